Context: an optimization exercise on an open-source flow, tuned for a short achievable clock period and few clock cycles. The choices shown serve that exercise and are no tape-out recipe. Where RTL was checked, it was by simulation tests only, not by an equivalence proof against the original. Runs are listed by start time; runs that overlapped did not see each other's results, and the first one shown may already differ from the original design. Not every run is shown, and edits may drop behaviour that the tests do not exercise. No functional check of the RTL was part of run 2. Power and IR drop assume default switching activity.

==> flow/design.v <==
`timescale 1 ns / 100 ps
module sign_ext_16_32(d, q);
	input [15:0] d;
	output [31:0] q;
	assign q = { {16{d[15]}}, d};
endmodule
`timescale 1ns/1ps
module alu(alucont, rd1, rd2, res, zero);
	input [3:0] alucont;
	input [31:0] rd1;
	input [31:0] rd2;
	output reg [31:0] res;
	output wire zero;
	localparam AND 	= 4'b0000;
	localparam OR 	= 4'b0001;
	localparam ADD 	= 4'b0010;
	localparam SUB 	= 4'b0110;
	localparam SLT 	= 4'b0111;
	localparam NOR 	= 4'b1100;
	always @(*) begin
		case(alucont)
			AND		: begin
				res = rd1 & rd2;
			end
			OR 		: begin
				res = rd1 | rd2;
			end
			ADD 	: begin
				res = rd1 + rd2;
			end
			SUB 	: begin
				res = rd1 - rd2;
			end
			SLT 	: begin
				res = (rd1 < rd2) ? 1 : 0;
			end
			NOR 	: begin
				res = ~(rd1 | rd2);
			end
			default	: begin
				res = 32'b0;
			end
		endcase
	end
	assign zero = ~(|res);
endmodule
`timescale 1ns/1ns
module register_file(clk, ra1, ra2, wa, wd, rd1, rd2, regwrite);
	input clk;
	input [4:0] ra1;
	input [4:0] ra2;
	input [4:0] wa;
	input [31:0] wd;
	output reg [31:0] rd1;
	output reg [31:0] rd2;
	input regwrite;
	reg [31:0] memory [1:31];
	always @(*) begin
		rd1 = (ra1 == 5'd0) ? 32'b0 : memory[ra1];
		rd2 = (ra2 == 5'd0) ? 32'b0 : memory[ra2];
	end
	always @(posedge clk) begin
		if(regwrite && (wa != 5'd0))
			memory[wa] <= wd;	
	end
endmodule
`timescale 1ns/1ns
module single_cycle_mips_32(clk, rst, imem_addr, imem_rdata, dmem_addr,
	dmem_wdata, dmem_we, dmem_rdata);
	input clk;
	input rst;
	output [31:0] imem_addr;
	input [31:0] imem_rdata;
	output [31:0] dmem_addr;
	output [31:0] dmem_wdata;
	output dmem_we;
	input [31:0] dmem_rdata;
	localparam R_TYPE 		= 6'b000000;
	localparam LOAD_WORD 	= 6'b100011;
	localparam STORE_WORD 	= 6'b101011;
	localparam BRANCH_EQ	= 6'b000100;
	localparam JUMP 		= 6'b000010;
	reg RegDst;
	reg Branch;
	reg MemRead;
	reg MemToReg;
	reg [1:0] AluOP;
	reg MemWrite;
	reg ALUSrc;
	reg RegWrite;
	reg Jump;
	wire [31:0] instruction;
	always @(*) begin
		case(instruction[31:26])
			R_TYPE 	: begin
				RegDst <= 1'b1;
				ALUSrc <= 1'b0;
				MemToReg <= 1'b0;
				RegWrite <= 1'b1;
				MemRead <= 1'b0;
				MemWrite <= 1'b0;
				Branch <= 1'b0;
				AluOP <= 2'b10;
				Jump <= 1'b0;
			end
			LOAD_WORD 	: begin
				RegDst <= 1'b0;
				ALUSrc <= 1'b1;
				MemToReg <= 1'b1;
				RegWrite <= 1'b1;
				MemRead <= 1'b1;
				MemWrite <= 1'b0;
				Branch <= 1'b0;
				AluOP <= 2'b00;
				Jump <= 1'b0;
			end
			STORE_WORD 	: begin
				RegDst <= 1'b0;
				ALUSrc <= 1'b1;
				MemToReg <= 1'b0;
				RegWrite <= 1'b0;
				MemRead <= 1'b0;
				MemWrite <= 1'b1; 
				Branch <= 1'b0;
				AluOP <= 2'b00;
				Jump <= 1'b0;
			end
			BRANCH_EQ 	: begin
				RegDst <= 1'b0;
				ALUSrc <= 1'b0;
				MemToReg <= 1'b0;
				RegWrite <= 1'b0;
				MemRead <= 1'b0;
				MemWrite <= 1'b0;
				Branch = 1'b1;
				AluOP <= 2'b01;
				Jump <= 1'b0;
			end
			JUMP 	: begin
				RegDst <= 1'b0;
				ALUSrc <= 1'b0;
				MemToReg <= 1'b0;
				RegWrite <= 1'b0;
				MemRead <= 1'b0;
				MemWrite <= 1'b0;
				Branch = 1'b0;
				AluOP <= 2'b00;
				Jump <= 1'b1;
			end
			default begin
				RegDst <= 1'b0;
				ALUSrc <= 1'b0;
				MemToReg <= 1'b0;
				RegWrite <= 1'b0;
				MemRead <= 1'b0;
				MemWrite <= 1'b0;
				Branch = 1'b0;
				AluOP <= 2'b00;
				Jump <= 1'b0;
			end
		endcase
	end
	wire [31:0] next_instruction;
	reg [31:0] program_counter;
	always @(posedge clk or posedge rst) begin
		if (rst) begin
			program_counter <= 32'b0;
		end
		else begin
			program_counter <= next_instruction;	
		end
	end
	wire [31:0] program_counter_plus_4;
	assign program_counter_plus_4 = program_counter + 4;
	assign imem_addr = program_counter;
	assign instruction = imem_rdata;
	wire [4:0] write_address;
	assign write_address = RegDst ? instruction[15:11] : instruction[20:16];
	wire [31:0] write_data;
	wire [31:0] read_data_1;
	wire [31:0] read_data_2;
	register_file reg_file(
		.clk(clk),
		.ra1(instruction[25:21]),
		.ra2(instruction[20:16]),
		.wa(write_address),
		.wd(write_data),
		.rd1(read_data_1),
		.rd2(read_data_2),
		.regwrite(RegWrite)
		);
	wire [31:0] sign_extended_immediate_16;
	sign_ext_16_32 sign_ext(
		.d(instruction[15:0]),
		.q(sign_extended_immediate_16)
		);
	reg [3:0] alu_control;
	localparam AND 	= 4'b0000;
	localparam OR 	= 4'b0001;
	localparam ADD 	= 4'b0010;
	localparam SUB 	= 4'b0110;
	localparam SLT 	= 4'b0111;
	localparam NOR 	= 4'b1100;
	wire [5:0] funct_control;
	assign funct_control = instruction[5:0];
	always @(*) begin
		if (~AluOP[1] && ~AluOP[0]) begin
			alu_control <= ADD;
		end
		else if (AluOP[0]) begin
			alu_control <= SUB;
		end
		else if(AluOP[1]) begin
			if(funct_control[3:0] == 4'b0000)
				alu_control <= ADD;
			else if(funct_control[3:0] == 4'b0010)
				alu_control <= SUB;
			else if(funct_control[3:0] == 4'b0100)
				alu_control <= AND;
			else if(funct_control[3:0] == 4'b0101)
				alu_control <= OR;
			else if(funct_control[3:0] == 4'b1010)
				alu_control <= SLT;
			else if(funct_control[3:0] == 4'b0111)
				alu_control <= NOR;
			else
				alu_control <= 4'b0000;
		end
		else
			alu_control <= 4'b0000;
	end
	wire [31:0] alu_input_1;
	wire [31:0] alu_input_2;
	wire [31:0] alu_result;
	wire alu_zero;
	assign alu_input_1 = read_data_1;
	assign alu_input_2 = ALUSrc ? sign_extended_immediate_16 : read_data_2;
	alu alu(
		.alucont(alu_control),
		.rd1(alu_input_1),
		.rd2(alu_input_2),
		.res(alu_result),
		.zero(alu_zero)
		);
	wire [31:0] address_calc;
	wire [31:0] immediate_shift_left_2;
	wire PCSrc;
	wire [31:0] pre_jump_inst;
	wire [31:0] jump_address;
	assign jump_address = {program_counter_plus_4[31:28], instruction[25:0], 2'b0};
	assign PCSrc = Branch & alu_zero;
	assign immediate_shift_left_2 = {sign_extended_immediate_16[29:0], 2'b0};
	assign address_calc = program_counter_plus_4 + immediate_shift_left_2;
	assign pre_jump_inst = PCSrc ? address_calc : program_counter_plus_4;
	assign next_instruction = Jump ? jump_address : pre_jump_inst;
	wire [31:0] data_mem_data;
	assign dmem_addr = alu_result;
	assign dmem_wdata = read_data_2;
	assign dmem_we = MemWrite;
	assign data_mem_data = dmem_rdata;
	assign write_data = MemToReg ? data_mem_data : alu_result;
endmodule
==> flow/run.sh <==
#!/bin/bash
# synth_recipe.tcl (not shown) runs the flow's synth.tcl, then flattens the netlist and writes it again
# the make line also repeats each setting of config.mk as NAME=value (left out here)
make -C /OpenROAD-flow-scripts/flow DESIGN_CONFIG=/design/flow/config.mk WORK_HOME=/design/flow/orfs CLKGATE_MAP_FILE= SYNTH_SCRIPT=/design/flow/synth_recipe.tcl finish
==> flow/config.mk <==
export PLATFORM = sky130hd
export DESIGN_NAME = single_cycle_mips_32
export DESIGN_NICKNAME = single_cycle_mips_32
export VERILOG_FILES = /design/flow/design.v
export SDC_FILE = /design/flow/constraint.sdc
export NUM_CORES = 4
export LEC_CHECK = 0
export CAP_MARGIN = 20
export CORE_MARGIN = 2
export CORE_UTILIZATION = 40
export SLEW_MARGIN = 20
==> flow/constraint.sdc <==
create_clock -name core_clock -period 12.0 [get_ports {clk}]
set_input_delay 2.4000 -clock core_clock [delete_from_list [all_inputs] [get_ports {clk}]]
set_output_delay 2.4000 -clock core_clock [all_outputs]
set_load 0.01 [all_outputs]
==> results of run 1 <==
## power by group
group	switching (uW)	internal (uW)
clock network	1400	1930
logic	1610	890
registers	48.1	4390
total	3060	7220
## worst min path at each step
stage                                    from                   to  cells past startpoint  slack, ns
after floorplan           program_counter[31]  program_counter[31]                      2       0.63
after global routing      program_counter[31]  program_counter[31]                      2       0.66
final                     program_counter[31]  program_counter[31]                      2       0.61
after global placement    program_counter[31]  program_counter[31]                      2       0.59
after CTS                 program_counter[31]  program_counter[31]                      2       0.63
after detailed placement  program_counter[31]  program_counter[31]                      2       0.62
## state kept, by name (all words and copies together) (netlist names)
name             cells
reg_file.memory    992
program_counter     30
## per-layer routing
metal	share of wire	vias to the layer above	global-route usage
li1	-	15253	-
met1	0.40	19330	0.3579
met2	0.47	1959	0.4187
met3	0.088	326	0.04332
met4	0.036	8	0.09154
met5	0.00032	-	0
## critical path: cells and delay by family
| kind | cells | cell delay, ns |
|---|---|---|
| AO/OA/AOI/OAI | 12 | 3.11 |
| buffers and inverters | 6 | 2.10 |
| multiplexers | 2 | 0.52 |
| adder cells (fa/ha/maj) | 1 | 0.42 |
| AND/OR/NAND/NOR | 1 | 0.09 |
## cell type report
| class | count | area, um^2 | area share |
|---|---|---|---|
| sequential | 1022 | 30540 | 0.4829 |
| timing repair buffer | 314 | 2912 | 0.04604 |
| antenna | 2 | 5.005 | 0.00007914 |
| inverter | 123 | 461.7 | 0.007301 |
| tap | 1794 | 2245 | 0.03550 |
| clock inverter | 64 | 735.7 | 0.01163 |
| multi-input combinational | 2270 | 23600 | 0.3731 |
| clock buffer | 128 | 2745 | 0.04341 |
## through the flow
stage               setup WS, ns  utilization  area, um^2  cells
floorplan                  1.409            -       55300   3678
global placement          0.9111       0.4351       59740   5523
detailed placement        0.9372       0.4351       59750   5523
CTS                       0.9064       0.4605       63230   5715
global route              0.3245       0.4605       63230   5715
finish                    0.8295       0.4605       63240   5717
## placed cells by master, fill, tap and decap left out, types with 24 or more instances in the layout
master / n
ha_1: 126
nand2_1: 145
nor2_4: 31
nor3_1: 41
xor2_1: 24
nor2_1: 209
o21ai_0: 113
mux2i_1: 197
a221o_1: 25
xnor2_1: 69
clkbuf_16: 106
dfrtp_1: 30
a21o_1: 28
a221oi_1: 33
edfxtp_1: 992
a211oi_1: 32
mux2_2: 85
buf_4: 147
inv_1: 122
clkdlybuf4s50_1: 149
mux4_2: 468
o221ai_1: 34
a21oi_1: 238
nand3_1: 25
## cells by family after synthesis
group / synth area share
DFF: 0.5523
AOI/OAI and AO/OA: 0.08314
adders and majority gates: 0.02960
other: 0.00006782
xor gates and xnor gates: 0.01473
and+or+nand+nor: 0.05001
buffers and inverters: 0.02657
muxes: 0.2436
==> qor.yml, run 1 <==
cells_and_area:
  nets: 4031
  drive_gt1_frac: 0.2410
  areaGrowthSynthToFinish_pct: 14.37
  fillCellCount: 11862
synthesis:
  async_flop_share: 0.02935
  ys_seq_elements: 1022
  synthTopCellsByCount: "edfxtp_1 (992), mux4_2 (468), a21oi_1 (242), nor2_1 (241), mux2i_1 (197)"
  synth_flop_cell: "edfxtp_1"
  synth_seq_area_share: 0.5523
  synth_most_common_cell: "edfxtp_1"
  netlist-cell-type-count: 86
  synth_area_per_cell_um2: 15.04
  synth-edff-count: 992
  synth_area_leader_cell: "edfxtp_1"
  mappedNetlistArea_um2: 55290
  synthTopCellsByArea: "edfxtp_1 (54%), mux4_2 (19%), mux2i_1 (3.6%), ha_1 (2.9%), a21oi_1 (2.2%)"
  postSynthCellCount: 3677
  synth_top_area_share: 0.5387
  ys.warnings.count: 3
timing:
  fmax_ghz: 0.08952
  setup_viol: 0
  tns_ns: 0
  slew_headroom: 0.2712
  finalHoldViolCount: 0
  drv_slew: 0
  timing.final.crit_share: 0.9309
  finalClockSkew_ns: 0.04074
  hold_ws_ns: 0.6119
  worst_pin_slew_ns: 1.091
  rsz0062_at_grt: "false"
  min_period_ns: 11.17
clock_tree:
  cts_sinks: 1022
  cts_hold_buf: 0
  worstSkewPairLatency_ns: 0.73
  postCtsSetupBuffers: 0
  numCtsBuffers: 105
  clockBufferDepth: 3
  cts_tree: "done"
  post_cts_resized: 0
  cts_max_level: 3
  cts_root_buffer: "clkbuf_16"
  cts.clk_slew.worst_paths_ns: 0.05
route:
  postRouteAntennaNets: 0
  drtIter0Drc: 4952
  vias_per_cell: 6.450
  wl_per_cell_um: 32.53
  post-route-drc-count: 0
  firstDrtPassIters: 6
  vias: 36876
  wl_mm: 186.0
worst_setup_path:
  start_kind: "input port"
  critPathMostFrequentCell: "a21oi_1"
  r2r_start: "reg_file.memory[15][6]"
  critPathSlowestCell: "clkdlybuf4s50_1"
  worstReg2RegEnd: "program_counter[30]"
  ff2ff_setup_slack_ns: 4.19
  critPathCapture: "dmem_addr[31]"
  crit_chain: "buf_8 > buf_12 > buf_4 > mux2_2 > a21oi_1 > o21ai_0 > a21oi_1 > nor3b_1 > o21ai_0 > inv_1 > a21oi_1 > ha_1 > inv_1 > a21oi_1 > o31ai_1 > a211oi_1 > o31ai_1 > a311oi_1 > o21bai_1 > mux2i_1 > a211o_1 > clkdlybuf4s50_1"
  critPathMaxFanout: 50
  cpPeakStageDelay_ns: 0.52
  worst-r2r-cell-count: 20
  endpoint_kind: "output port"
  crit_type: "in -> out"
  cp_data_required_time_ns: 9.60
  critPathLaunch: "imem_rdata[16]"
  crit_arrival_ns: 8.77
placed_design:
  gp_congestion: 0.9307
  hpwl_mm: 119.0
  port_buffers: 160
power:
  p_leak_uw: 0.02132
  p_per_area_nw_per_um2: 162.6
  p_total_uw: 10280
  peakVddDrop_v: 0.0001157
die:
  ios: 163
  die_x_um: 375.8
  die_y_um: 375.8
  dieArea_um2: 141200
  start_util: 0.4027
  row_count: 136
  core-area_um2: 137300
global_routing:
  grt_max_degree: 90
  grt_pass1_wl_mm: 263.6
  grt-ovfl-total: 0
  antenna_found_initial: 4
  grt_usage: 0.2602
  first_global_vias: 35944
run_status:
  status: "complete, no violations"
flow_run:
  maxCapViolations: 0
hold_path:
  min_path_type: "reg -> reg"
Testbench counts, summed over its fixed seeds: cycles 44,232.
==> run 2, diff against run 1 <==
==> flow/design.v (replaced) <==
`timescale 1 ns / 100 ps
module sign_ext_16_32(d, q);
	input [15:0] d;
	output [31:0] q;
	assign q = { {16{d[15]}}, d};
endmodule
`timescale 1ns/1ps
module alu(op_sub, sel_sum, sel_slt, sel_and, sel_or, sel_nor, rd1, rd2, res);
	input op_sub;
	input sel_sum;
	input sel_slt;
	input sel_and;
	input sel_or;
	input sel_nor;
	input [31:0] rd1;
	input [31:0] rd2;
	output [31:0] res;
	wire [32:0] sum;
	assign sum = {1'b0, rd1} + {1'b0, rd2 ^ {32{op_sub}}} + {32'b0, op_sub};
	wire [31:0] orv = rd1 | rd2;
	assign res = ({32{sel_sum}} & sum[31:0])
		| {31'b0, sel_slt & ~sum[32]}
		| ({32{sel_and}} & (rd1 & rd2))
		| ({32{sel_or}} & orv)
		| ({32{sel_nor}} & ~orv);
endmodule
`timescale 1ns/1ns
module register_file(clk, rsel1, rsel2, we, wd, rd1, rd2);
	input clk;
	input [31:1] rsel1;
	input [31:1] rsel2;
	input [31:1] we;
	input [31:0] wd;
	output reg [31:0] rd1;
	output reg [31:0] rd2;
	reg [31:0] memory [1:31];
	integer i;
	always @(*) begin
		rd1 = 32'b0;
		rd2 = 32'b0;
		for (i = 1; i < 32; i = i + 1) begin
			rd1 = rd1 | ({32{rsel1[i]}} & memory[i]);
			rd2 = rd2 | ({32{rsel2[i]}} & memory[i]);
		end
	end
	genvar g;
	generate
		for (g = 1; g < 32; g = g + 1) begin : regs
			always @(posedge clk) begin
				if (we[g])
					memory[g] <= wd;
			end
		end
	endgenerate
endmodule
`timescale 1ns/1ns
module single_cycle_mips_32(clk, rst, imem_addr, imem_rdata, dmem_addr,
	dmem_wdata, dmem_we, dmem_rdata);
	input clk;
	input rst;
	output [31:0] imem_addr;
	input [31:0] imem_rdata;
	output [31:0] dmem_addr;
	output [31:0] dmem_wdata;
	output dmem_we;
	input [31:0] dmem_rdata;
	localparam R_TYPE 		= 6'b000000;
	localparam LOAD_WORD 	= 6'b100011;
	localparam STORE_WORD 	= 6'b101011;
	localparam BRANCH_EQ	= 6'b000100;
	localparam JUMP 		= 6'b000010;
	reg [31:0] pc;
	reg x_valid;
	reg [31:0] x_pc4;
	reg [15:0] x_imm;
	reg [31:1] x_rs_oh;
	reg [31:1] x_rt_oh;
	reg [31:1] x_wd_oh;		 
	reg x_lw;
	reg x_sw;
	reg x_beq;
	reg x_imm_b;			 
	reg x_sub;
	reg x_sel_sum, x_sel_slt, x_sel_and, x_sel_or, x_sel_nor;
	reg x_fwd_rs;			 
	reg x_fwd_rt;
	reg x_luse;				 
	reg [31:0] m_res;
	reg [31:0] m_wdata;
	reg m_we;
	reg m_lw;
	reg [31:1] m_wd_oh;
	assign imem_addr = pc;
	wire [31:0] fi = imem_rdata;
	wire [31:0] pc4 = pc + 32'd4;
	wire [5:0] f_op = fi[31:26];
	wire [4:0] f_rs = fi[25:21];
	wire [4:0] f_rt = fi[20:16];
	wire [4:0] f_rd = fi[15:11];
	wire [3:0] f_fn = fi[3:0];
	wire f_rtype = f_op == R_TYPE;
	wire f_lw = f_op == LOAD_WORD;
	wire f_sw = f_op == STORE_WORD;
	wire f_beq = f_op == BRANCH_EQ;
	wire f_j = f_op == JUMP;
	wire [4:0] f_dst = f_rtype ? f_rd : f_rt;
	wire f_wen = (f_rtype | f_lw) & (f_dst != 5'd0);
	wire f_add = f_lw | f_sw | (f_rtype & (f_fn == 4'b0000));
	wire f_subf = f_rtype & (f_fn == 4'b0010);
	wire f_and = f_rtype & (f_fn == 4'b0100);
	wire f_or = f_rtype & (f_fn == 4'b0101);
	wire f_slt = f_rtype & (f_fn == 4'b1010);
	wire f_nor = f_rtype & (f_fn == 4'b0111);
	wire f_and_other = f_rtype & ~((f_fn == 4'b0000) | (f_fn == 4'b0010) |
		(f_fn == 4'b0101) | (f_fn == 4'b1010) | (f_fn == 4'b0111));
	wire f_use_rt = f_rtype | f_sw | f_beq;
	wire f_use_rs = f_rtype | f_sw | f_beq | f_lw;
	wire [4:0] x_dst;
	wire x_wen;
	wire f_hit_rs = x_valid & x_wen & (x_dst == f_rs);
	wire f_hit_rt = x_valid & x_wen & (x_dst == f_rt);
	integer k;
	reg [31:1] f_rs_oh, f_rt_oh, f_wd_oh;
	always @(*) begin
		for (k = 1; k < 32; k = k + 1) begin
			f_rs_oh[k] = f_rs == k;
			f_rt_oh[k] = f_rt == k;
			f_wd_oh[k] = f_wen & (f_dst == k);
		end
	end
	reg [4:0] x_dst_r;
	reg x_wen_r;
	assign x_dst = x_dst_r;
	assign x_wen = x_wen_r;
	wire [31:0] rf_rd1, rf_rd2;
	wire [31:0] wd;
	register_file reg_file(
		.clk(clk),
		.rsel1(x_rs_oh),
		.rsel2(x_rt_oh),
		.we(m_wd_oh),
		.wd(wd),
		.rd1(rf_rd1),
		.rd2(rf_rd2)
		);
	wire [31:0] rs_val = x_fwd_rs ? m_res : rf_rd1;
	wire [31:0] rt_val = x_fwd_rt ? m_res : rf_rd2;
	wire [31:0] x_sext;
	sign_ext_16_32 sign_ext(
		.d(x_imm),
		.q(x_sext)
		);
	wire [31:0] alu_b = x_imm_b ? x_sext : rt_val;
	wire [31:0] alu_res;
	alu alu(
		.op_sub(x_sub),
		.sel_sum(x_sel_sum),
		.sel_slt(x_sel_slt),
		.sel_and(x_sel_and),
		.sel_or(x_sel_or),
		.sel_nor(x_sel_nor),
		.rd1(rs_val),
		.rd2(alu_b),
		.res(alu_res)
		);
	wire stall = x_valid & x_luse;
	wire x_go = x_valid & ~x_luse;
	wire x_taken = x_go & x_beq & (rs_val == rt_val);
	wire [31:0] x_target = x_pc4 + {x_sext[29:0], 2'b00};
	always @(posedge clk or posedge rst) begin
		if (rst)
			pc <= 32'b0;
		else if (x_taken)
			pc <= x_target;
		else if (stall)
			pc <= pc;
		else if (f_j)
			pc <= {pc4[31:28], fi[25:0], 2'b00};
		else
			pc <= pc4;
	end
	always @(posedge clk or posedge rst) begin
		if (rst) begin
			x_valid <= 1'b0;
			x_luse <= 1'b0;
			x_fwd_rs <= 1'b0;
			x_fwd_rt <= 1'b0;
		end
		else if (stall) begin
			x_luse <= 1'b0;
			x_fwd_rs <= 1'b0;
			x_fwd_rt <= 1'b0;
		end
		else begin
			x_valid <= ~x_taken & ~f_j;
			x_luse <= x_lw & ((f_use_rs & f_hit_rs) | (f_use_rt & f_hit_rt));
			x_fwd_rs <= ~x_lw & f_hit_rs;
			x_fwd_rt <= ~x_lw & f_hit_rt;
		end
	end
	always @(posedge clk) begin
		if (~stall) begin
			x_pc4 <= pc4;
			x_imm <= fi[15:0];
			x_rs_oh <= f_rs_oh;
			x_rt_oh <= f_rt_oh;
			x_wd_oh <= f_wd_oh;
			x_dst_r <= f_dst;
			x_wen_r <= f_wen;
			x_lw <= f_lw;
			x_sw <= f_sw;
			x_beq <= f_beq;
			x_imm_b <= f_lw | f_sw;
			x_sub <= f_subf | f_slt;
			x_sel_sum <= f_add | f_subf;
			x_sel_slt <= f_slt;
			x_sel_and <= f_and | f_and_other;
			x_sel_or <= f_or;
			x_sel_nor <= f_nor;
		end
	end
	always @(posedge clk or posedge rst) begin
		if (rst) begin
			m_we <= 1'b0;
			m_wd_oh <= 31'b0;
		end
		else begin
			m_we <= x_go & x_sw;
			m_wd_oh <= x_go ? x_wd_oh : 31'b0;
		end
	end
	always @(posedge clk) begin
		m_res <= alu_res;
		m_wdata <= rt_val;
		m_lw <= x_lw;
	end
	assign dmem_addr = m_res;
	assign dmem_wdata = m_wdata;
	assign dmem_we = m_we;
	assign wd = m_lw ? dmem_rdata : m_res;
endmodule
==> flow/flow/run.sh (new file) <==
#!/bin/bash
# Standard synthesis and layout; the timing repair steps aim for a larger
# setup margin than the 12 ns clock needs, so that the achieved period shrinks.
set -euo pipefail
bash standard.sh synth > synth.log 2>&1
bash standard.sh SETUP_SLACK_MARGIN=${MARGIN:-8.2} finish > layout.log 2>&1
==> flow/standard.sh (new file) <==
#!/bin/bash
# synth_recipe.tcl (not shown) runs the flow's synth.tcl, then flattens the netlist and writes it again
# the make line also repeats each setting of config.mk as NAME=value (left out here)
make -C /OpenROAD-flow-scripts/flow DESIGN_CONFIG=/design/flow/config.mk WORK_HOME=/design/flow/orfs CLKGATE_MAP_FILE= SYNTH_SCRIPT=/design/flow/synth_recipe.tcl "${@:-finish}"
--- a/flow/config.mk
+++ b/flow/config.mk
@@ -6,4 +6,5 @@
 export NUM_CORES = 4
 export LEC_CHECK = 0
+export ABC_CLOCK_PERIOD_IN_PS = 3000
 export CAP_MARGIN = 20
 export CORE_MARGIN = 2
removed: flow/run.sh
==> run 2 against run 1 <==
Final area rose by 7.5%. Worst setup slack improved by 6.2 ns. Combinational power fell by 36%. Synthesized area rose by 2.1%.
==> qor.yml, run 2 <==
placed_design:
  preCtsSetupSlack_ns: 6.115
  post_dp_cell_area_um2: 60930
  gp_congestion: 0.9827
  port_buffers: 162
  dp.cells: 5948
  hpwl_mm: 151.3
cells_and_area:
  areaGrowthSynthToFinish_pct: 20.37
  nets: 4479
  regArea_um2: 37670
  stdcell_count: 6343
  final_common_cell: "edfxtp_1"
  fillCellCount: 12034
  final_area_um2: 67980
  final_cell_mix: "edfxtp_1 (1,149), a22oi_1 (331), a22o_1 (317)"
  largest_reg_flops: 992
  drive_gt1_frac: 0.1978
  regMostFlops: "reg_file.memory"
  multi_input_area_um2: 18780
synthesis:
  synthTopCellsByArea: "edfxtp_1 (61%), a22o_1 (4.9%), a221oi_1 (4.9%), a22oi_1 (4.4%), dfrtp_1 (3.0%)"
  synth_most_common_cell: "edfxtp_1"
  netlist-cell-type-count: 75
  postSynthCellCount: 4008
  synth_xor_area_frac: 0.02202
  synth-edff-count: 1149
  muxShareOfSynthArea: 0.01759
  synth_flop_cell: "edfxtp_1"
  synth_top_area_share: 0.6109
  ys.warnings.count: 3
  synth_area_leader_cell: "edfxtp_1"
  synth_fa_ha_area_frac: 0.01422
  async_flop_share: 0.05304
  yosys.area_share.simple: 0.06655
  mappedNetlistArea_um2: 56480
  synth_area_per_cell_um2: 14.09
  synth_compound_area_frac: 0.1938
  synth_top_family_by_area: "compound AO/OA/AOI/OAI gates"
  synthTopCellsByCount: "edfxtp_1 (1,149), a22oi_1 (331), a22o_1 (317), a221oi_1 (313), clkbuf_1 (174)"
  synth_seq_area_share: 0.6641
  ys_seq_elements: 1282
global_routing:
  antenna_found_initial: 5
  grt-ovfl-total: 0
  grt_pass1_wl_mm: 367.1
  grt_max_degree: 106
  grt_usage: 0.3681
  first_global_vias: 44225
timing:
  fmax_ghz: 0.2016
  finalClockSkew_ns: 0.03973
  setup_viol: 0
  setup_ws_ns: 7.040
  tns_ns: 0
  worst_pin_slew_ns: 1.155
  drv_slew: 0
  timing.final.crit_share: 0.4133
  min_period_ns: 4.960
  slew_headroom: 0.2298
  finalHoldViolCount: 0
  rsz0062_at_grt: "true"
die:
  row_count: 137
  start_util: 0.4038
  die_x_um: 379.8
  core-area_um2: 139900
  ios: 163
  dieArea_um2: 144200
  die_y_um: 379.8
power:
  p_total_uw: 10920
  p_sw_frac: 0.2630
  p_per_area_nw_per_um2: 160.6
  switchingPower_uw: 2872
  p_comb_frac: 0.147
  pwr-share-seq: 0.461
  p_int_uw: 8046
  clockPowerShare: 0.393
  p_leak_uw: 0.02360
  peakVddDrop_v: 0.0001509
route:
  firstDrtPassIters: 14
  vias: 47587
  wl_per_cell_um: 43.42
  vias_per_cell: 7.502
  wl_mm: 275.4
  drtIter0Drc: 11116
  post-route-drc-count: 0
  postRouteAntennaNets: 0
worst_setup_path:
  critPathSlowestCell: "o32a_1"
  cp_data_required_time_ns: 12.66
  endpoint_kind: "flip-flop"
  crit_chain: "buf_4 > inv_2 > buf_4 > o32a_1 > a21oi_4 > xnor2_1 > ha_1 > and3_2 > nand2_1 > o21ai_1 > a41oi_4 > o21ai_2 > a31o_2 > a41o_1 > nor2_2 > a211oi_1 > o22ai_1"
  cp_top_family: "compound AO/OA/AOI/OAI gates"
  crit_type: "reg -> reg"
  cpPeakStageDelay_ns: 0.57
  crit_arrival_ns: 5.62
  critPathMaxFanout: 19
  cp.buffers_inverters: 3
  start_kind: "flip-flop"
  critPathMostFrequentCell: "buf_4"
clock_tree:
  worstSkewPairLatency_ns: 0.81
  cts_tree: "done"
  numCtsBuffers: 137
  clockBufferDepth: 3
  cts_root_buffer: "clkbuf_16"
  cts_max_level: 4
  cts_sinks: 1282
  cts.clk_slew.worst_paths_ns: 0.06
run_status:
  status: "complete, no violations"
flow_run:
  maxCapViolations: 0
hold_path:
  min_path_type: "reg -> reg"
[run 2: changes by cell type in the layout (fill, tap and decap cells not counted), moves of 74 or more]
cell	before	now
a21oi_1	238	146
a221oi_1	33	303
a22o_1	2	317
a22oi_1	23	331
clkdlybuf4s50_1	149	55
edfxtp_1	992	1149
ha_1	126	51
inv_1	122	33
mux2i_1	197	35
mux4_2	468	0
nand4_1	13	147
o21ai_0	113	39
[run 2: metrics by stage]
| stage | hold slack (ns) | util |
|---|---|---|
| 6_report | 0.4355 | 0.4860 |
| 4_1_cts | 0.4288 | 0.4817 |
| 3_3_place_gp | 0.4129 | 0.4356 |
| 5_1_grt | 0.4322 | 0.4858 |
| 3_5_place_dp | 0.4317 | 0.4356 |
| 2_1_floorplan | 0.3946 | - |
[run 2: worst reg2reg max path: stages (launching register included)]
cell and delay [ns]:
dfrtp_2 0.39, buf_4 0.28, inv_2 0.50, buf_4 0.57
o32a_1 0.58, a21oi_4 0.21, xnor2_1 0.18, ha_1 0.41
and3_2 0.29, nand2_1 0.10, o21ai_1 0.24, a41oi_4 0.07
o21ai_2 0.19, a31o_2 0.19, a41o_1 0.21, nor2_2 0.06
a211oi_1 0.26, o22ai_1 0.11
[run 2: final cells by class]
class | count | share of cell area
Multi-Input combinational cell | 2421 | 0.2762
Sequential cell | 1282 | 0.5541
Timing Repair Buffer | 466 | 0.06648
Clock buffer | 173 | 0.05547
Tap cell | 1876 | 0.03453
Inverter | 42 | 0.002632
Antenna cell | 14 | 0.0005153
Clock inverter | 69 | 0.01005
[run 2: kinds of logic after synthesis]
family                     count (synthesis)
xor gates and xnor gates                 142
AOI/OAI and AO/OA                       1397
DFF                                     1282
adders and majority gates                 63
buffers and inverters                    305
muxes                                     94
and+or+nand+nor                          725
[run 2: power groups by stage]
| stage | Combinational [uW] | Sequential [uW] | Clock, uW |
|---|---|---|---|
| after floorplan | 815 | 5130 | 0 |
| after global placement | 1350 | 5150 | 0 |
| after detailed placement | 1350 | 5150 | 0 |
| after CTS | 1480 | 5030 | 4260 |
| after global routing | 1670 | 5030 | 4440 |
| final | 1600 | 5030 | 4290 |
[run 2: worst paths after layout]
check                      startpoint     endpoint  slack [ns]  cells after the start
hold reg to reg                  x_lw         m_lw        0.44                      0
setup reg to reg             x_fwd_rt     m_res[0]        7.04                     17
hold / removal                   x_lw         m_lw        0.44                      0
min in group asynchronous         rst        pc[9]        2.29                      3
max in group asynchronous         rst  m_wd_oh[25]        9.02                      3
setup / recovery             x_fwd_rt     m_res[0]        7.04                     17
[run 2: what timing repair did]
item	CTS	global route
gates resized for setup	591	119
pin swaps	37	35
setup buffers	110	21
hold buffers	0	0
setup endpoints to repair	194	115
gates cloned	6	2
[run 2: layer usage]
| layer | vias to the layer above | global-route usage | wire, um |
|---|---|---|---|
| met5 | - | 0 | 48 |
| met4 | 6 | 0.2568 | 25450 |
| met3 | 1470 | 0.1680 | 47760 |
| met2 | 5402 | 0.5002 | 108100 |
| met1 | 23267 | 0.4629 | 94080 |
| li1 | 17442 | - | - |
==> run 3, diff against run 2 <==
==> flow/design.v (replaced) <==
`timescale 1 ns / 100 ps
module sign_ext_16_32(d, q);
	input [15:0] d;
	output [31:0] q;
	assign q = { {16{d[15]}}, d};
endmodule
`timescale 1ns/1ps
module alu(op_sub, sel_sum, sel_slt, sel_and, sel_or, sel_nor, rd1, rd2, res);
	input op_sub;
	input sel_sum;
	input sel_slt;
	input sel_and;
	input sel_or;
	input sel_nor;
	input [31:0] rd1;
	input [31:0] rd2;
	output [31:0] res;
	wire [31:0] bx = rd2 ^ {32{op_sub}};
	wire [31:0] sum;
	wire cout;
	ks_add #(.W(32)) adder(.a(rd1), .b(bx), .cin(op_sub), .sum(sum), .cout(cout));
	wire [31:0] orv = rd1 | rd2;
	assign res = ({32{sel_sum}} & sum)
		| {31'b0, sel_slt & ~cout}
		| ({32{sel_and}} & (rd1 & rd2))
		| ({32{sel_or}} & orv)
		| ({32{sel_nor}} & ~orv);
endmodule
module ks_add(a, b, cin, sum, cout);
	parameter W = 32;
	localparam L = (W > 16) ? 5 : (W > 8) ? 4 : (W > 4) ? 3 : (W > 2) ? 2 : 1;
	input [W-1:0] a;
	input [W-1:0] b;
	input cin;
	output [W-1:0] sum;
	output cout;
	wire [W-1:0] p0 = a ^ b;
	wire [W-1:0] g0 = a & b;
	wire [W-1:0] g [0:L];
	wire [W-1:0] p [0:L];
	assign g[0] = {g0[W-1:1], g0[0] | (p0[0] & cin)};
	assign p[0] = p0;
	genvar l, i;
	generate
		for (l = 0; l < L; l = l + 1) begin : lvl
			for (i = 0; i < W; i = i + 1) begin : bt
				if (i >= (1 << l)) begin : comb
					if (l % 2 == 0) begin : t
						pg_aoi c(.g1(g[l][i]), .p1(p[l][i]),
							.g0(g[l][i - (1 << l)]), .p0(p[l][i - (1 << l)]),
							.gn(g[l+1][i]), .pn(p[l+1][i]));
					end
					else begin : n
						pg_oai c(.gn1(g[l][i]), .pn1(p[l][i]),
							.gn0(g[l][i - (1 << l)]), .pn0(p[l][i - (1 << l)]),
							.g(g[l+1][i]), .p(p[l+1][i]));
					end
				end
				else begin : pass
					pg_inv c(.g(g[l][i]), .p(p[l][i]),
						.gn(g[l+1][i]), .pn(p[l+1][i]));
				end
			end
		end
	endgenerate
	wire [W-1:0] gl = (L % 2 == 1) ? ~g[L] : g[L];
	assign sum = p0 ^ {gl[W-2:0], cin};
	assign cout = gl[W-1];
endmodule
module pg_aoi(g1, p1, g0, p0, gn, pn);
	input g1;
	input p1;
	input g0;
	input p0;
	output gn;
	output pn;
	assign gn = ~(g1 | (p1 & g0));
	assign pn = ~(p1 & p0);
endmodule
module pg_oai(gn1, pn1, gn0, pn0, g, p);
	input gn1;
	input pn1;
	input gn0;
	input pn0;
	output g;
	output p;
	assign g = ~(gn1 & (pn1 | gn0));
	assign p = ~(pn1 | pn0);
endmodule
module pg_inv(g, p, gn, pn);
	input g;
	input p;
	output gn;
	output pn;
	assign gn = ~g;
	assign pn = ~p;
endmodule
`timescale 1ns/1ns
module register_file(clk, ra1, ra2, we, wd, rd1, rd2);
	input clk;
	input [4:0] ra1;
	input [4:0] ra2;
	input [31:1] we;
	input [31:0] wd;
	output [31:0] rd1;
	output [31:0] rd2;
	reg [31:0] memory [1:31];
	reg [31:1] s1, s2;
	integer i;
	always @(*) begin
		for (i = 1; i < 32; i = i + 1) begin
			s1[i] = ra1 == i;
			s2[i] = ra2 == i;
		end
	end
	genvar g, b;
	generate
		for (g = 1; g < 32; g = g + 1) begin : regs
			always @(posedge clk) begin
				if (we[g])
					memory[g] <= wd;
			end
		end
		for (b = 0; b < 32; b = b + 1) begin : rd
			wire [31:1] col;
			for (g = 1; g < 32; g = g + 1) begin : c
				assign col[g] = memory[g][b];
			end
			rf_read_bit r1(.s(s1), .d(col), .q(rd1[b]));
			rf_read_bit r2(.s(s2), .d(col), .q(rd2[b]));
		end
	endgenerate
endmodule
module rf_read_bit(s, d, q);
	input [31:1] s;
	input [31:1] d;
	output q;
	wire [15:0] pn;
	rf_nand2 p0(.a(s[1]), .b(d[1]), .y(pn[0]));
	genvar k;
	generate
		for (k = 1; k < 16; k = k + 1) begin : pr
			rf_aoi22 p(.a0(s[2*k]), .b0(d[2*k]), .a1(s[2*k+1]), .b1(d[2*k+1]),
				.y(pn[k]));
		end
	endgenerate
	wire [3:0] o;
	rf_nand4 n0(.a(pn[0]), .b(pn[1]), .c(pn[2]), .d(pn[3]), .y(o[0]));
	rf_nand4 n1(.a(pn[4]), .b(pn[5]), .c(pn[6]), .d(pn[7]), .y(o[1]));
	rf_nand4 n2(.a(pn[8]), .b(pn[9]), .c(pn[10]), .d(pn[11]), .y(o[2]));
	rf_nand4 n3(.a(pn[12]), .b(pn[13]), .c(pn[14]), .d(pn[15]), .y(o[3]));
	wire [1:0] on;
	rf_nor2 r0(.a(o[0]), .b(o[1]), .y(on[0]));
	rf_nor2 r1(.a(o[2]), .b(o[3]), .y(on[1]));
	rf_nand2 f(.a(on[0]), .b(on[1]), .y(q));
endmodule
module rf_aoi22(a0, b0, a1, b1, y);
	input a0;
	input b0;
	input a1;
	input b1;
	output y;
	assign y = ~((a0 & b0) | (a1 & b1));
endmodule
module rf_nand2(a, b, y);
	input a;
	input b;
	output y;
	assign y = ~(a & b);
endmodule
module rf_nand4(a, b, c, d, y);
	input a;
	input b;
	input c;
	input d;
	output y;
	assign y = ~(a & b & c & d);
endmodule
module rf_nor2(a, b, y);
	input a;
	input b;
	output y;
	assign y = ~(a | b);
endmodule
`timescale 1ns/1ns
module single_cycle_mips_32(clk, rst, imem_addr, imem_rdata, dmem_addr,
	dmem_wdata, dmem_we, dmem_rdata);
	input clk;
	input rst;
	output [31:0] imem_addr;
	input [31:0] imem_rdata;
	output [31:0] dmem_addr;
	output [31:0] dmem_wdata;
	output dmem_we;
	input [31:0] dmem_rdata;
	localparam R_TYPE 		= 6'b000000;
	localparam LOAD_WORD 	= 6'b100011;
	localparam STORE_WORD 	= 6'b101011;
	localparam BRANCH_EQ	= 6'b000100;
	localparam JUMP 		= 6'b000010;
	reg [31:0] pc_o;		 
	reg [31:0] pc_n;		 
	wire [31:0] pc = ~pc_n;
	reg x_valid;
	reg [31:0] x_target;		 
	reg [15:0] x_imm;
	reg [31:0] x_a;			 
	reg [31:0] x_b;			 
	reg x_fm_a, x_fm_b;		 
	reg x_lu_a, x_lu_b;		 
	reg [4:0] x_dst;
	reg x_wen;
	reg x_lw;
	reg x_sw;
	reg x_beq;				 
	reg x_sub;
	reg x_sel_sum, x_sel_slt, x_sel_and, x_sel_or, x_sel_nor;
	reg [31:0] m_res;
	reg [31:0] m_addr;
	reg [31:0] m_wdata;
	reg m_we;
	reg m_lw;
	reg [31:1] m_wd_oh;
	reg [4:0] m_dst;
	reg m_wen;
	assign imem_addr = pc_o;
	wire [31:0] fi = imem_rdata;
	wire [31:0] pc4 = pc + 32'd4;
	wire [5:0] f_op = fi[31:26];
	wire [4:0] f_rs = fi[25:21];
	wire [4:0] f_rt = fi[20:16];
	wire [4:0] f_rd = fi[15:11];
	wire [3:0] f_fn = fi[3:0];
	wire f_rtype = f_op == R_TYPE;
	wire f_lw = f_op == LOAD_WORD;
	wire f_sw = f_op == STORE_WORD;
	wire f_beq = f_op == BRANCH_EQ;
	wire f_j = f_op == JUMP;
	wire f_same = f_rs == f_rt;
	wire f_bsame = f_beq & f_same;
	wire [4:0] f_dst = f_rtype ? f_rd : f_rt;
	wire f_wen = (f_rtype | f_lw) & (f_dst != 5'd0);
	wire fn_add = f_fn == 4'b0000;
	wire fn_sub = f_fn == 4'b0010;
	wire fn_or = f_fn == 4'b0101;
	wire fn_slt = f_fn == 4'b1010;
	wire fn_nor = f_fn == 4'b0111;
	wire fn_and = ~(fn_add | fn_sub | fn_or | fn_slt | fn_nor);
	wire f_use_rs = f_rtype | f_sw | f_beq | f_lw;
	wire f_use_rt = f_rtype | f_sw | f_beq;
	wire hx_a = x_valid & x_wen & (x_dst == f_rs);
	wire hx_b = x_valid & x_wen & (x_dst == f_rt);
	wire hm_a = m_wen & (m_dst == f_rs);
	wire hm_b = m_wen & (m_dst == f_rt);
	wire [31:0] rf_rd1, rf_rd2;
	wire [31:0] wd;
	register_file reg_file(
		.clk(clk),
		.ra1(f_rs),
		.ra2(f_rt),
		.we(m_wd_oh),
		.wd(wd),
		.rd1(rf_rd1),
		.rd2(rf_rd2)
		);
	wire f_tnear = (fi[15:7] == 9'h000) | (fi[15:7] == 9'h1ff);
	wire [8:0] f_tlo;
	ks_add #(.W(8)) f_tadd(.a(pc4[9:2]), .b(fi[7:0]), .cin(1'b0),
		.sum(f_tlo[7:0]), .cout(f_tlo[8]));
	wire [21:0] pc4_hi = pc4[31:10];
	wire [21:0] pc4_hi_p1 = pc4_hi + 22'd1;
	wire [21:0] pc4_hi_m1 = pc4_hi - 22'd1;
	wire [21:0] f_thi;
	near_hi f_tsel(.c(f_tlo[8]), .s(fi[15]), .hi(pc4_hi), .hi_p1(pc4_hi_p1),
		.hi_m1(pc4_hi_m1), .q(f_thi));
	wire [31:0] f_target = {f_thi, f_tlo[7:0], pc4[1:0]};
	wire f_bnear = f_bsame & f_tnear;
	wire [16:0] f_blo;
	ks_add #(.W(16)) f_badd(.a(pc4[17:2]), .b(fi[15:0]), .cin(1'b0),
		.sum(f_blo[15:0]), .cout(f_blo[16]));
	wire [13:0] f_bhi;
	wire [13:0] pc4_bhi_p1 = pc4[31:18] + 14'd1;
	wire [13:0] pc4_bhi_m1 = pc4[31:18] - 14'd1;
	near_hi #(.W(14)) f_bsel(.c(f_blo[16]), .s(fi[15]), .hi(pc4[31:18]),
		.hi_p1(pc4_bhi_p1), .hi_m1(pc4_bhi_m1), .q(f_bhi));
	wire [31:0] f_btarget = {f_bhi, f_blo[15:0], pc4[1:0]};
	wire [31:0] rs_val = x_fm_a ? m_res : x_a;
	wire [31:0] rt_val = x_fm_b ? m_res : x_b;
	wire [31:0] x_sext;
	sign_ext_16_32 x_sign_ext(
		.d(x_imm),
		.q(x_sext)
		);
	wire [31:0] alu_res;
	alu alu(
		.op_sub(x_sub),
		.sel_sum(x_sel_sum),
		.sel_slt(x_sel_slt),
		.sel_and(x_sel_and),
		.sel_or(x_sel_or),
		.sel_nor(x_sel_nor),
		.rd1(rs_val),
		.rd2(rt_val),
		.res(alu_res)
		);
	wire [31:0] agu;
	wire agu_c;
	ks_add #(.W(32)) agu_add(.a(rs_val), .b(x_sext), .cin(1'b0),
		.sum(agu), .cout(agu_c));
	integer k;
	reg [31:1] x_wd_oh;
	always @(*) begin
		for (k = 1; k < 32; k = k + 1)
			x_wd_oh[k] = x_wen & (x_dst == k);
	end
	wire stall = x_valid & (x_lu_a | x_lu_b);
	wire x_go = x_valid & ~(x_lu_a | x_lu_b);
	wire x_taken = x_go & x_beq & (rs_val == rt_val);
	wire [31:0] pc_base = x_taken ? x_target : stall ? pc : pc4;
	wire pc_use_ft = f_bnear & ~x_taken & ~stall;
	wire pc_use_j = f_j & ~x_taken & ~stall;
	wire [31:0] pc_next;
	pc_pick pick(.sel_ft(pc_use_ft), .ft(f_target), .sel_j(pc_use_j),
		.jt({pc4[31:28], fi[25:0], 2'b00}), .base(pc_base), .q(pc_next));
	always @(posedge clk or posedge rst) begin
		if (rst) begin
			pc_o <= 32'b0;
			pc_n <= 32'hffffffff;
		end
		else begin
			pc_o <= pc_next;
			pc_n <= ~pc_next;
		end
	end
	always @(posedge clk or posedge rst) begin
		if (rst)
			x_valid <= 1'b0;
		else if (~stall)
			x_valid <= ~x_taken & ~f_j & ~f_bnear;
	end
	always @(posedge clk) begin
		if (stall) begin
			x_a <= x_lu_a ? wd : rs_val;
			x_b <= x_lu_b ? wd : rt_val;
			x_fm_a <= 1'b0;
			x_fm_b <= 1'b0;
			x_lu_a <= 1'b0;
			x_lu_b <= 1'b0;
		end
		else begin
			x_a <= hm_a ? wd : rf_rd1;
			x_b <= hm_b ? wd : rf_rd2;
			x_fm_a <= hx_a & ~x_lw;
			x_fm_b <= hx_b & ~x_lw;
			x_lu_a <= hx_a & x_lw & f_use_rs;
			x_lu_b <= hx_b & x_lw & f_use_rt;
			x_target <= f_btarget;
			x_imm <= fi[15:0];
			x_dst <= f_dst;
			x_wen <= f_wen;
			x_lw <= f_lw;
			x_sw <= f_sw;
			x_beq <= f_beq & ~f_bnear;
			x_sub <= f_rtype & (fn_sub | fn_slt);
			x_sel_sum <= f_rtype & (fn_add | fn_sub);
			x_sel_slt <= f_rtype & fn_slt;
			x_sel_and <= f_rtype & fn_and;
			x_sel_or <= f_rtype & fn_or;
			x_sel_nor <= f_rtype & fn_nor;
		end
	end
	always @(posedge clk or posedge rst) begin
		if (rst) begin
			m_we <= 1'b0;
			m_wen <= 1'b0;
			m_wd_oh <= 31'b0;
		end
		else begin
			m_we <= x_go & x_sw;
			m_wen <= x_go & x_wen;
			m_wd_oh <= x_go ? x_wd_oh : 31'b0;
		end
	end
	always @(posedge clk) begin
		m_res <= alu_res;
		m_addr <= agu;
		m_wdata <= rt_val;
		m_lw <= x_lw;
		m_dst <= x_dst;
	end
	assign dmem_addr = m_addr;
	assign dmem_wdata = m_wdata;
	assign dmem_we = m_we;
	assign wd = m_lw ? dmem_rdata : m_res;
endmodule
module near_hi(c, s, hi, hi_p1, hi_m1, q);
	parameter W = 22;
	input c;
	input s;
	input [W-1:0] hi;
	input [W-1:0] hi_p1;
	input [W-1:0] hi_m1;
	output [W-1:0] q;
	assign q = (c == s) ? hi : (c ? hi_p1 : hi_m1);
endmodule
module pc_pick(sel_ft, ft, sel_j, jt, base, q);
	input sel_ft;
	input [31:0] ft;
	input sel_j;
	input [31:0] jt;
	input [31:0] base;
	output [31:0] q;
	assign q = sel_ft ? ft : (sel_j ? jt : base);
endmodule
==> flow/flow/run.sh (replaced) <==
#!/bin/bash
# Standard synthesis, except that full/half adders are not extracted (ABC maps
# the adders' gates for speed); then the standard layout, with strong port
# buffers and timing repair aiming for a larger setup margin than the 12 ns
# clock needs, so that the achieved period shrinks.
set -euo pipefail
bash standard.sh ADDER_MAP_FILE= synth > synth.log 2>&1
bash standard.sh SETUP_SLACK_MARGIN=${MARGIN:-8.8} \
  "BUFFER_PORTS_ARGS=-buffer_cell sky130_fd_sc_hd__buf_4" finish > layout.log 2>&1
--- a/flow/config.mk
+++ b/flow/config.mk
@@ -6,7 +6,9 @@
 export NUM_CORES = 4
 export LEC_CHECK = 0
-export ABC_CLOCK_PERIOD_IN_PS = 3000
 export CAP_MARGIN = 20
+export CELL_PAD_IN_SITES_DETAIL_PLACEMENT = 1
+export CELL_PAD_IN_SITES_GLOBAL_PLACEMENT = 2
 export CORE_MARGIN = 2
 export CORE_UTILIZATION = 40
 export SLEW_MARGIN = 20
+export SYNTH_HIERARCHICAL = 1
==> run 3 against run 2 <==
Clock skew is 0.0080 ns higher. Die area is 24% higher. Clock power is 14% higher. Critical endpoint is now x_b[20]. Largest power group unchanged.
==> qor.yml, run 3 <==
global_routing:
  grt_usage: 0.3619
  grt_max_degree: 145
  first_global_vias: 55717
  antenna_found_initial: 8
  grt-ovfl-total: 0
  grt_pass1_wl_mm: 455.3
placed_design:
  hpwl_mm: 180.1
  post_dp_cell_area_um2: 75590
  gp_congestion: 0.8445
  port_buffers: 162
worst_setup_path:
  worst-r2r-cell-count: 17
  cp_top_family: "simple AND/OR/NAND/NOR gates"
  critPathMaxFanout: 8
  critPathSlowestCell: "or3b_4"
  cp.buffers_inverters: 6
  endpoint_kind: "flip-flop"
  crit_arrival_ns: 4.56
  ff2ff_setup_slack_ns: 8.27
  critPathLaunch: "imem_rdata[18]"
  critPathMostFrequentCell: "buf_6"
  crit_chain: "buf_16 > buf_6 > or3b_4 > buf_6 > buf_6 > nor2_4 > buf_6 > buf_12 > nand2_4 > nand4_1 > nor2_2 > nand2_2 > o21ai_4 > o21ai_2"
  worstReg2RegEnd: "pc_o[2]"
  cp_num_cells: 14
  critPathCapture: "x_b[20]"
  start_kind: "input port"
  cp_data_required_time_ns: 12.73
  cpPeakStageDelay_ns: 0.45
  r2r_start: "x_fm_b"
  crit_type: "in -> reg"
synthesis:
  postSynthCellCount: 5379
  mappedNetlistArea_um2: 70400
  ys.warnings.count: 12
  synth_area_per_cell_um2: 13.09
cells_and_area:
  final_common_cell: "edfxtp_1"
  final_area_um2: 94080
  nets: 6327
  drive_gt1_frac: 0.5123
  areaGrowthSynthToFinish_pct: 33.63
  regMostFlops: "reg_file.memory"
  largest_reg_flops: 992
  final_cell_mix: "edfxtp_1 (1,055), a22oi_2 (961), buf_4 (392)"
timing:
  finalClockSkew_ns: 0.04772
  timing.final.crit_share: 0.3190
  tns_ns: 0
  min_period_ns: 3.828
  finalHoldViolCount: 0
  drv_slew: 0
  worst_pin_slew_ns: 1.003
  rsz0062_at_grt: "true"
  fmax_ghz: 0.2612
  slew_headroom: 0.3315
  setup_viol: 0
run_status:
  status: "complete, no violations"
route:
  wl_per_cell_um: 38.28
  wl_mm: 333.9
  firstDrtPassIters: 5
  vias: 55581
  vias_per_cell: 6.373
  post-route-drc-count: 0
  drtIter0Drc: 6532
  postRouteAntennaNets: 0
die:
  die_x_um: 423.5
  core-area_um2: 174400
  die_y_um: 423.5
  row_count: 153
  start_util: 0.4037
  ios: 163
  dieArea_um2: 179400
clock_tree:
  cts_root_buffer: "clkbuf_16"
  numCtsBuffers: 156
  cts_tree: "done"
  clockBufferDepth: 3
  cts_max_level: 4
  cts.clk_slew.worst_paths_ns: 0.06
  cts_sinks: 1323
  worstSkewPairLatency_ns: 0.83
flow_run:
  maxCapViolations: 0
power:
  p_per_area_nw_per_um2: 151.2
  peakVddDrop_v: 0.0001172
  p_leak_uw: 0.03189
hold_path:
  min_path_type: "reg -> reg"
run 3: routing by layer:
layer | global-route usage | vias to the layer above | wire length [um]
li1 | - | 22800 | -
met3 | 0.06961 | 605 | 28860
met1 | 0.5157 | 29327 | 143400
met2 | 0.5518 | 2845 | 148600
met5 | 0 | - | 34
met4 | 0.1218 | 4 | 12970
run 3: area by class of cell:
cell class / count / area, um^2
sequential: 1323 / 37720
inverter: 169 / 666.9
tap: 2325 / 2909
timing repair buffer: 883 / 11790
clock buffer: 213 / 4269
multi-input combinational: 3728 / 35810
antenna: 2 / 5.005
fill: 16806 / 80320
clock inverter: 79 / 913.4
run 3: worst min-delay path by stage:
stage / startpoint / endpoint / slack [ns] / cells after the start
2_1_floorplan: x_dst[2] / m_dst[2] / 0.37 / 0
3_3_place_gp: x_lw / m_lw / 0.43 / 0
3_5_place_dp: x_lw / m_lw / 0.43 / 0
4_1_cts: x_lw / m_lw / 0.44 / 0
5_1_grt: x_lw / m_lw / 0.46 / 0
6_report: x_lw / m_lw / 0.44 / 0
run 3: report_power, final:
group	switching, uW	total, uW	internal, uW
clock	2100	4890	2800
combinational	2170	3940	1770
sequential	207	5390	5190
run 3: timing repair:
item | 4_1_cts | 5_1_grt
buffers inserted | 375 | 107
setup endpoints to repair | 321 | 337
pin swaps | 463 | 280
cloned | 85 | 7
hold buffers | 0 | 0
resized for setup | 1206 | 341
run 3: through the flow:
step / setup slack (ns) / total power, uW / utilization / hold WS [ns] / cells
2_1_floorplan: 7.846 / 7423 / - / 0.3691 / 5386
3_3_place_gp: 6.314 / 8315 / 0.4334 / 0.4336 / 7854
3_5_place_dp: 6.236 / 8325 / 0.4334 / 0.4253 / 7854
4_1_cts: 8.138 / 13970 / 0.5248 / 0.4385 / 8606
5_1_grt: 8.165 / 14640 / 0.5394 / 0.4628 / 8721
6_report: 8.172 / 14220 / 0.5394 / 0.4395 / 8722
run 3: worst register-to-register path, delay by kind of cell, from the launching register on:
| kind | cells | cell delay, ns |
|---|---|---|
| AO/OA/AOI/OAI | 2 | 0.27 |
| XOR/XNOR | 1 | 0.18 |
| buffers and inverters | 8 | 1.04 |
| flip-flops | 1 | 0.36 |
| multiplexers | 3 | 0.83 |
| AND/OR/NAND/NOR | 3 | 0.93 |
Testbench counts for the RTL of run 3, summed over its fixed seeds: cycles 45,670.
==> run 4, diff against run 3 <==
--- a/flow/design.v
+++ b/flow/design.v
@@ -106,14 +106,16 @@
 	output [31:0] rd2;
 	reg [31:0] memory [1:31];
-	reg [31:1] s1, s2;
-	integer i;
-	always @(*) begin
-		for (i = 1; i < 32; i = i + 1) begin
-			s1[i] = ra1 == i;
-			s2[i] = ra2 == i;
-		end
-	end
+	wire [7:0] lo1 [0:3];
+	wire [3:0] hi1 [0:3];
+	wire [7:0] lo2 [0:3];
+	wire [3:0] hi2 [0:3];
 	genvar g, b;
 	generate
+		for (b = 0; b < 4; b = b + 1) begin : dec
+			rf_dec3 l1(.a(ra1[2:0]), .s(lo1[b]));
+			rf_dec2 h1(.a(ra1[4:3]), .s(hi1[b]));
+			rf_dec3 l2(.a(ra2[2:0]), .s(lo2[b]));
+			rf_dec2 h2(.a(ra2[4:3]), .s(hi2[b]));
+		end
 		for (g = 1; g < 32; g = g + 1) begin : regs
 			always @(posedge clk) begin
@@ -127,31 +129,50 @@
 				assign col[g] = memory[g][b];
 			end
-			rf_read_bit r1(.s(s1), .d(col), .q(rd1[b]));
-			rf_read_bit r2(.s(s2), .d(col), .q(rd2[b]));
+			rf_read_bit r1(.lo(lo1[b / 8]), .hi(hi1[b / 8]), .d(col), .q(rd1[b]));
+			rf_read_bit r2(.lo(lo2[b / 8]), .hi(hi2[b / 8]), .d(col), .q(rd2[b]));
 		end
 	endgenerate
 endmodule
-module rf_read_bit(s, d, q);
-	input [31:1] s;
+module rf_dec3(a, s);
+	input [2:0] a;
+	output reg [7:0] s;
+	integer i;
+	always @(*) begin
+		for (i = 0; i < 8; i = i + 1)
+			s[i] = a == i;
+	end
+endmodule
+module rf_dec2(a, s);
+	input [1:0] a;
+	output reg [3:0] s;
+	integer i;
+	always @(*) begin
+		for (i = 0; i < 4; i = i + 1)
+			s[i] = a == i;
+	end
+endmodule
+module rf_read_bit(lo, hi, d, q);
+	input [7:0] lo;
+	input [3:0] hi;
 	input [31:1] d;
 	output q;
 	wire [15:0] pn;
-	rf_nand2 p0(.a(s[1]), .b(d[1]), .y(pn[0]));
+	rf_nand2 p0(.a(lo[1]), .b(d[1]), .y(pn[0]));
 	genvar k;
 	generate
 		for (k = 1; k < 16; k = k + 1) begin : pr
-			rf_aoi22 p(.a0(s[2*k]), .b0(d[2*k]), .a1(s[2*k+1]), .b1(d[2*k+1]),
-				.y(pn[k]));
+			rf_aoi22 p(.a0(lo[(2*k) % 8]), .b0(d[2*k]), .a1(lo[(2*k+1) % 8]),
+				.b1(d[2*k+1]), .y(pn[k]));
 		end
 	endgenerate
-	wire [3:0] o;
-	rf_nand4 n0(.a(pn[0]), .b(pn[1]), .c(pn[2]), .d(pn[3]), .y(o[0]));
-	rf_nand4 n1(.a(pn[4]), .b(pn[5]), .c(pn[6]), .d(pn[7]), .y(o[1]));
-	rf_nand4 n2(.a(pn[8]), .b(pn[9]), .c(pn[10]), .d(pn[11]), .y(o[2]));
-	rf_nand4 n3(.a(pn[12]), .b(pn[13]), .c(pn[14]), .d(pn[15]), .y(o[3]));
-	wire [1:0] on;
-	rf_nor2 r0(.a(o[0]), .b(o[1]), .y(on[0]));
-	rf_nor2 r1(.a(o[2]), .b(o[3]), .y(on[1]));
-	rf_nand2 f(.a(on[0]), .b(on[1]), .y(q));
+	wire [3:0] grp;
+	rf_nand4 n0(.a(pn[0]), .b(pn[1]), .c(pn[2]), .d(pn[3]), .y(grp[0]));
+	rf_nand4 n1(.a(pn[4]), .b(pn[5]), .c(pn[6]), .d(pn[7]), .y(grp[1]));
+	rf_nand4 n2(.a(pn[8]), .b(pn[9]), .c(pn[10]), .d(pn[11]), .y(grp[2]));
+	rf_nand4 n3(.a(pn[12]), .b(pn[13]), .c(pn[14]), .d(pn[15]), .y(grp[3]));
+	wire [1:0] hn;
+	rf_aoi22 h0(.a0(hi[0]), .b0(grp[0]), .a1(hi[1]), .b1(grp[1]), .y(hn[0]));
+	rf_aoi22 h1(.a0(hi[2]), .b0(grp[2]), .a1(hi[3]), .b1(grp[3]), .y(hn[1]));
+	rf_nand2 f(.a(hn[0]), .b(hn[1]), .y(q));
 endmodule
 module rf_aoi22(a0, b0, a1, b1, y);
@@ -177,10 +198,4 @@
 	assign y = ~(a & b & c & d);
 endmodule
-module rf_nor2(a, b, y);
-	input a;
-	input b;
-	output y;
-	assign y = ~(a | b);
-endmodule
 `timescale 1ns/1ns
 module single_cycle_mips_32(clk, rst, imem_addr, imem_rdata, dmem_addr,
@@ -276,4 +291,5 @@
 	wire [31:0] f_target = {f_thi, f_tlo[7:0], pc4[1:0]};
 	wire f_bnear = f_bsame & f_tnear;
+	wire f_take = f_bnear;
 	wire [16:0] f_blo;
 	ks_add #(.W(16)) f_badd(.a(pc4[17:2]), .b(fi[15:0]), .cin(1'b0),
@@ -316,11 +332,24 @@
 	wire stall = x_valid & (x_lu_a | x_lu_b);
 	wire x_go = x_valid & ~(x_lu_a | x_lu_b);
-	wire x_taken = x_go & x_beq & (rs_val == rt_val);
-	wire [31:0] pc_base = x_taken ? x_target : stall ? pc : pc4;
-	wire pc_use_ft = f_bnear & ~x_taken & ~stall;
-	wire pc_use_j = f_j & ~x_taken & ~stall;
-	wire [31:0] pc_next;
-	pc_pick pick(.sel_ft(pc_use_ft), .ft(f_target), .sel_j(pc_use_j),
-		.jt({pc4[31:28], fi[25:0], 2'b00}), .base(pc_base), .q(pc_next));
+	wire x_eq = rs_val == rt_val;
+	wire x_taken = x_go & x_beq & x_eq;
+	wire x_bgo = x_go & x_beq;
+	wire [31:0] pc_jt = {pc4[31:28], fi[25:0], 2'b00};
+	wire [31:0] pc_next, pc_next_n;
+	genvar h;
+	generate
+		for (h = 0; h < 2; h = h + 1) begin : pk
+			pc_pick po(.bgo(x_bgo), .a(rs_val), .b(rt_val),
+				.xtarget(x_target[16*h+15:16*h]), .st(stall), .pc(pc[16*h+15:16*h]),
+				.bnear(f_take), .ft(f_target[16*h+15:16*h]), .j(f_j),
+				.jt(pc_jt[16*h+15:16*h]), .pc4(pc4[16*h+15:16*h]),
+				.q(pc_next[16*h+15:16*h]));
+			pc_pick pn(.bgo(x_bgo), .a(rs_val), .b(rt_val),
+				.xtarget(x_target[16*h+15:16*h]), .st(stall), .pc(pc[16*h+15:16*h]),
+				.bnear(f_take), .ft(f_target[16*h+15:16*h]), .j(f_j),
+				.jt(pc_jt[16*h+15:16*h]), .pc4(pc4[16*h+15:16*h]),
+				.q(pc_next_n[16*h+15:16*h]));
+		end
+	endgenerate
 	always @(posedge clk or posedge rst) begin
 		if (rst) begin
@@ -330,5 +359,5 @@
 		else begin
 			pc_o <= pc_next;
-			pc_n <= ~pc_next;
+			pc_n <= ~pc_next_n;
 		end
 	end
@@ -337,5 +366,5 @@
 			x_valid <= 1'b0;
 		else if (~stall)
-			x_valid <= ~x_taken & ~f_j & ~f_bnear;
+			x_valid <= ~x_taken & ~f_j & ~f_take;
 	end
 	always @(posedge clk) begin
@@ -361,5 +390,5 @@
 			x_lw <= f_lw;
 			x_sw <= f_sw;
-			x_beq <= f_beq & ~f_bnear;
+			x_beq <= f_beq & ~f_take;
 			x_sub <= f_rtype & (fn_sub | fn_slt);
 			x_sel_sum <= f_rtype & (fn_add | fn_sub);
@@ -404,11 +433,19 @@
 	assign q = (c == s) ? hi : (c ? hi_p1 : hi_m1);
 endmodule
-module pc_pick(sel_ft, ft, sel_j, jt, base, q);
-	input sel_ft;
-	input [31:0] ft;
-	input sel_j;
-	input [31:0] jt;
-	input [31:0] base;
-	output [31:0] q;
-	assign q = sel_ft ? ft : (sel_j ? jt : base);
+module pc_pick(bgo, a, b, xtarget, st, pc, bnear, ft, j, jt, pc4, q);
+	input bgo;
+	input [31:0] a;
+	input [31:0] b;
+	input [15:0] xtarget;
+	input st;
+	input [15:0] pc;
+	input bnear;
+	input [15:0] ft;
+	input j;
+	input [15:0] jt;
+	input [15:0] pc4;
+	output [15:0] q;
+	wire xt = bgo & (a == b);
+	wire [15:0] f = bnear ? ft : (j ? jt : pc4);
+	assign q = xt ? xtarget : (st ? pc : f);
 endmodule
==> run 4 against run 3 <==
Sequential power barely moved. Die area rose by 6.3%. Worst hold slack improved by 0.036 ns. Final cell count rose by 5.9%. Synthesized cell count rose by 8.5%. Total power rose by 2.9%. Non-clock buffer count fell by 95. Synthesized area rose by 6.3%. Still clean on timing, DRC and antenna.
==> qor.yml, run 4 <==
run_status:
  status: "complete, no violations"
synthesis:
  synth_area_per_cell_um2: 12.83
  mappedNetlistArea_um2: 74870
  postSynthCellCount: 5837
  ys.warnings.count: 15
die:
  start_util: 0.4033
  die_y_um: 436.6
  ios: 163
  dieArea_um2: 190600
  die_x_um: 436.6
  row_count: 158
  core-area_um2: 185600
worst_setup_path:
  endpoint_kind: "flip-flop"
  crit_type: "in -> reg"
  critPathMaxFanout: 8
  start_kind: "input port"
  cp_data_required_time_ns: 12.78
  crit_arrival_ns: 4.76
cells_and_area:
  areaGrowthSynthToFinish_pct: 29.28
  largest_reg_flops: 992
  final_cell_mix: "a22oi_2 (1,089), edfxtp_1 (1,055), nand2_1 (450)"
  final_area_um2: 96790
  final_common_cell: "a22oi_2"
  regMostFlops: "reg_file.memory"
  drive_gt1_frac: 0.4824
  nets: 6695
  fillCellCount: 18185
placed_design:
  gp_congestion: 0.8642
  preCtsSetupSlack_ns: 5.525
  post_dp_cell_area_um2: 80300
  port_buffers: 162
  hpwl_mm: 187.9
flow_run:
  maxCapViolations: 0
timing:
  min_period_ns: 3.978
  tns_ns: 0
  finalClockSkew_ns: 0.03415
  setup_ws_ns: 8.022
  setup_viol: 0
  timing.final.crit_share: 0.3315
  worst_pin_slew_ns: 1.252
  finalHoldViolCount: 0
  rsz0062_at_grt: "true"
  fmax_ghz: 0.2514
  slew_headroom: 0.1617
  drv_slew: 0
route:
  post-route-drc-count: 0
  vias_per_cell: 6.344
  vias: 58613
  wl_per_cell_um: 37.60
  wl_mm: 347.4
  postRouteAntennaNets: 0
  drtIter0Drc: 5913
  firstDrtPassIters: 6
global_routing:
  grt_pass1_wl_mm: 473.9
  grt-ovfl-total: 0
  first_global_vias: 59123
  grt_usage: 0.3518
  grt_max_degree: 126
  antenna_found_initial: 14
clock_tree:
  cts.clk_slew.worst_paths_ns: 0.06
  cts_sinks: 1323
  clockBufferDepth: 3
  numCtsBuffers: 159
  cts_root_buffer: "clkbuf_16"
  worstSkewPairLatency_ns: 0.84
  cts_max_level: 4
  cts_tree: "done"
power:
  clockPowerShare: 0.328
  p_leak_uw: 0.03278
  switchingPower_uw: 4769
  p_int_uw: 9869
  p_sw_frac: 0.3258
  p_total_uw: 14640
  peakVddDrop_v: 0.0001339
  p_per_area_nw_per_um2: 151.2
  pwr-share-seq: 0.367
  p_comb_frac: 0.305
hold_path:
  min_path_type: "reg -> reg"
[run 4: area by class of cell]
type,count,area (um^2),share of cell area
clock buffer,230,4499,0.04649
sequential,1323,37760,0.3901
multi-input combinational,4142,39240,0.4055
timing repair buffer,788,10780,0.1114
antenna,3,7.507,0.00007757
tap,2480,3103,0.03206
clock inverter,58,560.5,0.005792
inverter,215,832.0,0.008597
[run 4: worst max-delay path, cell delays in order]
cell	delay, ns
buf_12	0.10
maj3_2	0.33
a21oi_4	0.14
o21ai_2	0.10
a21oi_4	0.28
inv_8	0.14
buf_12	0.16
buf_16	0.14
mux2i_1	0.11
mux2i_1	0.32
a21oi_1	0.14
o21ai_1	0.16
mux2_4	0.17
inv_2	0.03
[run 4: layer usage]
| layer | routed length, um | part of all wire | vias up | track usage |
|---|---|---|---|---|
| met4 | 16900 | 0.049 | 2 | 0.1576 |
| met5 | 12 | 0.000035 | - | 0 |
| met1 | 147300 | 0.42 | 30715 | 0.4871 |
| met3 | 27480 | 0.079 | 695 | 0.06044 |
| met2 | 155700 | 0.45 | 2706 | 0.5394 |
| li1 | - | - | 24495 | - |
[run 4: power by group through the flow]
stage | combinational (uW) | clock [uW] | sequential, uW
after global routing | 4690 | 5030 | 5380
after global placement | 3380 | 0 | 5420
after detailed placement | 3400 | 0 | 5410
after CTS | 4230 | 4850 | 5350
after floorplan | 2370 | 0 | 5370
final | 4470 | 4800 | 5370
[run 4: repair_timing]
item	CTS	global route
hold buffers	0	0
pin swaps	490	344
gates resized for setup	1084	258
setup endpoints to repair	348	335
setup buffers	264	100
cloned	97	12
[run 4: final timing paths]
path                          startpoint     endpoint  slack [ns]  cells after the start
max reg2reg                      pc_n[2]     pc_n[31]        8.15                     17
min                                 x_lw         m_lw        0.48                      0
max                        imem_rdata[0]     pc_n[31]        8.02                     14
min reg2reg                         x_lw         m_lw        0.48                      0
max in group asynchronous            rst  m_wd_oh[17]        9.09                      4
min in group asynchronous            rst     pc_o[24]        1.77                      3
[run 4: per-stage QoR]
stage	hold slack [ns]	std cells	util
after floorplan	0.3691	5846	-
after global placement	0.4571	8475	0.4326
after detailed placement	0.4551	8475	0.4326
final	0.4759	9239	0.5214
after global routing	0.4835	9239	0.5214
after CTS	0.4727	9124	0.5092
Testbench counts for the RTL of run 4, summed over its fixed seeds: cycles 45,670.
==> run 5, diff against run 4 <==
--- a/flow/design.v
+++ b/flow/design.v
@@ -291,5 +291,7 @@
 	wire [31:0] f_target = {f_thi, f_tlo[7:0], pc4[1:0]};
 	wire f_bnear = f_bsame & f_tnear;
-	wire f_take = f_bnear;
+	wire f_bzc;
+	wire x_zero;
+	wire f_take = f_bnear | (f_bzc & x_zero);
 	wire [16:0] f_blo;
 	ks_add #(.W(16)) f_badd(.a(pc4[17:2]), .b(fi[15:0]), .cin(1'b0),
@@ -332,5 +334,8 @@
 	wire stall = x_valid & (x_lu_a | x_lu_b);
 	wire x_go = x_valid & ~(x_lu_a | x_lu_b);
-	wire x_eq = rs_val == rt_val;
+	wire x_eq;
+	zero32 x_eqz(.t(rs_val ^ rt_val), .z(x_eq));
+	assign f_bzc = f_beq & f_tnear & (f_rt == 5'd0) & hx_a & ~x_lw & x_sel_sum;
+	zero_res x_zr(.a(rs_val), .b(rt_val), .sub(x_sub), .z(x_zero));
 	wire x_taken = x_go & x_beq & x_eq;
 	wire x_bgo = x_go & x_beq;
@@ -340,12 +345,12 @@
 	generate
 		for (h = 0; h < 2; h = h + 1) begin : pk
-			pc_pick po(.bgo(x_bgo), .a(rs_val), .b(rt_val),
+			pc_pick po(.bgo(x_bgo), .a(rs_val), .b(rt_val), .bzc(f_bzc), .sub(x_sub),
 				.xtarget(x_target[16*h+15:16*h]), .st(stall), .pc(pc[16*h+15:16*h]),
-				.bnear(f_take), .ft(f_target[16*h+15:16*h]), .j(f_j),
+				.bnear(f_bnear), .ft(f_target[16*h+15:16*h]), .j(f_j),
 				.jt(pc_jt[16*h+15:16*h]), .pc4(pc4[16*h+15:16*h]),
 				.q(pc_next[16*h+15:16*h]));
-			pc_pick pn(.bgo(x_bgo), .a(rs_val), .b(rt_val),
+			pc_pick pn(.bgo(x_bgo), .a(rs_val), .b(rt_val), .bzc(f_bzc), .sub(x_sub),
 				.xtarget(x_target[16*h+15:16*h]), .st(stall), .pc(pc[16*h+15:16*h]),
-				.bnear(f_take), .ft(f_target[16*h+15:16*h]), .j(f_j),
+				.bnear(f_bnear), .ft(f_target[16*h+15:16*h]), .j(f_j),
 				.jt(pc_jt[16*h+15:16*h]), .pc4(pc4[16*h+15:16*h]),
 				.q(pc_next_n[16*h+15:16*h]));
@@ -433,8 +438,10 @@
 	assign q = (c == s) ? hi : (c ? hi_p1 : hi_m1);
 endmodule
-module pc_pick(bgo, a, b, xtarget, st, pc, bnear, ft, j, jt, pc4, q);
+module pc_pick(bgo, a, b, bzc, sub, xtarget, st, pc, bnear, ft, j, jt, pc4, q);
 	input bgo;
 	input [31:0] a;
 	input [31:0] b;
+	input bzc;
+	input sub;
 	input [15:0] xtarget;
 	input st;
@@ -446,6 +453,56 @@
 	input [15:0] pc4;
 	output [15:0] q;
-	wire xt = bgo & (a == b);
-	wire [15:0] f = bnear ? ft : (j ? jt : pc4);
+	wire eq;
+	zero32 eqz(.t(a ^ b), .z(eq));
+	wire xt = bgo & eq;
+	wire z;
+	zero_res zr(.a(a), .b(b), .sub(sub), .z(z));
+	wire take = bnear | (bzc & z);
+	wire [15:0] f = take ? ft : (j ? jt : pc4);
 	assign q = xt ? xtarget : (st ? pc : f);
 endmodule
+module zero_res(a, b, sub, z);
+	input [31:0] a;
+	input [31:0] b;
+	input sub;
+	output z;
+	wire [31:0] t_add = (a ^ b) ^ {a[30:0] | b[30:0], 1'b0};
+	wire [31:0] t = sub ? (a ^ b) : t_add;
+	zero32 tz(.t(t), .z(z));
+endmodule
+module zero32(t, z);
+	input [31:0] t;
+	output z;
+	wire [15:0] l1;
+	wire [7:0] l2;
+	wire [3:0] l3;
+	wire [1:0] l4;
+	genvar i;
+	generate
+		for (i = 0; i < 16; i = i + 1) begin : a1
+			z_nor2 g(.a(t[2*i]), .b(t[2*i+1]), .y(l1[i]));
+		end
+		for (i = 0; i < 8; i = i + 1) begin : a2
+			z_nand2 g(.a(l1[2*i]), .b(l1[2*i+1]), .y(l2[i]));
+		end
+		for (i = 0; i < 4; i = i + 1) begin : a3
+			z_nor2 g(.a(l2[2*i]), .b(l2[2*i+1]), .y(l3[i]));
+		end
+		for (i = 0; i < 2; i = i + 1) begin : a4
+			z_nand2 g(.a(l3[2*i]), .b(l3[2*i+1]), .y(l4[i]));
+		end
+	endgenerate
+	z_nor2 g5(.a(l4[0]), .b(l4[1]), .y(z));
+endmodule
+module z_nor2(a, b, y);
+	input a;
+	input b;
+	output y;
+	assign y = ~(a | b);
+endmodule
+module z_nand2(a, b, y);
+	input a;
+	input b;
+	output y;
+	assign y = ~(a & b);
+endmodule
==> run 5 against run 4 <==
Still clean on timing, DRC and antenna. Register-to-register slack gained 0.17 ns. Core utilization is 1.0 points lower. Final cell count is 8.1% higher. Die area rose by 6.4%. Combinational power is 11% higher. Synthesized area increased by 6.5%. Critical path type is now reg -> out. Highest routed layer is now met4.
==> qor.yml, run 5 <==
cells_and_area:
  nets: 7280
  areaGrowthSynthToFinish_pct: 26.77
  finalCoreUtilization: 0.5113
  largest_reg_flops: 992
  drive_gt1_frac: 0.4318
  final_cell_mix: "a22oi_2 (1,089), edfxtp_1 (1,055), nand2_1 (481)"
  final_common_cell: "a22oi_2"
  regMostFlops: "reg_file.memory"
global_routing:
  grt_max_degree: 117
  grt_usage: 0.3369
  grt-ovfl-total: 0
  antenna_found_initial: 6
  grt_pass1_wl_mm: 491.7
  first_global_vias: 63626
route:
  post-route-drc-count: 0
  drtIter0Drc: 6122
  firstDrtPassIters: 5
  vias: 62703
  vias_per_cell: 6.280
  wl_mm: 360.8
  wl_per_cell_um: 36.14
  postRouteAntennaNets: 0
synthesis:
  synth_area_per_cell_um2: 12.32
  postSynthCellCount: 6469
  mappedNetlistArea_um2: 79710
  ys.warnings.count: 15
worst_setup_path:
  cp.buffers_inverters: 1
  crit_chain: "buf_6"
  critPathSlowestCell: "dfrtp_2"
  critPathMaxFanout: 1
  crit_type: "reg -> out"
  cp_data_required_time_ns: 9.60
  cp_top_family: "flip-flops"
  endpoint_kind: "output port"
  cpPeakStageDelay_ns: 0.47
  crit_arrival_ns: 1.44
  start_kind: "flip-flop"
run_status:
  status: "complete, no violations"
clock_tree:
  cts.clk_slew.worst_paths_ns: 0.06
  cts_hold_buf: 0
  cts_tree: "done"
  worstSkewPairLatency_ns: 0.84
  cts_max_level: 4
  cts_root_buffer: "clkbuf_16"
  cts_sinks: 1323
  clockBufferDepth: 3
  numCtsBuffers: 156
placed_design:
  port_buffers: 162
  hpwl_mm: 186.5
  gp_congestion: 0.8237
die:
  row_count: 163
  ios: 163
  start_util: 0.4033
  die_x_um: 450.4
  dieArea_um2: 202900
  die_y_um: 450.4
  core-area_um2: 197600
timing:
  hold_ws_ns: 0.4915
  finalHoldViolCount: 0
  slew_headroom: 0.2883
  tns_ns: 0
  worst_pin_slew_ns: 1.068
  drv_slew: 0
  min_period_ns: 3.843
  finalClockSkew_ns: 0.04879
  setup_viol: 0
  timing.final.crit_share: 0.3202
  fmax_ghz: 0.2602
  rsz0062_at_grt: "true"
hold_path:
  min_path_type: "reg -> reg"
flow_run:
  maxCapViolations: 0
power:
  p_per_area_nw_per_um2: 148.0
  p_leak_uw: 0.03482
  peakVddDrop_v: 0.0001398
## run 5: routing by layer
| metal | wire length, um | up-vias | global-route usage |
|---|---|---|---|
| li1 | - | 26445 | - |
| met1 | 157200 | 33056 | 0.4677 |
| met2 | 163600 | 2569 | 0.5274 |
| met3 | 23870 | 633 | 0.04899 |
| met4 | 16090 | 0 | 0.1363 |
| met5 | 0 | - | 0 |
## run 5: worst paths after layout
check | from | to | slack, ns | cells past startpoint
setup / recovery | pc_o[19] | imem_addr[19] | 8.16 | 1
hold reg to reg | x_sw | m_we | 0.49 | 1
setup reg to reg | x_fm_a | pc_n[1] | 8.32 | 15
max in group asynchronous | rst | pc_n[17] | 9.47 | 4
hold / removal | x_sw | m_we | 0.49 | 1
min in group asynchronous | rst | pc_o[28] | 1.67 | 3
## run 5: area by class of cell
| class | count | area (um^2) |
|---|---|---|
| antenna | 1 | 2.502 |
| timing repair buffer | 723 | 9945 |
| sequential | 1323 | 37720 |
| tap | 2640 | 3303 |
| clock buffer | 202 | 4149 |
| fill | 19748 | 96580 |
| inverter | 258 | 997.2 |
| clock inverter | 85 | 735.7 |
| multi-input combinational | 4752 | 44190 |
## run 5: timing repair
item                                    4_1_cts  5_1_grt
gates cloned                                108       34
pin swaps                                   308      396
gates resized for setup                     902      308
endpoints found under the hold margin         0        0
endpoints found under the setup margin      507      319
setup buffers                               174      116
## run 5: where the power goes
| part | switching [uW] | internal (uW) |
|---|---|---|
| combinational | 2810 | 2130 |
| clock | 2070 | 2590 |
| sequential | 189 | 5170 |
## run 5: per-stage QoR
step                      setup slack [ns]  area, um^2  cells  total power [uW]
after detailed placement             6.290       85160   9262              9350
after CTS                            8.119       97850   9831             14700
after floorplan                      7.564       80480   6478              8203
final                                8.157      101000   9984             14950
after global placement               6.317       85160   9262              9298
after global routing                 8.102      101000   9983             15510
Testbench counts for the RTL of run 5, summed over its fixed seeds: cycles 45,000.
==> run 6, diff against run 5 <==
--- a/flow/design.v
+++ b/flow/design.v
@@ -458,7 +458,8 @@
 	wire z;
 	zero_res zr(.a(a), .b(b), .sub(sub), .z(z));
-	wire take = bnear | (bzc & z);
-	wire [15:0] f = take ? ft : (j ? jt : pc4);
-	assign q = xt ? xtarget : (st ? pc : f);
+	wire take = (bnear | (bzc & z)) & ~st;
+	wire [15:0] other = st ? pc : (j ? jt : pc4);
+	wire [15:0] f = take ? ft : other;
+	assign q = xt ? xtarget : f;
 endmodule
 module zero_res(a, b, sub, z);
==> run 6 against run 5 <==
Register-to-register slack barely moved. Clock skew rose by 0.016 ns. Final cell count fell by 0.15%. Combinational power fell by 4%. Via count rose by 0.26%. Core utilization fell by 0.37 points.
==> qor.yml, run 6 <==
route:
  wl_met3_mm: 25.79
  drtIter0Drc: 6321
  wl_per_cell_um: 36.01
  post-route-drc-count: 0
  vias: 62869
  route.met2.wl_mm: 163.4
  firstDrtPassIters: 6
  vias_per_cell: 6.306
  highest_layer: "met4"
  wl_mm: 359.0
  wl_met1_mm: 153.6
  postRouteAntennaNets: 0
power:
  p_sw_frac: 0.3362
  switchingPower_uw: 5019
  pwr-share-seq: 0.358
  peakVddDrop_v: 0.0001282
  clockPowerShare: 0.324
  p_per_area_nw_per_um2: 149.1
  p_leak_uw: 0.03408
  p_comb_frac: 0.318
  p_int_uw: 9909
die:
  start_util: 0.4024
  ios: 163
  dieArea_um2: 202000
  row_count: 163
  core-area_um2: 197200
  die_x_um: 449.4
  die_y_um: 449.4
timing:
  rsz0062_at_grt: "true"
  setup_viol: 0
  fmax_ghz: 0.2578
  timing.final.crit_share: 0.3233
  drv_slew: 0
  worst_pin_slew_ns: 1.197
  tns_ns: 0
  min_period_ns: 3.879
  finalClockSkew_ns: 0.06431
  finalHoldViolCount: 0
  slew_headroom: 0.2021
  hold_ws_ns: 0.4685
synthesis:
  mappedNetlistArea_um2: 79370
  postSynthCellCount: 6493
  synth_area_per_cell_um2: 12.22
  ys.warnings.count: 15
clock_tree:
  cts_sinks: 1323
  numCtsBuffers: 157
  clockBufferDepth: 3
  worstSkewPairLatency_ns: 0.86
  cts_tree: "done"
  cts.clk_slew.worst_paths_ns: 0.07
  cts_hold_buf: 0
  cts_max_level: 4
  cts_root_buffer: "clkbuf_16"
worst_setup_path:
  cp_num_cells: 1
  worst-r2r-cell-count: 13
  cp.buffers_inverters: 1
  r2r_start: "pc_n[8]"
  critPathSlowestCell: "dfrtp_2"
  crit_type: "reg -> out"
  start_kind: "flip-flop"
  cp_data_required_time_ns: 9.60
  worstReg2RegEnd: "pc_o[30]"
  crit_arrival_ns: 1.48
  cp_top_family: "flip-flops"
  ff2ff_setup_slack_ns: 8.31
  cpPeakStageDelay_ns: 0.47
  critPathMaxFanout: 1
  endpoint_kind: "output port"
  crit_chain: "buf_6"
placed_design:
  gp_congestion: 0.8203
  hpwl_mm: 189.3
  port_buffers: 162
hold_path:
  hp-start: "x_sw"
  min_to: "m_we"
  min_path_type: "reg -> reg"
  min_path_cells: 1
global_routing:
  first_global_vias: 63955
  grt_usage: 0.3423
  grt-ovfl-total: 0
  antenna_found_initial: 4
  grt_max_degree: 139
  grt_pass1_wl_mm: 495.9
cells_and_area:
  multi_input_area_um2: 43630
  final_cell_mix: "a22oi_2 (1,093), edfxtp_1 (1,055), nand2_1 (535)"
  final_common_cell: "a22oi_2"
  regMostFlops: "reg_file.memory"
  regArea_um2: 37720
  largest_reg_flops: 992
  drive_gt1_frac: 0.4335
  nets: 7261
  fillCellCount: 19860
  areaGrowthSynthToFinish_pct: 26.12
run_status:
  status: "complete, no violations"
flow_run:
  maxCapViolations: 0
[run 6: metal layers]
metal / vias up / global-route usage
met5: - / 0
met4: 0 / 0.1395
met3: 679 / 0.05553
met2: 2748 / 0.5385
met1: 32917 / 0.4690
li1: 26525 / -
[run 6: how the worst max path moves through the flow]
stage,startpoint,to
6_report,pc_o[20],imem_addr[20]
5_1_grt,pc_o[20],imem_addr[20]
4_1_cts,pc_o[20],imem_addr[20]
3_5_place_dp,imem_rdata[22],pc_n[7]
3_3_place_gp,imem_rdata[22],pc_n[25]
2_1_floorplan,imem_rdata[26],x_wen
[run 6: through the flow]
step	instance area, um^2	setup WS (ns)	power, uW	instances	utilization
2_1_floorplan	80130	7.564	8141	6502	-
3_3_place_gp	84800	6.580	9228	9285	0.4300
3_5_place_dp	84820	6.560	9275	9286	0.4301
4_1_cts	98030	8.095	14780	9870	0.4971
5_1_grt	100100	8.103	15460	9967	0.5075
6_report	100100	8.121	14930	9969	0.5076
[run 6: cell type report]
| type | instances | area share |
|---|---|---|
| Clock buffer | 216 | 0.04310 |
| Antenna cell | 3 | 0.00007500 |
| Timing Repair Buffer | 705 | 0.09536 |
| Multi-Input combinational cell | 4810 | 0.4359 |
| Tap cell | 2640 | 0.03300 |
| Clock inverter | 74 | 0.008100 |
| Inverter | 198 | 0.007625 |
| Sequential cell | 1323 | 0.3769 |
[run 6: power by group through the flow]
stage	clock network, uW	logic [uW]	registers (uW)
after floorplan	0	2780	5360
final	4830	4750	5350
after detailed placement	0	3880	5390
after CTS	4890	4550	5340
after global placement	0	3830	5390
after global routing	5060	5030	5360
[run 6: repair_timing]
action	4_1_cts	5_1_grt
gates cloned	102	16
resized for setup	904	258
pin swaps	290	342
setup buffers	192	80
setup endpoints to repair	517	458
Testbench counts for the RTL of run 6, summed over its fixed seeds: cycles 45,000.
==> run 7, diff against run 6 <==
--- a/flow/config.mk
+++ b/flow/config.mk
@@ -10,5 +10,5 @@
 export CELL_PAD_IN_SITES_GLOBAL_PLACEMENT = 2
 export CORE_MARGIN = 2
-export CORE_UTILIZATION = 40
+export CORE_UTILIZATION = 55
 export SLEW_MARGIN = 20
 export SYNTH_HIERARCHICAL = 1
==> run 7 against run 6 <==
Via count rose by 19%. Wire length rose by 18%. Total power rose by 2.9%. Still clean. Final area fell by 0.16%. Largest cell class unchanged. Combinational power rose by 6.1%. Die area fell by 27%. Flip-flop and latch count did not move. Sequential share of layout area rose by 0.088 points. Worst setup slack got worse by 0.52 ns.
==> qor.yml, run 7 <==
run_status:
  status: "complete, no violations"
worst_setup_path:
  crit_arrival_ns: 5.09
  endpoint_kind: "flip-flop"
  r2r_start: "x_fm_a"
  crit_type: "reg -> reg"
  cp_data_required_time_ns: 12.69
  critPathSlowestCell: "nor2_1"
  ff2ff_setup_slack_ns: 7.60
  worstReg2RegEnd: "pc_o[26]"
  cpPeakStageDelay_ns: 0.69
  worst-r2r-cell-count: 13
  cp_top_family: "simple AND/OR/NAND/NOR gates"
  crit_chain: "buf_16 > mux2_4 > o21bai_1 > xnor2_1 > nor2_1 > nand2_1 > nor2_1 > nand2_1 > nor2_1 > a21o_1 > a22oi_2 > buf_12 > a221o_1"
  critPathMaxFanout: 25
  cp.buffers_inverters: 2
  critPathMostFrequentCell: "nor2_1"
  start_kind: "flip-flop"
clock_tree:
  cts_tree: "done"
  cts_hold_buf: 0
  cts_max_level: 4
  cts.clk_slew.worst_paths_ns: 0.06
  cts_sinks: 1323
  worstSkewPairLatency_ns: 0.87
  clockBufferDepth: 3
  numCtsBuffers: 145
  cts_root_buffer: "clkbuf_16"
power:
  clockPowerShare: 0.322
  p_per_area_nw_per_um2: 153.7
  switchingPower_uw: 5546
  p_total_uw: 15360
  p_leak_uw: 0.03427
  peakVddDrop_v: 0.0001549
  p_sw_frac: 0.3609
  pwr-share-seq: 0.350
  p_comb_frac: 0.328
  p_int_uw: 9819
cells_and_area:
  final_common_cell: "a22oi_2"
  final_cell_mix: "a22oi_2 (1,093), edfxtp_1 (1,055), nand2_1 (557)"
  largest_reg_flops: 992
  drive_gt1_frac: 0.4297
  regMostFlops: "reg_file.memory"
  areaGrowthSynthToFinish_pct: 25.92
  nets: 7291
timing:
  setup_viol: 0
  finalHoldViolCount: 0
  tns_ns: 0
  fmax_ghz: 0.2274
  drv_slew: 0
  worst_pin_slew_ns: 1.285
  hold_ws_ns: 0.4901
  finalClockSkew_ns: 0.07462
  slew_headroom: 0.1373
  timing.final.crit_share: 0.3664
  min_period_ns: 4.397
  rsz0062_at_grt: "true"
  setup_ws_ns: 7.603
route:
  vias_per_cell: 8.056
  wl_per_cell_um: 45.54
  post-route-drc-count: 0
  drtIter0Drc: 13270
  vias: 74818
  postRouteAntennaNets: 0
  firstDrtPassIters: 11
  wl_mm: 422.9
synthesis:
  mappedNetlistArea_um2: 79370
  synth_area_per_cell_um2: 12.22
  postSynthCellCount: 6493
  ys.warnings.count: 15
placed_design:
  preCtsSetupSlack_ns: 6.664
  hpwl_mm: 178.8
  gp_congestion: 0.8946
  port_buffers: 162
hold_path:
  hp-start: "x_sw"
  min_path_cells: 1
  min_path_type: "reg -> reg"
  min_to: "m_we"
die:
  die_x_um: 383.9
  start_util: 0.5532
  die_y_um: 383.9
  dieArea_um2: 147400
  ios: 163
  core-area_um2: 143500
  row_count: 139
global_routing:
  grt-ovfl-total: 0
  first_global_vias: 69863
  grt_usage: 0.4879
  grt_max_degree: 167
  grt_pass1_wl_mm: 518.6
  antenna_found_initial: 41
flow_run:
  maxCapViolations: 0
run 7: layout make-up:
type	instances	area (um^2)
Sequential cell	1323	37750
Timing Repair Buffer	744	10430
Antenna cell	39	97.59
Multi-Input combinational cell	4813	43720
Fill cell	13225	43540
Clock inverter	67	844.6
Tap cell	1903	2381
Inverter	198	765.7
Clock buffer	200	3956
run 7: stage by stage:
| step | area, um^2 | instances | utilization |
|---|---|---|---|
| finish | 99940 | 9287 | 0.6965 |
| global route | 99870 | 9259 | 0.6960 |
| CTS | 96160 | 9080 | 0.6702 |
| detailed placement | 83690 | 8520 | 0.5833 |
| global placement | 83680 | 8520 | 0.5832 |
| floorplan | 80130 | 6502 | - |
run 7: routing by layer:
metal  vias up  GRT usage  routed length [um]
met5         -   0.002274                1155
met4        50     0.3630               47190
met3      3344     0.1605               67870
met2      8388     0.7235              172300
met1     36436     0.5924              134400
li1      26600          -                   -
run 7: worst max path at each step:
| stage | start | end | slack, ns | cells after the start |
|---|---|---|---|---|
| after detailed placement | imem_rdata[26] | pc_n[24] | 6.66 | 9 |
| after global placement | imem_rdata[22] | x_a[3] | 6.76 | 9 |
| after CTS | pc_o[1] | imem_addr[1] | 8.15 | 1 |
| final | x_fm_a | pc_o[26] | 7.60 | 13 |
| after global routing | x_fm_a | pc_o[26] | 7.71 | 13 |
| after floorplan | imem_rdata[26] | x_wen | 7.56 | 7 |
run 7: timing repair:
item	CTS	global route
pin swaps	287	419
endpoints found under the setup margin	482	321
gates cloned	113	31
endpoints found under the hold margin	0	0
gates resized for setup	808	363
buffers inserted	180	137
run 7: worst reg2reg max path: stages (launching register included):
cell      delay (ns)
dfxtp_4         0.44
buf_16          0.29
mux2_4          0.53
o21bai_1        0.57
xnor2_1         0.15
nor2_1          0.21
nand2_1         0.17
nor2_1          0.69
nand2_1         0.11
nor2_1          0.23
a21o_1          0.20
a22oi_2         0.09
buf_12          0.21
a221o_1         0.38
run 7: power groups by stage:
| stage | Clock (uW) | Combinational, uW | Sequential, uW |
|---|---|---|---|
| 2_1_floorplan | 0 | 2780 | 5360 |
| 3_3_place_gp | 0 | 3700 | 5390 |
| 3_5_place_dp | 0 | 3800 | 5400 |
| 4_1_cts | 4610 | 4360 | 5350 |
| 5_1_grt | 4990 | 5190 | 5390 |
| 6_report | 4940 | 5040 | 5380 |
==> run 8, diff against run 7 <==
--- a/flow/design.v
+++ b/flow/design.v
@@ -218,5 +218,7 @@
 	wire [31:0] pc = ~pc_n;
 	reg x_valid;
-	reg [31:0] x_target;		 
+	reg [17:0] x_tlo;		 
+	reg x_tc;				 
+	reg [13:0] x_pc4hi;		 
 	reg [15:0] x_imm;
 	reg [31:0] x_a;			 
@@ -297,10 +299,4 @@
 	ks_add #(.W(16)) f_badd(.a(pc4[17:2]), .b(fi[15:0]), .cin(1'b0),
 		.sum(f_blo[15:0]), .cout(f_blo[16]));
-	wire [13:0] f_bhi;
-	wire [13:0] pc4_bhi_p1 = pc4[31:18] + 14'd1;
-	wire [13:0] pc4_bhi_m1 = pc4[31:18] - 14'd1;
-	near_hi #(.W(14)) f_bsel(.c(f_blo[16]), .s(fi[15]), .hi(pc4[31:18]),
-		.hi_p1(pc4_bhi_p1), .hi_m1(pc4_bhi_m1), .q(f_bhi));
-	wire [31:0] f_btarget = {f_bhi, f_blo[15:0], pc4[1:0]};
 	wire [31:0] rs_val = x_fm_a ? m_res : x_a;
 	wire [31:0] rt_val = x_fm_b ? m_res : x_b;
@@ -339,4 +335,10 @@
 	zero_res x_zr(.a(rs_val), .b(rt_val), .sub(x_sub), .z(x_zero));
 	wire x_taken = x_go & x_beq & x_eq;
+	wire [13:0] x_pc4hi_p1 = x_pc4hi + 14'd1;
+	wire [13:0] x_pc4hi_m1 = x_pc4hi - 14'd1;
+	wire [13:0] x_thi;
+	near_hi #(.W(14)) x_tsel(.c(x_tc), .s(x_imm[15]), .hi(x_pc4hi),
+		.hi_p1(x_pc4hi_p1), .hi_m1(x_pc4hi_m1), .q(x_thi));
+	wire [31:0] x_target = {x_thi, x_tlo};
 	wire x_bgo = x_go & x_beq;
 	wire [31:0] pc_jt = {pc4[31:28], fi[25:0], 2'b00};
@@ -389,5 +391,7 @@
 			x_lu_a <= hx_a & x_lw & f_use_rs;
 			x_lu_b <= hx_b & x_lw & f_use_rt;
-			x_target <= f_btarget;
+			x_tlo <= {f_blo[15:0], pc4[1:0]};
+			x_tc <= f_blo[16];
+			x_pc4hi <= pc4[31:18];
 			x_imm <= fi[15:0];
 			x_dst <= f_dst;
--- a/flow/config.mk
+++ b/flow/config.mk
@@ -10,5 +10,5 @@
 export CELL_PAD_IN_SITES_GLOBAL_PLACEMENT = 2
 export CORE_MARGIN = 2
-export CORE_UTILIZATION = 55
+export CORE_UTILIZATION = 40
 export SLEW_MARGIN = 20
 export SYNTH_HIERARCHICAL = 1
==> run 8 against run 7 <==
Synthesized cell count about the same. Clock power shrank 3%. Still clean. Largest cell class unchanged. Via count down 16%. Critical endpoint is now imem_addr[18].
==> qor.yml, run 8 <==
hold_path:
  min_path_cells: 0
  min_path_type: "reg -> reg"
worst_setup_path:
  cp_num_cells: 1
  cp.buffers_inverters: 1
  critPathMaxFanout: 1
  crit_chain: "buf_6"
  cpPeakStageDelay_ns: 0.45
  worst-r2r-cell-count: 14
  crit_arrival_ns: 1.42
  ff2ff_setup_slack_ns: 8.29
  endpoint_kind: "output port"
  crit_type: "reg -> out"
  start_kind: "flip-flop"
  cp_data_required_time_ns: 9.60
  critPathSlowestCell: "dfrtp_2"
  cp_top_family: "flip-flops"
clock_tree:
  clockBufferDepth: 3
  cts_sinks: 1324
  numCtsBuffers: 155
  cts.clk_slew.worst_paths_ns: 0.06
  cts_root_buffer: "clkbuf_16"
  cts_max_level: 4
  cts_hold_buf: 0
  worstSkewPairLatency_ns: 0.83
  cts_tree: "done"
placed_design:
  gp_congestion: 0.8360
  port_buffers: 162
  post_dp_cell_area_um2: 84700
  hpwl_mm: 190.1
timing:
  min_period_ns: 3.819
  drv_slew: 0
  rsz0062_at_grt: "true"
  fmax_ghz: 0.2618
  setup_viol: 0
  worst_pin_slew_ns: 1.153
  tns_ns: 0
  finalClockSkew_ns: 0.05083
  hold_ws_ns: 0.4870
  slew_headroom: 0.2308
  finalHoldViolCount: 0
  timing.final.crit_share: 0.3183
die:
  ios: 163
  start_util: 0.4023
  row_count: 163
  core-area_um2: 197200
  die_y_um: 449.4
  dieArea_um2: 201900
  die_x_um: 449.4
cells_and_area:
  nets: 7216
  regMostFlops: "reg_file.memory"
  final_cell_mix: "a22oi_2 (1,093), edfxtp_1 (1,056), nand2_1 (560)"
  final_common_cell: "a22oi_2"
  regArea_um2: 37740
  largest_reg_flops: 992
  fillCellCount: 19927
  drive_gt1_frac: 0.4221
  areaGrowthSynthToFinish_pct: 25.24
  multi_input_area_um2: 43370
  final_area_um2: 99360
route:
  post-route-drc-count: 0
  drtIter0Drc: 6311
  vias_per_cell: 6.337
  postRouteAntennaNets: 0
  wl_per_cell_um: 36.00
  vias: 62873
  firstDrtPassIters: 6
  wl_mm: 357.2
global_routing:
  antenna_found_initial: 7
  grt_usage: 0.3400
  grt-ovfl-total: 0
  grt_pass1_wl_mm: 494.1
  first_global_vias: 63357
  grt_max_degree: 178
synthesis:
  ys.warnings.count: 15
  synth_area_per_cell_um2: 12.21
  mappedNetlistArea_um2: 79340
  postSynthCellCount: 6495
power:
  p_per_area_nw_per_um2: 148.1
  p_leak_uw: 0.03389
  peakVddDrop_v: 0.0001514
flow_run:
  maxCapViolations: 0
run_status:
  status: "complete, no violations"
run 8: final timing paths:
| check | end | start |
|---|---|---|
| max in group asynchronous | pc_o[16] | rst |
| min | m_lw | x_lw |
| max | imem_addr[18] | pc_o[18] |
| min in group asynchronous | m_wd_oh[22] | rst |
| max reg2reg | pc_o[22] | x_fm_a |
| min reg2reg | m_lw | x_lw |
run 8: area by class of cell:
cell class,count,area share
clock buffers,188,0.04173
inverters,200,0.007807
flip-flops and latches,1324,0.3799
well taps,2640,0.03324
clock inverters,93,0.008853
multi-input cells,4813,0.4365
repair buffers,656,0.09182
diodes,8,0.0002015
run 8: metrics by stage:
step	util	setup slack, ns	std cells	total power (uW)
global placement	0.4292	6.658	9270	9180
detailed placement	0.4295	6.621	9274	9231
finish	0.5038	8.181	9922	14710
floorplan	-	7.569	6504	8118
CTS	0.4924	8.127	9813	14510
global route	0.5037	8.097	9915	15250
run 8: where the power goes:
group / switching [uW] / leakage [uW] / internal (uW) / total (uW)
registers: 204 / 0.0125 / 5160 / 5370
clock network: 2100 / 0.00246 / 2680 / 4780
logic: 2610 / 0.0189 / 1960 / 4570
total: 4920 / 0.0339 / 9800 / 14700
run 8: per-layer routing:
metal  GRT usage  part of all wire
met4      0.1533             0.050
met1      0.4700              0.43
met2      0.5311              0.45
met3     0.04535             0.068
met5           0          0.000036
run 8: what timing repair did:
item,in CTS,in global routing
cloned,110,17
buffers inserted,148,84
pin swaps,256,356
setup endpoints to repair,524,343
gates resized for setup,827,251
Testbench counts for the RTL of run 8, summed over its fixed seeds: cycles 45,000.
==> run 9, diff against run 8 <==
--- a/flow/design.v
+++ b/flow/design.v
@@ -218,7 +218,5 @@
 	wire [31:0] pc = ~pc_n;
 	reg x_valid;
-	reg [17:0] x_tlo;		 
-	reg x_tc;				 
-	reg [13:0] x_pc4hi;		 
+	reg [31:0] x_target;		 
 	reg [15:0] x_imm;
 	reg [31:0] x_a;			 
@@ -299,4 +297,10 @@
 	ks_add #(.W(16)) f_badd(.a(pc4[17:2]), .b(fi[15:0]), .cin(1'b0),
 		.sum(f_blo[15:0]), .cout(f_blo[16]));
+	wire [13:0] f_bhi;
+	wire [13:0] pc4_bhi_p1 = pc4[31:18] + 14'd1;
+	wire [13:0] pc4_bhi_m1 = pc4[31:18] - 14'd1;
+	near_hi #(.W(14)) f_bsel(.c(f_blo[16]), .s(fi[15]), .hi(pc4[31:18]),
+		.hi_p1(pc4_bhi_p1), .hi_m1(pc4_bhi_m1), .q(f_bhi));
+	wire [31:0] f_btarget = {f_bhi, f_blo[15:0], pc4[1:0]};
 	wire [31:0] rs_val = x_fm_a ? m_res : x_a;
 	wire [31:0] rt_val = x_fm_b ? m_res : x_b;
@@ -335,10 +339,4 @@
 	zero_res x_zr(.a(rs_val), .b(rt_val), .sub(x_sub), .z(x_zero));
 	wire x_taken = x_go & x_beq & x_eq;
-	wire [13:0] x_pc4hi_p1 = x_pc4hi + 14'd1;
-	wire [13:0] x_pc4hi_m1 = x_pc4hi - 14'd1;
-	wire [13:0] x_thi;
-	near_hi #(.W(14)) x_tsel(.c(x_tc), .s(x_imm[15]), .hi(x_pc4hi),
-		.hi_p1(x_pc4hi_p1), .hi_m1(x_pc4hi_m1), .q(x_thi));
-	wire [31:0] x_target = {x_thi, x_tlo};
 	wire x_bgo = x_go & x_beq;
 	wire [31:0] pc_jt = {pc4[31:28], fi[25:0], 2'b00};
@@ -391,7 +389,5 @@
 			x_lu_a <= hx_a & x_lw & f_use_rs;
 			x_lu_b <= hx_b & x_lw & f_use_rt;
-			x_tlo <= {f_blo[15:0], pc4[1:0]};
-			x_tc <= f_blo[16];
-			x_pc4hi <= pc4[31:18];
+			x_target <= f_btarget;
 			x_imm <= fi[15:0];
 			x_dst <= f_dst;
--- a/flow/config.mk
+++ b/flow/config.mk
@@ -8,5 +8,5 @@
 export CAP_MARGIN = 20
 export CELL_PAD_IN_SITES_DETAIL_PLACEMENT = 1
-export CELL_PAD_IN_SITES_GLOBAL_PLACEMENT = 2
+export CELL_PAD_IN_SITES_GLOBAL_PLACEMENT = 1
 export CORE_MARGIN = 2
 export CORE_UTILIZATION = 40
==> run 9 against run 8 <==
Critical endpoint is now pc_n[17]. Still clean. Highest routed layer is now met4. Total power rose by 1.3%. Sequential share of layout area fell by 0.38 points. First-iteration DRC count rose by 3.5%. Clock power barely moved.
==> qor.yml, run 9 <==
synthesis:
  mappedNetlistArea_um2: 79370
  synth_area_per_cell_um2: 12.22
  postSynthCellCount: 6493
  ys.warnings.count: 15
hold_path:
  min_path_cells: 1
  min_to: "m_we"
  min_path_type: "reg -> reg"
  hp-start: "x_sw"
clock_tree:
  cts_root_buffer: "clkbuf_16"
  clockBufferDepth: 3
  cts_sinks: 1323
  numCtsBuffers: 155
  cts_max_level: 4
  cts.clk_slew.worst_paths_ns: 0.06
  cts_tree: "done"
  cts_hold_buf: 0
  worstSkewPairLatency_ns: 0.84
timing:
  timing.final.crit_share: 0.3224
  fmax_ghz: 0.2584
  rsz0062_at_grt: "true"
  setup_viol: 0
  drv_slew: 0
  finalClockSkew_ns: 0.04943
  setup_ws_ns: 8.131
  hold_ws_ns: 0.4800
  tns_ns: 0
  worst_pin_slew_ns: 1.143
  min_period_ns: 3.869
  finalHoldViolCount: 0
  slew_headroom: 0.2351
placed_design:
  preCtsSetupSlack_ns: 6.548
  gp_congestion: 0.8521
  port_buffers: 162
  hpwl_mm: 184.1
power:
  pwr-share-seq: 0.360
  clockPowerShare: 0.323
  switchingPower_uw: 4993
  p_leak_uw: 0.03419
  p_comb_frac: 0.317
  p_sw_frac: 0.3351
  p_per_area_nw_per_um2: 148.5
  peakVddDrop_v: 0.0001638
  p_int_uw: 9909
die:
  ios: 163
  dieArea_um2: 202000
  die_y_um: 449.4
  core-area_um2: 197200
  row_count: 163
  start_util: 0.4024
  die_x_um: 449.4
cells_and_area:
  final_cell_mix: "a22oi_2 (1,092), edfxtp_1 (1,055), nand2_1 (547)"
  finalCoreUtilization: 0.5090
  nets: 7258
  final_common_cell: "a22oi_2"
  regMostFlops: "reg_file.memory"
  largest_reg_flops: 992
  drive_gt1_frac: 0.4298
  areaGrowthSynthToFinish_pct: 26.47
worst_setup_path:
  cpPeakStageDelay_ns: 0.59
  crit_arrival_ns: 4.64
  r2r_start: "x_fm_a"
  cp_data_required_time_ns: 12.78
  crit_type: "in -> reg"
  critPathSlowestCell: "or4_4"
  crit_chain: "buf_6 > or4_4 > buf_6 > nor3b_4 > buf_6 > buf_12 > buf_16 > mux2i_1 > o21ai_1 > a221o_1 > inv_1"
  worstReg2RegEnd: "pc_n[2]"
  ff2ff_setup_slack_ns: 8.33
  critPathMostFrequentCell: "buf_6"
  critPathMaxFanout: 6
  start_kind: "input port"
  worst-r2r-cell-count: 15
  endpoint_kind: "flip-flop"
global_routing:
  grt_usage: 0.3374
  antenna_found_initial: 8
  first_global_vias: 64540
  grt_pass1_wl_mm: 493.4
  grt_max_degree: 118
  grt-ovfl-total: 0
run_status:
  status: "complete, no violations"
route:
  firstDrtPassIters: 5
  vias_per_cell: 6.384
  drtIter0Drc: 6534
  vias: 63606
  wl_per_cell_um: 35.79
  wl_mm: 356.6
  postRouteAntennaNets: 0
  post-route-drc-count: 0
flow_run:
  maxCapViolations: 0
==> run 9: worst max path at each step <==
stage	cells past startpoint	end	slack, ns	from
floorplan	7	x_wen	7.56	imem_rdata[26]
global placement	9	pc_o[12]	6.68	imem_rdata[22]
detailed placement	9	pc_o[28]	6.55	imem_rdata[23]
CTS	1	imem_addr[20]	8.11	pc_o[20]
global route	10	pc_o[18]	8.12	imem_rdata[26]
finish	11	pc_n[17]	8.13	imem_rdata[26]
==> run 9: final cells by class <==
cell class              count  area, um^2
fillers                 19894       96840
multi-input cells        4816       43850
flip-flops and latches   1323       37750
repair buffers            698        9649
clock buffers             226        4339
well taps                2640        3303
inverters                 198       768.2
clock inverters            61       718.2
diodes                      2       5.005
==> run 9: through the flow <==
| step | instance area (um^2) | power, uW | instances |
|---|---|---|---|
| floorplan | 80130 | 8141 | 6502 |
| global placement | 84660 | 9200 | 9266 |
| detailed placement | 84660 | 9259 | 9266 |
| CTS | 98090 | 14700 | 9871 |
| global route | 100400 | 15400 | 9963 |
| finish | 100400 | 14900 | 9964 |
==> run 9: power by group through the flow <==
stage               clock network, uW  registers, uW  logic, uW
floorplan                           0           5360       2780
global placement                    0           5400       3800
detailed placement                  0           5400       3860
CTS                              4860           5360       4480
global route                     5030           5380       5000
finish                           4810           5360       4730
==> run 9: per-layer routing <==
| metal | GRT usage | vias to the layer above | share of wire |
|---|---|---|---|
| met4 | 0.1568 | 0 | 0.051 |
| li1 | - | 26557 | - |
| met1 | 0.4562 | 33386 | 0.42 |
| met5 | 0 | - | 0 |
| met2 | 0.5352 | 2914 | 0.46 |
| met3 | 0.04729 | 749 | 0.069 |
==> run 9: timing repair <==
| action | CTS | global route |
|---|---|---|
| resized for setup | 928 | 261 |
| buffers inserted | 203 | 72 |
| endpoints found under the hold margin | 0 | 0 |
| cloned | 115 | 19 |
| endpoints found under the setup margin | 478 | 316 |
| pin swaps | 304 | 377 |
==> run 9: worst max-delay path, delay by kind of cell <==
kind | cells | cell delay, ns
multiplexers | 1 | 0.22
buffers and inverters | 6 | 0.76
AO/OA/AOI/OAI | 2 | 0.43
AND/OR/NAND/NOR | 2 | 0.80
Testbench counts for the RTL of run 9, summed over its fixed seeds: cycles 45,000.
==> run 10, diff against run 9 <==
--- a/flow/config.mk
+++ b/flow/config.mk
@@ -8,7 +8,8 @@
 export CAP_MARGIN = 20
 export CELL_PAD_IN_SITES_DETAIL_PLACEMENT = 1
-export CELL_PAD_IN_SITES_GLOBAL_PLACEMENT = 1
+export CELL_PAD_IN_SITES_GLOBAL_PLACEMENT = 2
 export CORE_MARGIN = 2
 export CORE_UTILIZATION = 40
+export PLACE_DENSITY = 0.7
 export SLEW_MARGIN = 20
 export SYNTH_HIERARCHICAL = 1
==> run 10 against run 9 <==
Still clean. Sequential power about the same. Flip-flop and latch count unchanged. Non-clock buffer count up 18. Worst setup slack better by 0.022 ns. Critical endpoint is now imem_addr[1]. Wire length down 1.6%. Die area unchanged. Total power up 1.2%. Global-route usage down 0.95 points. Final area up 0.20%. Highest routed layer is now met5. Critical path type is now reg -> out. Via count down 0.65%.
==> qor.yml, run 10 <==
clock_tree:
  cts_tree: "done"
  clockBufferDepth: 3
  numCtsBuffers: 156
  cts_root_buffer: "clkbuf_16"
  cts_max_level: 4
  cts_sinks: 1323
  cts.clk_slew.worst_paths_ns: 0.06
  worstSkewPairLatency_ns: 0.86
power:
  pwr-share-seq: 0.355
  switchingPower_uw: 5044
  peakVddDrop_v: 0.0001692
  clockPowerShare: 0.328
  p_int_uw: 10040
  p_total_uw: 15080
  p_per_area_nw_per_um2: 150.0
  p_leak_uw: 0.03431
  p_sw_frac: 0.3344
  p_comb_frac: 0.317
worst_setup_path:
  cp.buffers_inverters: 1
  start_kind: "flip-flop"
  critPathMaxFanout: 1
  crit_chain: "buf_6"
  cp_data_required_time_ns: 9.60
  endpoint_kind: "output port"
  cp_top_family: "flip-flops"
  crit_type: "reg -> out"
  cpPeakStageDelay_ns: 0.46
  critPathSlowestCell: "dfrtp_2"
  crit_arrival_ns: 1.45
timing:
  finalHoldViolCount: 0
  hold_ws_ns: 0.4902
  rsz0062_at_grt: "true"
  min_period_ns: 3.847
  drv_slew: 0
  worst_pin_slew_ns: 1.123
  tns_ns: 0
  finalClockSkew_ns: 0.04935
  setup_viol: 0
  slew_headroom: 0.2444
  fmax_ghz: 0.2599
  timing.final.crit_share: 0.3206
cells_and_area:
  regMostFlops: "reg_file.memory"
  final_common_cell: "a22oi_2"
  nets: 7269
  final_cell_mix: "a22oi_2 (1,093), edfxtp_1 (1,055), nand2_1 (524)"
  largest_reg_flops: 992
  drive_gt1_frac: 0.4330
  areaGrowthSynthToFinish_pct: 26.73
  fillCellCount: 19766
global_routing:
  grt-ovfl-total: 0
  first_global_vias: 64047
  grt_max_degree: 140
  antenna_found_initial: 12
  grt_usage: 0.3279
  grt_pass1_wl_mm: 480.5
die:
  start_util: 0.4024
  core-area_um2: 197200
  die_y_um: 449.4
  die_x_um: 449.4
  dieArea_um2: 202000
  row_count: 163
  ios: 163
synthesis:
  mappedNetlistArea_um2: 79370
  ys.warnings.count: 15
  postSynthCellCount: 6493
  synth_area_per_cell_um2: 12.22
flow_run:
  maxCapViolations: 0
route:
  vias_per_cell: 6.334
  postRouteAntennaNets: 0
  vias: 63191
  wl_mm: 351.0
  wl_per_cell_um: 35.18
  drtIter0Drc: 6924
  post-route-drc-count: 0
  firstDrtPassIters: 6
placed_design:
  port_buffers: 162
  gp_congestion: 0.8429
  hpwl_mm: 184.2
run_status:
  status: "complete, no violations"
hold_path:
  min_path_type: "reg -> reg"
==> run 10: path summary, 6_finish.rpt <==
| kind | endpoint | start | slack (ns) | cells after the start |
|---|---|---|---|---|
| hold reg to reg | m_lw | x_lw | 0.49 | 0 |
| max in group asynchronous | pc_n[2] | rst | 9.17 | 4 |
| hold / removal | m_lw | x_lw | 0.49 | 0 |
| setup reg to reg | x_target[19] | pc_n[5] | 8.25 | 17 |
| setup / recovery | imem_addr[1] | pc_o[1] | 8.15 | 1 |
| min in group asynchronous | m_wd_oh[30] | rst | 1.78 | 3 |
==> run 10: layer usage <==
metal | up-vias | global-route usage | routed length [um]
li1 | 26504 | - | -
met1 | 33053 | 0.4476 | 148900
met2 | 2897 | 0.5189 | 159800
met3 | 731 | 0.04634 | 25020
met4 | 6 | 0.1431 | 17280
met5 | - | 0 | 43
==> run 10: cell type report <==
| cell class | instances | area, um^2 | share of cell area |
|---|---|---|---|
| Timing Repair Buffer | 716 | 9749 | 0.09693 |
| Sequential cell | 1323 | 37720 | 0.3750 |
| Clock inverter | 88 | 1044 | 0.01037 |
| Clock buffer | 202 | 4219 | 0.04195 |
| Inverter | 198 | 768.2 | 0.007638 |
| Tap cell | 2640 | 3303 | 0.03284 |
| Antenna cell | 2 | 5.005 | 0.00004976 |
| Multi-Input combinational cell | 4808 | 43770 | 0.4352 |
==> run 10: stage by stage <==
step | cell area [um^2] | std cells | utilization | worst slack, ns
finish | 100600 | 9977 | 0.5100 | 8.153
global placement | 84710 | 9276 | 0.4295 | 6.563
global route | 100600 | 9977 | 0.5100 | 8.063
CTS | 97320 | 9839 | 0.4935 | 8.097
floorplan | 80130 | 6502 | - | 7.564
detailed placement | 84780 | 9279 | 0.4299 | 6.465
==> run 10: power groups by stage <==
stage / Clock (uW) / Combinational [uW] / Sequential (uW)
after CTS: 4990 / 4420 / 5350
after floorplan: 0 / 2780 / 5360
after global routing: 5160 / 5050 / 5370
final: 4940 / 4790 / 5360
after detailed placement: 0 / 3880 / 5400
after global placement: 0 / 3810 / 5400
==> run 10: repair_timing <==
action | 4_1_cts | 5_1_grt
buffers inserted | 187 | 98
gates resized for setup | 813 | 387
cloned | 83 | 38
hold endpoints to repair | 0 | 0
pin swaps | 225 | 380
hold buffers | 0 | 0
setup endpoints to repair | 471 | 394

[re-timing with driven ports]
No port has a modelled driver above. Below, the same layouts with a new extraction and two added sets of constraints. Step 1 assumes that a clkbuf_16 drives the clock port and a buf_2 every other input. Step 2 adds t to the input delays and takes it off the output delays; t is the mean of the earliest and latest rising clock arrival at the registers after step 1. Input paths then give back, and output paths get back, about the clock's delay inside the block. Three values: ideal, step 1, step 2; two values: the first two.
run	shift t [ns]	setup WS [ns]	worst hold slack (ns)	worst register clock-pin slew, ns	worst slew at a driven data input, ns
run 1	0.780	0.829 / 0.746 / 0.746	0.612 / 0.612 / 0.612	0.07 / 0.07	0.10
run 2	0.865	7.040 / 7.040 / 7.040	0.436 / 0.436 / 0.436	0.07 / 0.07	0.05
run 3	0.901	8.172 / 8.098 / 7.226	0.440 / 0.440 / 0.440	0.07 / 0.07	0.24
run 4	0.913	8.022 / 8.066 / 7.153	0.476 / 0.476 / 0.476	0.06 / 0.06	0.33
run 5	0.919	8.157 / 8.054 / 7.180	0.492 / 0.492 / 0.492	0.06 / 0.06	0.56
run 6	0.914	8.121 / 8.035 / 7.120	0.468 / 0.468 / 0.468	0.07 / 0.07	0.49
run 7	0.911	7.603 / 7.076 / 6.164	0.490 / 0.490 / 0.490	0.08 / 0.08	1.13
run 8	0.901	8.181 / 8.010 / 7.108	0.487 / 0.487 / 0.487	0.07 / 0.07	0.50
run 9	0.906	8.131 / 8.075 / 7.195	0.480 / 0.480 / 0.480	0.07 / 0.07	0.62
run 10	0.931	8.153 / 7.948 / 7.017	0.490 / 0.490 / 0.490	0.07 / 0.07	0.62
After both steps every run listed still meets setup and hold. The setup slack of run 7, which loses most, moves by -0.527 ns with the drivers and by -1.439 ns with both steps.
